Background: an optimization exercise with open tools, aiming at a short achievable clock period and few clock cycles. Do not read the settings as production practice. In this exercise RTL edits were held to simulation tests only and were not proved equivalent to the original. Runs are listed by start time; runs that overlapped did not see each other's results, and the first one shown may already differ from the original design. Some runs may be left out. An edit can pass the tests and still lose a function that they never use. No activity file was given, so power comes from the tool's default toggle rates.

===== design.v =====
`timescale 1ns / 1ps
module RISC5(
input clk, rst, irq, stallX,
input [31:0] inbus, codebus,
output [23:0] adr,
output rd, wr, ben,
output [31:0] outbus);
localparam [21:0] StartAdr = 22'h3FF800;
reg [31:0] IR;
reg bub;                  
reg [21:0] pcn;           
reg [21:0] tgt;           
reg [31:0] opA, opB, opC;    
reg N, Z, C, OV;
reg [31:0] H;
reg memph, mulph, divph, fixph;
reg [2:0] dcnt;
reg [23:0] madr;
reg mld, mst, mben;
reg [31:0] mdata;
reg [3:0] lwa;            
wire p = IR[31], q = IR[30], u = IR[29], v = IR[28];
wire [3:0] op = IR[19:16], ira = IR[27:24];
wire [2:0] cc = IR[26:24];
wire ph0 = ~(memph | mulph | divph | fixph);
wire go = rst & ~stallX;
wire ex = ~bub & ph0;     
wire MUL = ~p & (op == 10);
wire DIV = ~p & (op == 11);
wire ADD = ~p & (op == 8);
wire SUB = ~p & (op == 9);
wire LDR = p & ~q & ~u;
wire STR = p & ~q & u;
wire MEM = p & ~q;
wire BR = p & q;
wire S = N ^ OV;
wire cond = IR[27] ^
  ((cc == 0) & N | (cc == 1) & Z | (cc == 2) & C | (cc == 3) & OV |
   (cc == 4) & (C|Z) | (cc == 5) & S | (cc == 6) & (S|Z) | (cc == 7));
wire taken = ex & BR & cond;
wire [21:0] fa = ~taken ? pcn : u ? tgt : opC[23:2];
assign adr = memph ? madr : {fa, 2'b00};
assign rd = memph & mld;
assign wr = memph & mst;
assign ben = mben;
assign outbus = mdata;
wire [31:0] lshout, rshout;
LeftShifter LSUnit (.x(opB), .y(lshout), .sc(opC[4:0]));
RightShifter RSUnit (.x(opB), .y(rshout), .sc(opC[4:0]), .md(IR[16]));
wire cin = u & C;
wire [31:0] addend = SUB ? ~opC : opC;
wire [31:0] sum = opB + addend + {31'b0, SUB ? ~cin : cin};
wire [31:0] movres = (~q & u) ? (~v ? H : {N, Z, C, OV, 20'b0, 8'h54}) : opC;
wire [31:0] aluRes =
  ~op[3] ?
    (~op[2] ?
      (~op[1] ? (~op[0] ? movres : lshout) : rshout) :
      (~op[1] ? (~op[0] ? opB & opC : opB & ~opC) :
                (~op[0] ? opB | opC : opB ^ opC))) :
    (~op[2] & ~op[1] ? sum : 32'b0);
wire [31:0] link = {8'b0, pcn, 2'b0};
wire [31:0] eres = BR ? link : aluRes;
wire ewr = ex & ((~p & ~MUL & ~DIV) | (BR & cond & v));
wire [3:0] ewa = BR ? 4'd15 : ira;
wire sa = sum[31], sb = opB[31], sc = opC[31];
wire [63:0] product;
wire [31:0] quotient, remainder;
Multiplier mulUnit (.clk(clk), .en(go & ex & MUL), .u(~u), .x(opB), .y(opC),
  .z(product));
Divider divUnit (.clk(clk), .init(go & ex & DIV), .step(go & divph), .u(~u),
  .x(opB), .y(opC), .quot(quotient), .rem(remainder));
wire [31:0] ldata = ~mben ? inbus :
  {24'b0, (madr[1] ? (madr[0] ? inbus[31:24] : inbus[23:16]) :
                     (madr[0] ? inbus[15:8] : inbus[7:0]))};
wire lwr = (memph & mld) | mulph | fixph;    
wire [31:0] ldat = memph ? ldata : mulph ? product[31:0] : quotient;
wire [31:0] rA, rB, rC;
wire [3:0] fa_ra = codebus[27:24], fa_rb = codebus[23:20], fa_rc = codebus[3:0];
wire rfwr = go & (ewr | lwr);
wire [31:0] rfdin = ph0 ? eres : ldat;
Registers regs (.clk(clk), .wr(rfwr), .wno(ph0 ? ewa : lwa),
  .rno0(fa_ra), .rno1(fa_rb), .rno2(fa_rc), .din(rfdin),
  .dout0(rA), .dout1(rB), .dout2(rC));
wire fp = codebus[31], fq = codebus[30], fu = codebus[29], fv = codebus[28];
wire [15:0] fimm = codebus[15:0];
wire fimmop = ~fp & fq;
wire [31:0] fC1 = (codebus[19:16] == 0 & fu) ? {fimm, 16'b0} : {{16{fv}}, fimm};
wire [31:0] nA = (ewr & ewa == fa_ra) ? eres : rA;
wire [31:0] nB = (ewr & ewa == fa_rb) ? eres : rB;
wire [31:0] nC = fimmop ? fC1 : (ewr & ewa == fa_rc) ? eres : rC;
wire [21:0] fpcn = fa + 1;
wire [21:0] ftgt = fa + codebus[21:0] + 22'd1;
wire lwA = lwr & (IR[27:24] == lwa);
wire lwB = lwr & (IR[23:20] == lwa);
wire lwC = lwr & (p | ~q) & (IR[3:0] == lwa);
always @ (posedge clk) begin
  if (~rst) begin
    bub <= 1'b1;
    pcn <= StartAdr;
    memph <= 1'b0;
    mulph <= 1'b0;
    divph <= 1'b0;
    fixph <= 1'b0;
    mld <= 1'b0;
    mst <= 1'b0;
  end else if (~stallX) begin
    if (ph0) begin
      IR <= codebus;
      bub <= 1'b0;
      pcn <= fpcn;
      tgt <= ftgt;
      opA <= nA;
      opB <= nB;
      opC <= nC;
      if (ex) begin
        if (ewr) begin
          N <= eres[31];
          Z <= eres == 0;
        end
        if (ADD) begin
          C <= (~sb&sc&~sa) | (sb&sc&sa) | (sb&~sa);
          OV <= (sa&~sb&~sc) | (~sa&sb&sc);
        end
        if (SUB) begin
          C <= (~sb&sc&~sa) | (sb&sc&sa) | (~sb&sa);
          OV <= (sa&~sb&sc) | (~sa&sb&~sc);
        end
        lwa <= ira;
        if (MEM) begin
          memph <= 1'b1;
          madr <= opB[23:0] + {{4{IR[19]}}, IR[19:0]};
          mld <= ~u;
          mst <= u;
          mben <= v;
          mdata <= ~v ? opA : {4{opA[7:0]}};
        end
        mulph <= MUL;
        if (DIV) begin
          divph <= 1'b1;
          dcnt <= 0;
        end
      end
    end else begin
      if (lwr) begin
        N <= ldat[31];
        Z <= ldat == 0;
        if (lwA) opA <= ldat;
        if (lwB) opB <= ldat;
        if (lwC) opC <= ldat;
      end
      if (mulph) H <= product[63:32];
      if (fixph) H <= remainder;
      memph <= 1'b0;
      mulph <= 1'b0;
      fixph <= 1'b0;
      if (divph) begin
        dcnt <= dcnt + 1;
        if (dcnt == 7) begin
          divph <= 1'b0;
          fixph <= 1'b1;
        end
      end
    end
  end
end
endmodule
module Registers(
input clk, wr,
input [3:0] wno, rno0, rno1, rno2,
input [31:0] din,
output [31:0] dout0, dout1, dout2);
reg [31:0] R [0:15];
assign dout0 = R[rno0];
assign dout1 = R[rno1];
assign dout2 = R[rno2];
always @ (posedge clk) begin
  if (wr) R[wno] <= din;
end
endmodule
module CSA64(input [63:0] a, b, c, output [63:0] s, co);
  wire [63:0] m = (a & b) | (a & c) | (b & c);
  assign s = a ^ b ^ c;
  assign co = {m[62:0], 1'b0};
endmodule
module Multiplier(
input clk, en, u,
input [31:0] x, y,
output [63:0] z);
wire [63:0] xe = {{32{u & x[31]}}, x};
wire [33:0] ye = {{2{u & y[31]}}, y};
wire [64*17-1:0] pp;
wire [63:0] negs;
genvar i;
generate for (i = 0; i < 17; i = i + 1) begin : booth
  wire b1 = ye[2*i+1];
  wire b0 = ye[2*i];
  wire bm = (i == 0) ? 1'b0 : ye[2*i-1];
  wire one = b0 ^ bm;
  wire two = (b1 & ~b0 & ~bm) | (~b1 & b0 & bm);
  wire neg = b1 & ~(b0 & bm);
  wire [63:0] m = one ? xe : two ? {xe[62:0], 1'b0} : 64'b0;
  wire [63:0] r = m ^ {64{neg}};
  assign pp[64*i +: 64] = r << (2*i);
  assign negs[2*i] = neg;
  if (i < 16) assign negs[2*i+1] = 1'b0;
end endgenerate
assign negs[63:33] = 0;
wire [63:0] s1 [0:5], c1 [0:5];
generate for (i = 0; i < 5; i = i + 1) begin : l1
  CSA64 k (pp[64*(3*i) +: 64], pp[64*(3*i+1) +: 64], pp[64*(3*i+2) +: 64], s1[i], c1[i]);
end endgenerate
CSA64 k15 (pp[64*15 +: 64], pp[64*16 +: 64], negs, s1[5], c1[5]);
wire [63:0] s2 [0:3], c2 [0:3];
CSA64 k20 (s1[0], c1[0], s1[1], s2[0], c2[0]);
CSA64 k21 (c1[1], s1[2], c1[2], s2[1], c2[1]);
CSA64 k22 (s1[3], c1[3], s1[4], s2[2], c2[2]);
CSA64 k23 (c1[4], s1[5], c1[5], s2[3], c2[3]);
wire [63:0] s3 [0:1], c3 [0:1];
CSA64 k30 (s2[0], c2[0], s2[1], s3[0], c3[0]);
CSA64 k31 (c2[1], s2[2], c2[2], s3[1], c3[1]);
wire [63:0] s4 [0:1], c4 [0:1];
CSA64 k40 (s3[0], c3[0], s3[1], s4[0], c4[0]);
CSA64 k41 (c3[1], s2[3], c2[3], s4[1], c4[1]);
wire [63:0] s5, c5;
CSA64 k50 (s4[0], c4[0], s4[1], s5, c5);
wire [63:0] s6, c6;
CSA64 k60 (s5, c5, c4[1], s6, c6);
reg [63:0] S, C;
always @ (posedge clk) if (en) begin
  S <= s6;
  C <= c6;
end
assign z = S + C;
endmodule
module Divider(
input clk, init, step, u,
input [31:0] x, y,
output [31:0] quot, rem);
reg [31:0] R, Q;
reg [31:0] y1, y3, y5, y7, y9, y11, y13, y15;
reg sign;
wire [31:0] P1 = {R[30:0], Q[31]};
wire [31:0] P2 = {R[29:0], Q[31:30]};
wire [31:0] P3 = {R[28:0], Q[31:29]};
wire [31:0] P4 = {R[27:0], Q[31:28]};
wire [31:0] a1 = P1 - y1;
wire [31:0] a20 = P2 - y1, a21 = P2 - y3;
wire [31:0] a30 = P3 - y1, a31 = P3 - y3, a32 = P3 - y5, a33 = P3 - y7;
wire [31:0] a40 = P4 - y1, a41 = P4 - y3, a42 = P4 - y5, a43 = P4 - y7,
            a44 = P4 - y9, a45 = P4 - y11, a46 = P4 - y13, a47 = P4 - y15;
wire q1 = ~a1[31];
wire q2 = ~((q1 & a21[31]) | (~q1 & a20[31]));
wire [3:0] a3s = {a33[31], a32[31], a31[31], a30[31]};
wire q3 = ~a3s[{q1, q2}];
wire [7:0] a4s = {a47[31], a46[31], a45[31], a44[31], a43[31], a42[31], a41[31], a40[31]};
wire q4 = ~a4s[{q1, q2, q3}];
wire [3:0] M = {q1, q2, q3, q4};
wire [32*16-1:0] cand = {
  a47, {a33[30:0], Q[28]}, a46, {a21[29:0], Q[29:28]},
  a45, {a32[30:0], Q[28]}, a44, {a1[28:0], Q[30:28]},
  a43, {a31[30:0], Q[28]}, a42, {a20[29:0], Q[29:28]},
  a41, {a30[30:0], Q[28]}, a40, P4};
reg [31:0] R4;
integer k;
always @* begin
  R4 = 32'b0;
  for (k = 0; k < 16; k = k + 1)
    R4 = R4 | (cand[32*k +: 32] & {32{M == k}});
end
wire s0 = x[31] & u;
always @ (posedge clk) begin
  if (init) begin
    sign <= s0;
    R <= 0;
    Q <= s0 ? -x : x;
    y1 <= y;
    y3 <= y + {y[30:0], 1'b0};
    y5 <= y + {y[29:0], 2'b0};
    y7 <= {y[28:0], 3'b0} - y;
    y9 <= {y[28:0], 3'b0} + y;
    y11 <= {y[28:0], 3'b0} + {y[30:0], 1'b0} + y;
    y13 <= {y[28:0], 3'b0} + {y[29:0], 2'b0} + y;
    y15 <= {y[27:0], 4'b0} - y;
  end else if (step) begin
    R <= R4;
    Q <= {Q[27:0], q1, q2, q3, q4};
  end
end
assign quot = ~sign ? Q : ~Q + {31'b0, R == 0};
assign rem = ~sign ? R : (R == 0) ? 32'b0 : y1 - R;
endmodule
module LeftShifter(
input [31:0] x,
input [4:0] sc,
output [31:0] y);
wire [31:0] t1, t2, t3, t4;
assign t1 = sc[0] ? {x[30:0], 1'b0} : x;
assign t2 = sc[1] ? {t1[29:0], 2'b0} : t1;
assign t3 = sc[2] ? {t2[27:0], 4'b0} : t2;
assign t4 = sc[3] ? {t3[23:0], 8'b0} : t3;
assign y  = sc[4] ? {t4[15:0], 16'b0} : t4;
endmodule
module RightShifter(
input [31:0] x,
input [4:0] sc,
input md,
output [31:0] y);
wire s;
wire [31:0] t1, t2, t3, t4;
assign s = x[31];
assign t1 = sc[0] ? {(md ? x[0] : s), x[31:1]} : x;
assign t2 = sc[1] ? {(md ? t1[1:0] : {2{s}}), t1[31:2]} : t1;
assign t3 = sc[2] ? {(md ? t2[3:0] : {4{s}}), t2[31:4]} : t2;
assign t4 = sc[3] ? {(md ? t3[7:0] : {8{s}}), t3[31:8]} : t3;
assign y  = sc[4] ? {(md ? t4[15:0] : {16{s}}), t4[31:16]} : t4;
endmodule

===== run.sh =====
#!/bin/bash
# synth_recipe.tcl (not shown) runs the flow's synth.tcl, then flattens the netlist and writes it again
# the make line also repeats each setting of config.mk as NAME=value (left out here)
make -C /OpenROAD-flow-scripts/flow DESIGN_CONFIG=/design/flow/config.mk WORK_HOME=/design/flow/orfs CLKGATE_MAP_FILE= SYNTH_SCRIPT=/design/flow/synth_recipe.tcl finish

===== config.mk =====
export PLATFORM = sky130hd
export DESIGN_NAME = RISC5
export DESIGN_NICKNAME = RISC5
export VERILOG_FILES = /design/flow/design.v
export SDC_FILE = /design/flow/constraint.sdc
export NUM_CORES = 4
export LEC_CHECK = 0
export ABC_CLOCK_PERIOD_IN_PS = 4000
export CAP_MARGIN = 20
export CORE_MARGIN = 2
export CORE_UTILIZATION = 30
export SETUP_SLACK_MARGIN = 5
export SLEW_MARGIN = 20
export TNS_END_PERCENT = 100

===== constraint.sdc =====
create_clock -name core_clock -period 13.0 [get_ports {clk}]
set_input_delay 2.6000 -clock core_clock [delete_from_list [all_inputs] [get_ports {clk}]]
set_output_delay 2.6000 -clock core_clock [all_outputs]
set_load 0.01 [all_outputs]

==> results by group, run 1 <==
Routing
  • Via count: 116000
  • 1st-pass router iterations: 8
  • WL per Instance: 27.9 um
  • Post-DRT Antenna Nets: 0
  • Detailed router's first-iteration violation count: 15600
  • Vias per cell: 5.80
  • Final wirelength: 558 mm
  • # DRC: 0

Yosys
  • Synth unique cells: 116
  • Gate count of the mapped netlist: 14100
  • Synthesized flop and latch total: 1218
  • Avg Cell Area, Syn: 9.48 sq um
  • Main flop type after synthesis: edfxtp_1
  • Post-synth EDFFs: 1157
  • Ys async rst share: 0%
  • Syn Std Cell Area: 134000 sq um
  • Synthesized Nets: 15800
  • Yosys warnings: 4
  • Register area share after synthesis: 26.8%

Critical path
  • Startpoint types: flop
  • CP arrival: 8460 ps
  • Worst Path Required: 13670 ps
  • Worst path slowest cell: nor2_2
  • CP max FO: 38
  • Kind of critical path: reg2reg
  • Max incr delay on CP: 560 ps
  • Worst setup EP type: flop
  • CP Cell Sequence: buf_4, inv_1, ha_1, nor2b_1, o2111ai_1, nand3_1, nand3_1, a21oi_1, a21oi_1, mux2i_1, nand2_1, buf_4, nor2_2, a221oi_4, buf_4, and2_1, buf_4, or2_2, buf_4, a221oi_1, o211a_1, a221oi_2
  • CP dominant cell by count: buf_4

Min path
  • Hold WC Path Type: reg2reg

Pwr
  • Clock network power share: 16.1%
  • Internal power: 15.3 mW
  • Total power: 27.5 mW
  • Switching share of total power: 44.1%
  • Pleak: 57.5 nW
  • Net Switching: 12.1 mW
  • Max rail drop VDD: 0.404 mV
  • Sequential power share: 21.7%
  • PD cells: 186 nW/um^2
  • Combinational fraction of design power: 62.2%

STA
  • Worst slew margin: 11.4%
  • Worst hold slack: 448 ps
  • Slew Viols, Final: 0
  • Worst Max-Slew Pin Slew: 1320 ps
  • Final number of setup-violating endpoints: 0
  • Min setup slack post-route: 5210 ps
  • RSZ-0062 raised after global routing: true
  • Period utilisation layout: 59.9%
  • Setup TNS: 0 ps
  • Final min period: 7790 ps
  • Final hold viol count: 0
  • Clk_skew: 120 ps
  • FMAX: 128 MHz

Job
  • Max cap viols: 0

Cells and area
  • Layout cell share with drive strength beyond 1: 9.83%
  • Fin nets: 15600
  • Area growth, synth to finish: 10.3%

Placement
  • HPWL after DPL: 397 mm
  • Place WS: 4750 ps
  • GP Congestion: 1.01
  • Port Buffer Count: 125

Clock tree
  • Skew-Pair Late Insertion Delay: 910 ps
  • Root Buffer: clkbuf_16
  • CTS buffer count: 158
  • Htree depth: 4
  • TritonCTS Sinks: 1218
  • Hold_buf cts: 0
  • Clock Path Buffers: 4
  • Clk pin slew, worst setup/hold paths: 60 ps
  • TritonCTS clock tree: yes

Global route
  • Pin count of the biggest net entering global routing: 107
  • Global route total overflow: 0
  • Antenna violations before repair: 25
  • Vias in the first global route: 110000
  • Overall routing resource usage: 23.8%
  • First-pass GRT wire length: 789 mm

Floorplanning
  • Die width: 672 um
  • Rows: 245
  • Chip height: 672 um
  • IO Pins: 127
  • Initial core utilization: 30.1%
  • Die area: 452000 sq um
  • Core area: 445000 sq um

Run status
  • Status: timing/DRC/antenna clean
flip-flops by register name, summed over array words and instances (netlist names), 30 cells and up:
signal,cells
regs.R,512
mulUnit.S,64
mulUnit.C,59
H,32
IR,32
divUnit.Q,32
divUnit.R,32
divUnit.y15,32
mdata,32
opA,32
opB,32
opC,32
divUnit.y13,31
divUnit.y11,30
divUnit.y9,30
worst max-delay path: cells and delay by family, from the launching register on:
family | cells | cell delay (ps)
adder cells (fa/ha/maj) | 1 | 390
multiplexers | 1 | 390
AND/OR/NAND/NOR | 7 | 2470
buffers and inverters | 6 | 2090
flip-flops | 1 | 330
AO/OA/AOI/OAI | 7 | 1830
power groups by stage:
stage / Clock (mW) / Combinational, mW / Sequential, mW
2_1_floorplan: 0 / 11.5 / 6.05
3_5_place_dp: 0 / 16.9 / 6.04
6_report: 4.42 / 17.1 / 5.96
5_1_grt: 4.60 / 19.5 / 5.96
4_1_cts: 4.45 / 17.1 / 5.95
3_3_place_gp: 0 / 16.7 / 6.04
what timing repair did:
item / 4_1_cts / 5_1_grt
pin swaps: 0 / 0
endpoints found under the setup margin: 16 / 95
gates resized for setup: 1 / 9
buffers inserted: 0 / 2
cells in the final DEF (no fill, tap or decap), types with 133 or more instances in the layout:
cell type and n:
xor2_1 302, inv_1 1246, a21o_1 265, fa_1 642, nand2_1 1591, nand3_1 185, buf_4 334, o21ai_0 1133
nor3_1 192, nand2b_1 133, xnor2_1 1085, clkbuf_16 160, mux2i_1 172, ha_1 971, and3_1 139, edfxtp_1 1157
a21oi_1 867, nor2_1 752, mux4_2 549
logic make-up after synthesis:
| family | count (synthesis) | synth area share [%] |
|---|---|---|
| buf+inv | 2062 | 5.87 |
| xor+xnor | 1390 | 9.10 |
| compound gates | 3569 | 16.8 |
| simple gates | 3492 | 11.6 |
| mux | 769 | 10.9 |
| flops | 1218 | 26.8 |
| fa+ha+maj | 1628 | 18.8 |
cells in the mapped netlist, types with 64 or more instances:
cell type,number,area (sq um)
a211oi_1,116,871
a21o_1,265,1990
a21oi_1,872,4360
a221oi_1,71,622
a31oi_1,110,688
and2_1,72,450
and3_1,140,876
buf_1,123,462
clkbuf_1,634,2380
edfxtp_1,1157,34700
fa_1,642,12900
ha_1,986,12300
inv_1,1251,4700
mux2i_1,172,1720
mux4_2,549,12400
nand2_1,1594,5980
nand2b_1,140,876
nand3_1,187,936
nor2_1,787,2950
nor2b_1,93,582
nor3_1,198,991
o211ai_1,82,616
o21a_1,118,886
o21ai_0,1143,5720
o21bai_1,110,826
o22ai_1,64,400
or3_1,69,432
xnor2_1,1086,9510
xor2_1,303,2650
through the flow:
step | cell area (sq um) | utilization (%) | cells
global route | 148000 | 33.2 | 20000
detailed placement | 143000 | 32.0 | 19700
finish | 148000 | 33.2 | 20000
CTS | 148000 | 33.1 | 20000
floorplan | 134000 | - | 14100
global placement | 143000 | 32.0 | 19700
routing by layer:
metal  wire, um  track usage [%]
met3      69300             6.42
met2     232000             34.9
met1     218000             31.6
met4      38300             13.6
met5        137                0
worst paths after layout:
check	slack [ps]	cells past startpoint	end	from
worst max-delay path	5210	22	divUnit.R[30]$_SDFFE_PP0P_	divUnit.Q[31]$_DFFE_PP_
worst min-delay path	450	0	mdata[5]$_DFFE_PP_	opA[5]$_DFFE_PP_
worst max register to register	5210	22	divUnit.R[30]$_SDFFE_PP0P_	divUnit.Q[31]$_DFFE_PP_
worst min register to register	450	0	mdata[5]$_DFFE_PP_	opA[5]$_DFFE_PP_
cell type report:
type,count,area [sq um]
Antenna cell,17,42.5
Inverter,1261,4740
Clock inverter,81,830
Fill cell,45400,297000
Clock buffer,192,4150
Timing Repair Buffer,466,3870
Tap cell,5928,7420
Multi-Input combinational cell,10800,90700
Sequential cell,1218,36000
Testbench counts, summed over its fixed seeds: cycles 92,656.
==> run 2, diff against run 1 <==
--- a/design.v
+++ b/design.v
@@ -9,9 +9,14 @@
 reg [31:0] IR;
 reg bub;                  
 reg [21:0] pcn;           
-reg [21:0] tgt;           
+reg [10:0] tgtl;          
+reg [10:0] tgth0, tgth1;   
+reg tgtc;                  
 reg [31:0] opA, opB, opC;    
 reg N, Z, C, OV;
+reg dADD, dSUB, dwr, dBL;
+reg [3:0] dewa;
+reg [8:0] dsel;    
 reg [31:0] H;
 reg memph, mulph, divph, fixph;
 reg [2:0] dcnt;
@@ -38,6 +43,7 @@
   ((cc == 0) & N | (cc == 1) & Z | (cc == 2) & C | (cc == 3) & OV |
    (cc == 4) & (C|Z) | (cc == 5) & S | (cc == 6) & (S|Z) | (cc == 7));
 wire taken = ex & BR & cond;
+wire [21:0] tgt = {tgtc ? tgth1 : tgth0, tgtl};
 wire [21:0] fa = ~taken ? pcn : u ? tgt : opC[23:2];
 assign adr = memph ? madr : {fa, 2'b00};
 assign rd = memph & mld;
@@ -48,20 +54,23 @@
 LeftShifter LSUnit (.x(opB), .y(lshout), .sc(opC[4:0]));
 RightShifter RSUnit (.x(opB), .y(rshout), .sc(opC[4:0]), .md(IR[16]));
 wire cin = u & C;
-wire [31:0] addend = SUB ? ~opC : opC;
-wire [31:0] sum = opB + addend + {31'b0, SUB ? ~cin : cin};
+wire [31:0] addend = dSUB ? ~opC : opC;
+wire acin = dSUB ? ~cin : cin;
+wire [31:0] sum = opB + addend + {31'b0, acin};
 wire [31:0] movres = (~q & u) ? (~v ? H : {N, Z, C, OV, 20'b0, 8'h54}) : opC;
-wire [31:0] aluRes =
-  ~op[3] ?
-    (~op[2] ?
-      (~op[1] ? (~op[0] ? movres : lshout) : rshout) :
-      (~op[1] ? (~op[0] ? opB & opC : opB & ~opC) :
-                (~op[0] ? opB | opC : opB ^ opC))) :
-    (~op[2] & ~op[1] ? sum : 32'b0);
 wire [31:0] link = {8'b0, pcn, 2'b0};
-wire [31:0] eres = BR ? link : aluRes;
-wire ewr = ex & ((~p & ~MUL & ~DIV) | (BR & cond & v));
-wire [3:0] ewa = BR ? 4'd15 : ira;
+wire [31:0] other =
+  (movres & {32{dsel[0]}}) | (lshout & {32{dsel[1]}}) |
+  (rshout & {32{dsel[2]}}) | (opB & opC & {32{dsel[3]}}) |
+  (opB & ~opC & {32{dsel[4]}}) | ((opB | opC) & {32{dsel[5]}}) |
+  ((opB ^ opC) & {32{dsel[6]}}) | (link & {32{dsel[8]}});
+wire [31:0] eres = other | (sum & {32{dsel[7]}});
+wire ewr = ex & (dwr | (dBL & cond));
+wire [3:0] ewa = dewa;
+wire [31:0] zx = opB ^ addend;
+wire [31:0] zo = opB | addend;
+wire zadd = (zx == {zo[30:0], acin});
+wire ezero = (~dsel[7] | zadd) & (other == 0);
 wire sa = sum[31], sb = opB[31], sc = opC[31];
 wire [63:0] product;
 wire [31:0] quotient, remainder;
@@ -89,7 +98,9 @@
 wire [31:0] nB = (ewr & ewa == fa_rb) ? eres : rB;
 wire [31:0] nC = fimmop ? fC1 : (ewr & ewa == fa_rc) ? eres : rC;
 wire [21:0] fpcn = fa + 1;
-wire [21:0] ftgt = fa + codebus[21:0] + 22'd1;
+wire [11:0] ftgtl = {1'b0, fa[10:0]} + {1'b0, codebus[10:0]} + 12'd1;
+wire [10:0] ftgth0 = fa[21:11] + codebus[21:11];
+wire [10:0] ftgth1 = fa[21:11] + codebus[21:11] + 11'd1;
 wire lwA = lwr & (IR[27:24] == lwa);
 wire lwB = lwr & (IR[23:20] == lwa);
 wire lwC = lwr & (p | ~q) & (IR[3:0] == lwa);
@@ -108,20 +119,37 @@
       IR <= codebus;
       bub <= 1'b0;
       pcn <= fpcn;
-      tgt <= ftgt;
+      tgtl <= ftgtl[10:0];
+      tgtc <= ftgtl[11];
+      tgth0 <= ftgth0;
+      tgth1 <= ftgth1;
       opA <= nA;
       opB <= nB;
       opC <= nC;
+      dADD <= ~fp & (codebus[19:16] == 8);
+      dSUB <= ~fp & (codebus[19:16] == 9);
+      dwr <= ~fp & (codebus[19:16] != 10) & (codebus[19:16] != 11);
+      dBL <= fp & fq & fv;
+      dewa <= (fp & fq) ? 4'd15 : codebus[27:24];
+      dsel[0] <= ~fp & (codebus[19:16] == 0);
+      dsel[1] <= ~fp & (codebus[19:16] == 1);
+      dsel[2] <= ~fp & (codebus[19:17] == 1);
+      dsel[3] <= ~fp & (codebus[19:16] == 4);
+      dsel[4] <= ~fp & (codebus[19:16] == 5);
+      dsel[5] <= ~fp & (codebus[19:16] == 6);
+      dsel[6] <= ~fp & (codebus[19:16] == 7);
+      dsel[7] <= ~fp & (codebus[19:17] == 4);
+      dsel[8] <= fp & fq;
       if (ex) begin
         if (ewr) begin
           N <= eres[31];
-          Z <= eres == 0;
+          Z <= ezero;
         end
-        if (ADD) begin
+        if (dADD) begin
           C <= (~sb&sc&~sa) | (sb&sc&sa) | (sb&~sa);
           OV <= (sa&~sb&~sc) | (~sa&sb&sc);
         end
-        if (SUB) begin
+        if (dSUB) begin
           C <= (~sb&sc&~sa) | (sb&sc&sa) | (~sb&sa);
           OV <= (sa&~sb&sc) | (~sa&sb&~sc);
         end
@@ -221,16 +249,18 @@
 wire [63:0] s4 [0:1], c4 [0:1];
 CSA64 k40 (s3[0], c3[0], s3[1], s4[0], c4[0]);
 CSA64 k41 (c3[1], s2[3], c2[3], s4[1], c4[1]);
-wire [63:0] s5, c5;
-CSA64 k50 (s4[0], c4[0], s4[1], s5, c5);
-wire [63:0] s6, c6;
-CSA64 k60 (s5, c5, c4[1], s6, c6);
-reg [63:0] S, C;
+reg [63:0] T0, T1, T2, T3;
 always @ (posedge clk) if (en) begin
-  S <= s6;
-  C <= c6;
+  T0 <= s4[0];
+  T1 <= c4[0];
+  T2 <= s4[1];
+  T3 <= c4[1];
 end
-assign z = S + C;
+wire [63:0] s5, c5;
+CSA64 k50 (T0, T1, T2, s5, c5);
+wire [63:0] s6, c6;
+CSA64 k60 (s5, c5, T3, s6, c6);
+assign z = s6 + c6;
 endmodule
 module Divider(
 input clk, init, step, u,
==> flow/run.sh (new file) <==
#!/bin/bash
set -euo pipefail
bash standard.sh synth > synth.log 2>&1
bash standard.sh SETUP_SLACK_MARGIN=7 finish > layout.log 2>&1
test -f out/final.def
==> standard.sh (new file) <==
#!/bin/bash
# synth_recipe.tcl (not shown) runs the flow's synth.tcl, then flattens the netlist and writes it again
# the make line also repeats each setting of config.mk as NAME=value (left out here)
make -C /OpenROAD-flow-scripts/flow DESIGN_CONFIG=/design/flow/config.mk WORK_HOME=/design/flow/orfs CLKGATE_MAP_FILE= SYNTH_SCRIPT=/design/flow/synth_recipe.tcl "${@:-finish}"
--- a/config.mk
+++ b/config.mk
@@ -9,6 +9,5 @@
 export CAP_MARGIN = 20
 export CORE_MARGIN = 2
 export CORE_UTILIZATION = 30
-export SETUP_SLACK_MARGIN = 5
 export SLEW_MARGIN = 20
 export TNS_END_PERCENT = 100
removed: run.sh
==> results by group, run 2 <==
Run status
  • Status: timing/DRC/antenna clean

Yosys
  • Most common cell in the netlist: nand2_1
  • Post-synth EDFFs: 1279 (+11%)
  • Syn Std Cell Area: 138000 sq um (+3.0%)
  • Yosys top cell area share: 27.8% (+1.9 points)
  • Ys async rst share: 0% (unchanged)
  • Top cell type by total area after synthesis: edfxtp_1
  • Gate count of the mapped netlist: 14300 (+1.3%)
  • Register area share after synthesis: 28.7% (+1.9 points)
  • Top cells by count, synth: nand2_1, edfxtp_1, o21ai_0, xnor2_1, ha_1
  • Yosys warnings: 4 (unchanged)
  • Main flop type after synthesis: edfxtp_1
  • Avg Cell Area, Syn: 9.64 sq um (+1.6%)
  • Synth unique cells: 103 (-11%)
  • Synthesized flop and latch total: 1340 (+10%)
  • Synth area leaders: edfxtp_1, ha_1, fa_1
  • Synthesized Nets: 16100 (+1.8%)

Cells and area
  • Commonest cells after routing, fill and taps aside: nand2_1, edfxtp_1, o21ai_0
  • Layout cell share with drive strength beyond 1: 11.5% (+1.7 points)
  • Fin nets: 16100 (+2.7%)
  • Finished Core Util: 33.8% (+0.62 points)
  • Filler cells: 46400 (+2.1%)
  • Largest register FFs: 512 (unchanged)
  • Area growth, synth to finish: 12.5%
  • Most flops, register: regs.R
  • Sequential Area: 39600 sq um (+10%)
  • Most common cell after layout, fill and taps aside: nand2_1
  • Top flop regs: regs.R: 512 flops, mulUnit.T0: 63 flops, mulUnit.T1: 58 flops
  • Final non-filler cell total: 20600 (+2.8%)
  • Finished Cell Area: 155000 sq um (+5.0%)
  • Area of the multi-input gates: 93200 sq um (+2.8%)

Critical path
  • Worst setup EP type: primary output
  • Kind of critical path: reg2out
  • R2R Path Start: divUnit.y1[4]$_DFFE_PP_
  • Worst path slowest cell: mux4_2
  • Max incr delay on CP: 530 ps (-30 ps)
  • CP max FO: 6 (-84%)
  • RR Endpoint: divUnit.R[15]$_SDFFE_PP0P_
  • CP Cell Sequence: mux4_2, mux2i_4, xnor2_2, nand4_1, buf_6, buf_12, buf_16, buf_12, nand2_4, o21ai_4, mux2_4, buf_6
  • Startpoint types: flop
  • CP arrival: 3560 ps (-4900 ps)
  • Worst R2R Path Depth: 21 (-4.5%)
  • Worst Path Required: 10400 ps (-3270 ps)
  • Internal reg-to-reg setup slack: 7030 ps (+1820 ps)

Min path
  • Worst min-delay path endpoint: mdata[7]$_DFFE_PP_
  • Hold WC Path Type: reg2reg
  • Hold Path Depth: 0 (unchanged)
  • Hold path startpoint: opA[7]$_DFFE_PP_

Floorplanning
  • Initial core utilization: 30.1% (-0.043 points)
  • Die width: 682 um (+1.5%)
  • Chip height: 682 um (+1.5%)
  • Die area: 465000 sq um (+2.9%)
  • Core area: 459000 sq um (+3.1%)
  • Rows: 249 (+1.6%)
  • IO Pins: 127 (unchanged)

Global route
  • Global route total overflow: 0 (unchanged)
  • Overall routing resource usage: 24.2% (+0.37 points)
  • Vias in the first global route: 113000 (+3.0%)
  • Pin count of the biggest net entering global routing: 178 (+66%)
  • First-pass GRT wire length: 821 mm (+3.9%)
  • Antenna violations before repair: 24 (-4.0%)

STA
  • Period utilisation layout: 47.4% (-13 points)
  • Worst hold slack: 457 ps (+8.80 ps)
  • FMAX: 162 MHz (+26%)
  • Min setup slack post-route: 6840 ps (+1630 ps)
  • Setup TNS: 0 ps (unchanged)
  • Final number of setup-violating endpoints: 0 (unchanged)
  • Clk_skew: 125 ps (+4.99 ps)
  • RSZ-0062 raised after global routing: true
  • Worst slew margin: 14.0% (+2.6 points)
  • Final hold viol count: 0 (unchanged)
  • Final min period: 6160 ps (-1630 ps)
  • Slew Viols, Final: 0 (unchanged)
  • Worst Max-Slew Pin Slew: 1290 ps (-24.7 ps)

Placement
  • Placed Cells: 20200 (+2.2%)
  • HPWL after DPL: 420 mm (+5.9%)
  • Place WS: 5470 ps (+723 ps)
  • GP Congestion: 1.02 (+1.2%)
  • Area after DPL: 147000 sq um (+3.1%)
  • Port Buffer Count: 125 (unchanged)

Routing
  • Via count: 119000 (+2.5%)
  • Detailed router's first-iteration violation count: 15700 (+0.60%)
  • WL per Instance: 28.3 um (+1.7%)
  • Vias per cell: 5.78 (-0.35%)
  • # DRC: 0 (unchanged)
  • Post-DRT Antenna Nets: 0 (unchanged)
  • 1st-pass router iterations: 9 (+1)
  • Final wirelength: 583 mm (+4.5%)

Clock tree
  • Root Buffer: clkbuf_16
  • Skew-Pair Late Insertion Delay: 930 ps (+20 ps)
  • TritonCTS Sinks: 1340 (+10%)
  • Clock Path Buffers: 4 (unchanged)
  • TritonCTS clock tree: yes
  • Htree depth: 4 (unchanged)
  • Clk pin slew, worst setup/hold paths: 70 ps (about the same)
  • Hold_buf cts: 0 (unchanged)
  • CTS buffer count: 163 (+3.2%)

Pwr
  • PD cells: 140 nW/um^2 (-25%)
  • Max rail drop VDD: 0.193 mV (-52%)
  • Pleak: 60.1 nW (+4.5%)
  • Total power: 21.7 mW (-21%)

Job
  • Max cap viols: 0 (unchanged)
==> run 2: cell types whose count changed after synthesis, sizes merged, moves of 40 or more <==
cell / previous run / this run
edfxtp: 1157 / 1279
ha: 986 / 1079
a22oi: 38 / 78
nand2: 1594 / 1766
mux4: 550 / 495
xor2: 303 / 353
nor2: 790 / 748
inv: 1255 / 1040
==> run 2: how the worst max path moves through the flow <==
stage | startpoint | slack, ps | cells past startpoint | to
finish | C$_DFFE_PP_ | 6840 | 12 | adr[16]
global route | IR[24]$_DFFE_PP_ | 6740 | 14 | adr[20]
CTS | C$_DFFE_PP_ | 6810 | 12 | adr[20]
detailed placement | stallX | 5470 | 7 | divUnit.y5[26]$_DFFE_PP_
global placement | stallX | 5510 | 7 | divUnit.y5[5]$_DFFE_PP_
floorplan | stallX | 4640 | 3 | mulUnit.T0[0]$_DFFE_PP_
==> run 2: logic make-up after synthesis <==
logic type,synth area share [%]
adder cells (fa/ha/maj),19.1
multiplexers,9.96
AND/OR/NAND/NOR,12.1
AO/OA/AOI/OAI,15.9
buffers and inverters,5.00
XOR/XNOR,9.14
flip-flops,28.7
==> run 2: layout make-up <==
class	count	share of cell area [%]
inverters	1047	2.55
well taps	6149	4.96
clock buffers	182	2.70
multi-input cells	11200	60.1
clock inverters	108	0.841
repair inverters	1	0.00565
flip-flops and latches	1340	25.5
repair buffers	580	3.26
diodes	17	0.0274
==> run 2: metal layers <==
layer  share of wire (%)  global-route usage (%)
met5               0.062                   0.167
met4                 6.6                    13.4
met3                  12                    5.70
met2                  43                    36.4
met1                  39                    32.0
==> run 2: repair_timing <==
item                       CTS  global route
setup buffers               58            48
resized for setup          323           150
setup endpoints to repair  615           433
gates cloned                 6             1
pin swaps                   28            33
==> run 2: worst max-delay path, delay by kind of cell (launching register included) <==
family	cells	cell delay, ps
muxes	3	1020
buffers and inverters	5	700
DFF	1	500
and+or+nand+nor	2	210
xor gates and xnor gates	1	160
AOI/OAI and AO/OA	1	90
==> run 2: power breakdown <==
group          internal (mW)  switching, mW
Combinational           4.23           6.89
Clock                   2.83           2.06
Sequential              5.59         0.0677
Total                   12.7           9.02
Testbench counts for the RTL of run 2, summed over its fixed seeds: cycles 92,656.
==> run 3, diff against run 2 <==
==> flow/run.sh (replaced) <==
#!/bin/bash
set -euo pipefail
bash standard.sh synth > synth.log 2>&1
bash standard.sh SETUP_SLACK_MARGIN=8 finish > layout.log 2>&1
test -f out/final.def
==> results by group, run 3 <==
Run status
  • Status: timing/DRC/antenna clean

Yosys
  • Yosys warnings: 4 (unchanged)
  • Synth unique cells: 103 (unchanged)
  • Main flop type after synthesis: edfxtp_1
  • Syn Std Cell Area: 138000 sq um (unchanged)
  • Gate count of the mapped netlist: 14300 (unchanged)
  • Synthesized flop and latch total: 1340 (unchanged)
  • Register area share after synthesis: 28.7% (unchanged)
  • Top cell type by total area after synthesis: edfxtp_1
  • Most common cell in the netlist: nand2_1
  • Ys async rst share: 0% (unchanged)
  • Avg Cell Area, Syn: 9.64 sq um (unchanged)
  • Synth area leaders: edfxtp_1, ha_1, fa_1
  • Post-synth EDFFs: 1279 (unchanged)
  • Synthesized Nets: 16100 (unchanged)
  • Yosys top cell area share: 27.8% (unchanged)
  • Top cells by count, synth: nand2_1, edfxtp_1, o21ai_0, xnor2_1, ha_1

Cells and area
  • Fin nets: 16500 (+2.7%)
  • Top flop regs: regs.R: 512 flops, mulUnit.T0: 63 flops, mulUnit.T1: 58 flops
  • Final non-filler cell total: 21000 (+2.0%)
  • Finished Cell Area: 165000 sq um (+6.1%)
  • Most common cell after layout, fill and taps aside: nand2_1
  • Area growth, synth to finish: 19.4%
  • Largest register FFs: 512 (unchanged)
  • Most flops, register: regs.R
  • Layout cell share with drive strength beyond 1: 17.7% (+6.2 points)
  • Commonest cells after routing, fill and taps aside: nand2_1, edfxtp_1, xnor2_1

Routing
  • Via count: 122000 (+3.0%)
  • Detailed router's first-iteration violation count: 16500 (+5.7%)
  • WL per Instance: 28.4 um (+0.25%)
  • Top Metal Used: met5
  • # DRC: 0 (unchanged)
  • Vias per cell: 5.83 (+0.91%)
  • Met3 wire len: 77.7 mm (+16%)
  • Post-DRT Antenna Nets: 0 (unchanged)
  • WL met2: 249 mm (-0.14%)
  • Final wirelength: 596 mm (+2.3%)
  • 1st-pass router iterations: 7 (-2)
  • Wl on met1: 224 mm (-2.0%)

Floorplanning
  • Initial core utilization: 30.1% (unchanged)
  • IO Pins: 127 (unchanged)
  • Chip height: 682 um (unchanged)
  • Die area: 465000 sq um (unchanged)
  • Rows: 249 (unchanged)
  • Die width: 682 um (unchanged)
  • Core area: 459000 sq um (unchanged)

STA
  • Final hold viol count: 0 (unchanged)
  • Final number of setup-violating endpoints: 0 (unchanged)
  • Clk_skew: 122 ps (-3.11 ps)
  • Final min period: 6020 ps (-139 ps)
  • Slew Viols, Final: 0 (unchanged)
  • Worst Max-Slew Pin Slew: 1270 ps (-18.9 ps)
  • RSZ-0062 raised after global routing: true
  • Worst slew margin: 14.3% (+0.37 points)
  • FMAX: 166 MHz (+2.3%)
  • Setup TNS: 0 ps (unchanged)
  • Period utilisation layout: 46.3% (-1.1 points)

Global route
  • Pin count of the biggest net entering global routing: 169 (-5.1%)
  • Global route total overflow: 0 (unchanged)
  • First-pass GRT wire length: 828 mm (+0.92%)
  • Vias in the first global route: 115000 (+1.9%)
  • Antenna violations before repair: 31 (+29%)
  • Overall routing resource usage: 24.4% (+0.23 points)

Clock tree
  • Hold_buf cts: 0 (unchanged)
  • Skew-Pair Late Insertion Delay: 930 ps (about the same)
  • Root Buffer: clkbuf_16
  • Htree depth: 4 (unchanged)
  • TritonCTS Sinks: 1340 (unchanged)
  • Clk pin slew, worst setup/hold paths: 70 ps (about the same)
  • Clock Path Buffers: 4 (unchanged)
  • TritonCTS clock tree: yes
  • CTS buffer count: 163 (unchanged)

Pwr
  • Max rail drop VDD: 0.160 mV (-17%)
  • Clock network power share: 21.0% (-1.6 points)
  • Internal power: 13.2 mW (+4.0%)
  • Pleak: 63.5 nW (+5.8%)
  • Net Switching: 9.44 mW (+4.6%)
  • Switching share of total power: 41.8% (+0.13 points)
  • Total power: 22.6 mW (+4.3%)
  • PD cells: 137 nW/um^2 (-1.8%)
  • Combinational fraction of design power: 53.9% (+2.6 points)
  • Sequential power share: 25.1% (-1.0 points)

Placement
  • Area after DPL: 147000 sq um (about the same)
  • HPWL after DPL: 412 mm (-2.1%)
  • Placed Cells: 20100 (-0.079%)
  • Port Buffer Count: 125 (unchanged)
  • GP Congestion: 1.05 (+2.2%)

Critical path
  • CP arrival: 3420 ps (-140 ps)
  • Worst Path Required: 10400 ps (about the same)
  • Startpoint types: flop
  • Worst setup EP type: primary output
  • CP max FO: 5 (-1)
  • Kind of critical path: reg2out

Job
  • Max cap viols: 0 (unchanged)

Min path
  • Hold WC Path Type: reg2reg
[run 3: cell counts after synthesis]
No cell type changed its count.
[run 3: critical path, stage by stage, from the launching register on]
cell	delay (ps)
edfxtp_1	450
mux4_2	530
mux2i_1	190
xnor2_1	180
nand4_1	150
buf_6	210
buf_16	160
a211oi_4	260
a21oi_4	50
inv_2	90
mux2_4	170
buf_6	100
[run 3: logic make-up (layout without fill, tap and decap cells)]
group | Yosys count | after routing | synth area share, %
compound gates | 3524 | 3524 | 15.9
other cells | 0 | 10 | 0
fa+ha+maj | 1722 | 1722 | 19.1
flops | 1340 | 1340 | 28.7
buf+inv | 1824 | 2345 | 5.00
simple gates | 3715 | 3717 | 12.1
xor+xnor | 1439 | 1439 | 9.14
mux | 747 | 747 | 9.96
[run 3: path summary, 6_finish.rpt]
check	from	depth (start not counted)	slack, ps	end
max	IR[24]$_DFFE_PP_	11	6980	adr[19]
min	opA[4]$_DFFE_PP_	0	450	mdata[4]$_DFFE_PP_
max reg2reg	divUnit.y3[16]$_DFFE_PP_	24	7640	divUnit.R[2]$_SDFFE_PP0P_
min reg2reg	opA[4]$_DFFE_PP_	0	450	mdata[4]$_DFFE_PP_
[run 3: power by group through the flow]
stage	combinational [mW]	sequential, mW	clock (mW)
floorplan	7.10	5.79	0
global placement	10.5	5.75	0
detailed placement	10.7	5.75	0
CTS	11.6	5.66	4.78
global route	13.3	5.67	4.94
finish	12.2	5.67	4.74
[run 3: layout make-up]
| class | instances | area (sq um) |
|---|---|---|
| Sequential cell | 1340 | 39700 |
| Inverter | 1047 | 4070 |
| Clock buffer | 194 | 4250 |
| Clock inverter | 94 | 1040 |
| Antenna cell | 10 | 25.0 |
| Timing Repair Buffer | 1010 | 10700 |
| Multi-Input combinational cell | 11100 | 97200 |
| Tap cell | 6149 | 7690 |
| Fill cell | 45300 | 294000 |
[run 3: per-stage QoR]
stage          setup WS [ps]  utilization, %  hold WS, ps
3_5_place_dp            5510            32.0          434
4_1_cts                 6970            34.9          437
5_1_grt                 6930            35.9          462
2_1_floorplan           4640               -          424
6_report                6980            35.9          449
3_3_place_gp            5510            32.0          435
[run 3: metal layers]
metal  vias up  global-route usage, %
met5         -                      0
met4        18                   15.4
met1     59700                   31.6
met3      2012                   6.87
met2      8406                   35.8
li1      52300                      -
[run 3: repair_timing]
| item | CTS | global route |
|---|---|---|
| resized for setup | 1106 | 544 |
| gates cloned | 20 | 17 |
| pin swaps | 228 | 275 |
| setup endpoints to repair | 2006 | 1269 |
| setup buffers | 314 | 205 |
==> run 4, diff against run 3 <==
==> design.v (replaced) <==
`timescale 1ns / 1ps
module RISC5(
input clk, rst, irq, stallX,
input [31:0] inbus, codebus,
output [23:0] adr,
output rd, wr, ben,
output [31:0] outbus);
localparam [21:0] StartAdr = 22'h3FF800;
reg [31:0] IR;
reg bub;                  
reg [21:0] pcn;           
reg [10:0] tgtl;          
reg [10:0] tgth0, tgth1;   
reg tgtc;                  
reg [31:0] opA, opB, opC;    
reg N, Z, C, OV;
reg N1, Z1, C1, OV1;      
reg [31:0] H;
reg dADD, dSUB, dwr, dBL;
reg [3:0] dewa;
reg [8:0] dsel;    
reg [7:0] conds;
reg [7:0] dcc;    
reg dinv;         
reg memph;
reg [23:0] madr;
reg mld, mst, mben;
reg [31:0] mdata;
reg [3:0] mla;            
reg lp;                   
reg lmul;                 
reg lrdy;                 
reg divph;                
reg [2:0] dcnt;
reg [3:0] ld;             
reg ldv;                  
reg lnz;                  
wire p = IR[31], q = IR[30], u = IR[29], v = IR[28];
wire [3:0] op = IR[19:16], ira = IR[27:24];
wire [2:0] cc = IR[26:24];
wire MUL = ~p & (op == 10);
wire DIV = ~p & (op == 11);
wire MEM = p & ~q;
wire BR = p & q;
wire rdB = (~p & (op != 0)) | MEM;
wire rdC = (~p & ~q) | (BR & ~u);
wire rdA = MEM & u;
wire rdNZ = (BR & (cc != 7)) | (~p & (op == 0) & ~q & u & v);
wire rdH = ~p & (op == 0) & ~q & u & ~v;
wire haz = lp & ((ldv & ((rdB & (IR[23:20] == ld)) | (rdC & (IR[3:0] == ld)) |
                         (rdA & (ira == ld)))) |
                 (lnz & rdNZ) | rdH | MUL | DIV);
wire run = ~bub & ~memph & ~haz;             
wire adv = ~memph & (bub | ~haz) & ~stallX;  
wire cond = dinv ^ |(conds & dcc);
wire taken = cond;
wire [21:0] tgt = {tgtc ? tgth1 : tgth0, tgtl};
wire [21:0] fa = ~taken ? pcn : u ? tgt : opC[23:2];
assign adr = memph ? madr : {fa, 2'b00};
assign rd = memph & mld;
assign wr = memph & mst;
assign ben = mben;
assign outbus = mdata;
wire [31:0] lshout, rshout;
LeftShifter LSUnit (.x(opB), .y(lshout), .sc(opC[4:0]));
RightShifter RSUnit (.x(opB), .y(rshout), .sc(opC[4:0]), .md(IR[16]));
wire cin = u & C;
wire [31:0] addend = dSUB ? ~opC : opC;
wire acin = dSUB ? ~cin : cin;
wire [31:0] sum;
KSAdd #(32) addUnit (.a(opB), .b(addend), .cin(acin), .s(sum));
wire [31:0] movres = (~q & u) ? (~v ? H : {N, Z, C, OV, 20'b0, 8'h54}) : opC;
wire [31:0] link = {8'b0, pcn, 2'b0};
wire [31:0] other =
  (movres & {32{dsel[0]}}) | (lshout & {32{dsel[1]}}) |
  (rshout & {32{dsel[2]}}) | (opB & opC & {32{dsel[3]}}) |
  (opB & ~opC & {32{dsel[4]}}) | ((opB | opC) & {32{dsel[5]}}) |
  ((opB ^ opC) & {32{dsel[6]}}) | (link & {32{dsel[8]}});
wire [31:0] eres = other | (sum & {32{dsel[7]}});
wire ewr = run & (dwr | (dBL & cond));
wire [3:0] ewa = dewa;
wire [31:0] zx = opB ^ addend;
wire [31:0] zo = opB | addend;
wire zadd = (zx == {zo[30:0], acin});
wire ezero = (~dsel[7] | zadd) & (other == 0);
wire sa = sum[31], sb = opB[31], sc = opC[31];
wire [63:0] product;
wire [31:0] quotient, remainder;
wire lfree = ~bub & ~memph & ~lp;
Multiplier mulUnit (.clk(clk), .en(lfree & MUL), .u(~u), .x(opB), .y(opC),
  .z(product));
Divider divUnit (.clk(clk), .init(lfree & DIV), .step(divph), .u(~u),
  .x(opB), .y(opC), .quot(quotient), .rem(remainder));
wire lwb = lp & lrdy & ~memph & ~stallX;    
wire [31:0] lres = lmul ? product[31:0] : quotient;
wire [31:0] ldata = ~mben ? inbus :
  {24'b0, (madr[1] ? (madr[0] ? inbus[31:24] : inbus[23:16]) :
                     (madr[0] ? inbus[15:8] : inbus[7:0]))};
wire [3:0] bz = {inbus[31:24] == 0, inbus[23:16] == 0, inbus[15:8] == 0, inbus[7:0] == 0};
wire ldz = mben ? bz[madr[1:0]] : &bz;
wire ldn = ~mben & inbus[31];
wire lwr = (memph & mld) | (lwb & ldv);
wire [3:0] lwa = memph ? mla : ld;
wire [31:0] ldat = memph ? ldata : lres;
wire [31:0] rA, rB, rC;
wire [3:0] fa_ra = codebus[27:24], fa_rb = codebus[23:20], fa_rc = codebus[3:0];
Registers regs (.clk(clk), .wr0(ewr), .wr1(lwr), .wno0(ewa), .wno1(lwa),
  .rno0(fa_ra), .rno1(fa_rb), .rno2(fa_rc), .din0(eres), .din1(ldat),
  .dout0(rA), .dout1(rB), .dout2(rC));
wire fp = codebus[31], fq = codebus[30], fu = codebus[29], fv = codebus[28];
wire [15:0] fimm = codebus[15:0];
wire fimmop = ~fp & fq;
wire [31:0] fC1 = (codebus[19:16] == 0 & fu) ? {fimm, 16'b0} : {{16{fv}}, fimm};
wire [31:0] nA = (ewr & ewa == fa_ra) ? eres : (lwr & lwa == fa_ra) ? ldat : rA;
wire [31:0] nB = (ewr & ewa == fa_rb) ? eres : (lwr & lwa == fa_rb) ? ldat : rB;
wire [31:0] nC = fimmop ? fC1 :
  (ewr & ewa == fa_rc) ? eres : (lwr & lwa == fa_rc) ? ldat : rC;
wire [21:0] fpcn = fa + 1;
wire [11:0] ftgtl;
wire [10:0] ftgth0, ftgth1;
KSAdd #(12) tgtL (.a({1'b0, fa[10:0]}), .b({1'b0, codebus[10:0]}), .cin(1'b1), .s(ftgtl));
KSAdd #(11) tgtH0 (.a(fa[21:11]), .b(codebus[21:11]), .cin(1'b0), .s(ftgth0));
KSAdd #(11) tgtH1 (.a(fa[21:11]), .b(codebus[21:11]), .cin(1'b1), .s(ftgth1));
wire lwA = lwr & (IR[27:24] == lwa);
wire lwB = lwr & (IR[23:20] == lwa);
wire lwC = lwr & (p | ~q) & (IR[3:0] == lwa);
always @* begin
  N1 = N; Z1 = Z; C1 = C; OV1 = OV;
  if (~stallX & memph & mld) begin
    N1 = ldn;
    Z1 = ldz;
  end
  if (lwb & lnz) begin
    N1 = lres[31];
    Z1 = lres == 0;
  end
  if (~stallX & run) begin
    if (ewr) begin
      N1 = eres[31];
      Z1 = ezero;
    end
    if (dADD) begin
      C1 = (~sb&sc&~sa) | (sb&sc&sa) | (sb&~sa);
      OV1 = (sa&~sb&~sc) | (~sa&sb&sc);
    end
    if (dSUB) begin
      C1 = (~sb&sc&~sa) | (sb&sc&sa) | (~sb&sa);
      OV1 = (sa&~sb&sc) | (~sa&sb&~sc);
    end
  end
end
always @ (posedge clk) begin
  N <= N1;
  Z <= Z1;
  C <= C1;
  OV <= OV1;
  conds <= {1'b1, (N1 ^ OV1) | Z1, N1 ^ OV1, C1 | Z1, OV1, C1, Z1, N1};
end
always @ (posedge clk) begin
  if (~rst) begin
    bub <= 1'b1;
    pcn <= StartAdr;
    memph <= 1'b0;
    mld <= 1'b0;
    mst <= 1'b0;
    lp <= 1'b0;
    lrdy <= 1'b0;
    divph <= 1'b0;
  end else begin
    if (divph) begin
      dcnt <= dcnt + 1;
      if (dcnt == 7) begin
        divph <= 1'b0;
        lrdy <= 1'b1;
      end
    end
    if (lwb) begin
      lp <= 1'b0;
      lrdy <= 1'b0;
    end
    if (~stallX) begin
      if (memph) begin
        memph <= 1'b0;
        if (mld & (mla == ld)) ldv <= 1'b0;
        if (mld) lnz <= 1'b0;
      end
      if (adv) begin
        bub <= 1'b0;
        pcn <= fpcn;
      end
      if (run) begin
        if (MEM) begin
          memph <= 1'b1;
          mld <= ~u;
          mst <= u;
        end
        if (MUL | DIV) begin
          lp <= 1'b1;
          lmul <= MUL;
          ld <= ira;
          ldv <= 1'b1;
          lnz <= 1'b1;
          lrdy <= MUL;
          if (DIV) begin
            divph <= 1'b1;
            dcnt <= 0;
          end
        end
        if (ewr & (ewa == ld)) ldv <= 1'b0;
        if (ewr) lnz <= 1'b0;
      end
    end
  end
end
always @ (posedge clk) begin
  if (~rst) begin
    dcc <= 8'b0;
    dinv <= 1'b0;
  end else if (adv) begin
    dcc <= (fp & fq) ? 8'b1 << codebus[26:24] : 8'b0;
    dinv <= fp & fq & codebus[27];
  end
end
always @ (posedge clk) begin
  if (adv) begin
    IR <= codebus;
    tgtl <= ftgtl[10:0];
    tgtc <= ftgtl[11];
    tgth0 <= ftgth0;
    tgth1 <= ftgth1;
    opA <= nA;
    opB <= nB;
    opC <= nC;
    dADD <= ~fp & (codebus[19:16] == 8);
    dSUB <= ~fp & (codebus[19:16] == 9);
    dwr <= ~fp & (codebus[19:16] != 10) & (codebus[19:16] != 11);
    dBL <= fp & fq & fv;
    dewa <= (fp & fq) ? 4'd15 : codebus[27:24];
    dsel[0] <= ~fp & (codebus[19:16] == 0);
    dsel[1] <= ~fp & (codebus[19:16] == 1);
    dsel[2] <= ~fp & (codebus[19:17] == 1);
    dsel[3] <= ~fp & (codebus[19:16] == 4);
    dsel[4] <= ~fp & (codebus[19:16] == 5);
    dsel[5] <= ~fp & (codebus[19:16] == 6);
    dsel[6] <= ~fp & (codebus[19:16] == 7);
    dsel[7] <= ~fp & (codebus[19:17] == 4);
    dsel[8] <= fp & fq;
  end else if (lwr) begin
    if (lwA) opA <= ldat;
    if (lwB) opB <= ldat;
    if (lwC) opC <= ldat;
  end
  if (~bub & ~memph) begin
    mla <= ira;
    madr <= opB[23:0] + {{4{IR[19]}}, IR[19:0]};
    mben <= v;
    mdata <= ~v ? opA : {4{opA[7:0]}};
  end
  if (lwb) H <= lmul ? product[63:32] : remainder;
end
endmodule
module Registers(
input clk, wr0, wr1,
input [3:0] wno0, wno1, rno0, rno1, rno2,
input [31:0] din0, din1,
output [31:0] dout0, dout1, dout2);
reg [31:0] R [0:15];
assign dout0 = R[rno0];
assign dout1 = R[rno1];
assign dout2 = R[rno2];
integer i;
always @ (posedge clk) begin
  for (i = 0; i < 16; i = i + 1)
    if (wr0 && wno0 == i) R[i] <= din0;
    else if (wr1 && wno1 == i) R[i] <= din1;
end
endmodule
module CSA64(input [63:0] a, b, c, output [63:0] s, co);
  wire [63:0] m = (a & b) | (a & c) | (b & c);
  assign s = a ^ b ^ c;
  assign co = {m[62:0], 1'b0};
endmodule
module Multiplier(
input clk, en, u,
input [31:0] x, y,
output [63:0] z);
wire [63:0] xe = {{32{u & x[31]}}, x};
wire [33:0] ye = {{2{u & y[31]}}, y};
wire [64*17-1:0] pp;
wire [63:0] negs;
genvar i;
generate for (i = 0; i < 17; i = i + 1) begin : booth
  wire b1 = ye[2*i+1];
  wire b0 = ye[2*i];
  wire bm = (i == 0) ? 1'b0 : ye[2*i-1];
  wire one = b0 ^ bm;
  wire two = (b1 & ~b0 & ~bm) | (~b1 & b0 & bm);
  wire neg = b1 & ~(b0 & bm);
  wire [63:0] m = one ? xe : two ? {xe[62:0], 1'b0} : 64'b0;
  wire [63:0] r = m ^ {64{neg}};
  assign pp[64*i +: 64] = r << (2*i);
  assign negs[2*i] = neg;
  if (i < 16) assign negs[2*i+1] = 1'b0;
end endgenerate
assign negs[63:33] = 0;
wire [63:0] s1 [0:5], c1 [0:5];
generate for (i = 0; i < 5; i = i + 1) begin : l1
  CSA64 k (pp[64*(3*i) +: 64], pp[64*(3*i+1) +: 64], pp[64*(3*i+2) +: 64], s1[i], c1[i]);
end endgenerate
CSA64 k15 (pp[64*15 +: 64], pp[64*16 +: 64], negs, s1[5], c1[5]);
wire [63:0] s2 [0:3], c2 [0:3];
CSA64 k20 (s1[0], c1[0], s1[1], s2[0], c2[0]);
CSA64 k21 (c1[1], s1[2], c1[2], s2[1], c2[1]);
CSA64 k22 (s1[3], c1[3], s1[4], s2[2], c2[2]);
CSA64 k23 (c1[4], s1[5], c1[5], s2[3], c2[3]);
wire [63:0] s3 [0:1], c3 [0:1];
CSA64 k30 (s2[0], c2[0], s2[1], s3[0], c3[0]);
CSA64 k31 (c2[1], s2[2], c2[2], s3[1], c3[1]);
wire [63:0] s4 [0:1], c4 [0:1];
CSA64 k40 (s3[0], c3[0], s3[1], s4[0], c4[0]);
CSA64 k41 (c3[1], s2[3], c2[3], s4[1], c4[1]);
reg [63:0] T0, T1, T2, T3;
always @ (posedge clk) if (en) begin
  T0 <= s4[0];
  T1 <= c4[0];
  T2 <= s4[1];
  T3 <= c4[1];
end
wire [63:0] s5, c5;
CSA64 k50 (T0, T1, T2, s5, c5);
wire [63:0] s6, c6;
CSA64 k60 (s5, c5, T3, s6, c6);
KSAdd #(64) cpa (.a(s6), .b(c6), .cin(1'b0), .s(z));
endmodule
module Divider(
input clk, init, step, u,
input [31:0] x, y,
output [31:0] quot, rem);
reg [31:0] R, Q;
reg [31:0] y1, y3, y5, y7, y9, y11, y13, y15;
reg sign;
wire [31:0] P1 = {R[30:0], Q[31]};
wire [31:0] P2 = {R[29:0], Q[31:30]};
wire [31:0] P3 = {R[28:0], Q[31:29]};
wire [31:0] P4 = {R[27:0], Q[31:28]};
wire [31:0] a1, a20, a21, a30, a31, a32, a33, a40, a41, a42, a43, a44, a45, a46, a47;
KSAdd #(32) s1 (.a(P1), .b(~y1), .cin(1'b1), .s(a1));
KSAdd #(32) s20 (.a(P2), .b(~y1), .cin(1'b1), .s(a20));
KSAdd #(32) s21 (.a(P2), .b(~y3), .cin(1'b1), .s(a21));
KSAdd #(32) s30 (.a(P3), .b(~y1), .cin(1'b1), .s(a30));
KSAdd #(32) s31 (.a(P3), .b(~y3), .cin(1'b1), .s(a31));
KSAdd #(32) s32 (.a(P3), .b(~y5), .cin(1'b1), .s(a32));
KSAdd #(32) s33 (.a(P3), .b(~y7), .cin(1'b1), .s(a33));
KSAdd #(32) s40 (.a(P4), .b(~y1), .cin(1'b1), .s(a40));
KSAdd #(32) s41 (.a(P4), .b(~y3), .cin(1'b1), .s(a41));
KSAdd #(32) s42 (.a(P4), .b(~y5), .cin(1'b1), .s(a42));
KSAdd #(32) s43 (.a(P4), .b(~y7), .cin(1'b1), .s(a43));
KSAdd #(32) s44 (.a(P4), .b(~y9), .cin(1'b1), .s(a44));
KSAdd #(32) s45 (.a(P4), .b(~y11), .cin(1'b1), .s(a45));
KSAdd #(32) s46 (.a(P4), .b(~y13), .cin(1'b1), .s(a46));
KSAdd #(32) s47 (.a(P4), .b(~y15), .cin(1'b1), .s(a47));
wire q1 = ~a1[31];
wire q2 = ~((q1 & a21[31]) | (~q1 & a20[31]));
wire [3:0] a3s = {a33[31], a32[31], a31[31], a30[31]};
wire q3 = ~a3s[{q1, q2}];
wire [7:0] a4s = {a47[31], a46[31], a45[31], a44[31], a43[31], a42[31], a41[31], a40[31]};
wire q4 = ~a4s[{q1, q2, q3}];
wire [3:0] M = {q1, q2, q3, q4};
wire [32*16-1:0] cand = {
  a47, {a33[30:0], Q[28]}, a46, {a21[29:0], Q[29:28]},
  a45, {a32[30:0], Q[28]}, a44, {a1[28:0], Q[30:28]},
  a43, {a31[30:0], Q[28]}, a42, {a20[29:0], Q[29:28]},
  a41, {a30[30:0], Q[28]}, a40, P4};
reg [31:0] R4;
integer k;
always @* begin
  R4 = 32'b0;
  for (k = 0; k < 16; k = k + 1)
    R4 = R4 | (cand[32*k +: 32] & {32{M == k}});
end
wire s0 = x[31] & u;
always @ (posedge clk) begin
  if (init) begin
    sign <= s0;
    R <= 0;
    Q <= s0 ? -x : x;
    y1 <= y;
    y3 <= y + {y[30:0], 1'b0};
    y5 <= y + {y[29:0], 2'b0};
    y7 <= {y[28:0], 3'b0} - y;
    y9 <= {y[28:0], 3'b0} + y;
    y11 <= {y[28:0], 3'b0} + {y[30:0], 1'b0} + y;
    y13 <= {y[28:0], 3'b0} + {y[29:0], 2'b0} + y;
    y15 <= {y[27:0], 4'b0} - y;
  end else if (step) begin
    R <= R4;
    Q <= {Q[27:0], q1, q2, q3, q4};
  end
end
assign quot = ~sign ? Q : ~Q + {31'b0, R == 0};
assign rem = ~sign ? R : (R == 0) ? 32'b0 : y1 - R;
endmodule
module LeftShifter(
input [31:0] x,
input [4:0] sc,
output [31:0] y);
wire [31:0] t1, t2, t3, t4;
assign t1 = sc[0] ? {x[30:0], 1'b0} : x;
assign t2 = sc[1] ? {t1[29:0], 2'b0} : t1;
assign t3 = sc[2] ? {t2[27:0], 4'b0} : t2;
assign t4 = sc[3] ? {t3[23:0], 8'b0} : t3;
assign y  = sc[4] ? {t4[15:0], 16'b0} : t4;
endmodule
module KSAdd #(parameter W = 32) (
input [W-1:0] a, b,
input cin,
output [W-1:0] s);
localparam L = (W < 8) ? 3 : (W < 16) ? 4 : (W < 32) ? 5 : (W < 64) ? 6 : 7;
wire [W:0] g [0:L];
wire [W:0] p [0:L];
assign g[0] = {a & b, cin};
assign p[0] = {a ^ b, 1'b0};
genvar k, i;
generate for (k = 0; k < L; k = k + 1) begin : lv
  for (i = 0; i <= W; i = i + 1) begin : bt
    if (i >= (1 << k)) begin : m
      assign g[k+1][i] = g[k][i] | (p[k][i] & g[k][i - (1 << k)]);
      assign p[k+1][i] = p[k][i] & p[k][i - (1 << k)];
    end else begin : c
      assign g[k+1][i] = g[k][i];
      assign p[k+1][i] = p[k][i];
    end
  end
end endgenerate
assign s = p[0][W:1] ^ g[L][W-1:0];
endmodule
module RightShifter(
input [31:0] x,
input [4:0] sc,
input md,
output [31:0] y);
wire s;
wire [31:0] t1, t2, t3, t4;
assign s = x[31];
assign t1 = sc[0] ? {(md ? x[0] : s), x[31:1]} : x;
assign t2 = sc[1] ? {(md ? t1[1:0] : {2{s}}), t1[31:2]} : t1;
assign t3 = sc[2] ? {(md ? t2[3:0] : {4{s}}), t2[31:4]} : t2;
assign t4 = sc[3] ? {(md ? t3[7:0] : {8{s}}), t3[31:8]} : t3;
assign y  = sc[4] ? {(md ? t4[15:0] : {16{s}}), t4[31:16]} : t4;
endmodule
==> results by group, run 4 <==
Global route
  • First-pass GRT wire length: 989 mm (+19%)
  • Overall routing resource usage: 28.3% (+3.8 points)
  • Global route total overflow: 0 (unchanged)
  • Vias in the first global route: 132000 (+15%)
  • Pin count of the biggest net entering global routing: 155 (-8.3%)
  • Antenna violations before repair: 39 (+26%)

STA
  • Final hold viol count: 0 (unchanged)
  • Final min period: 5580 ps (-441 ps)
  • Worst Max-Slew Pin Slew: 1340 ps (+63.8 ps)
  • Worst slew margin: 11.0% (-3.4 points)
  • Final number of setup-violating endpoints: 0 (unchanged)
  • Period utilisation layout: 42.9% (-3.4 points)
  • Clk_skew: 141 ps (+19.3 ps)
  • RSZ-0062 raised after global routing: true
  • Slew Viols, Final: 0 (unchanged)
  • FMAX: 179 MHz (+7.9%)
  • Setup TNS: 0 ps (unchanged)

Cells and area
  • Largest register FFs: 512 (unchanged)
  • Layout cell share with drive strength beyond 1: 14.5% (-3.2 points)
  • Commonest cells after routing, fill and taps aside: nand2_1, edfxtp_1, o21ai_0
  • Most common cell after layout, fill and taps aside: nand2_1
  • Most flops, register: regs.R
  • Top flop regs: regs.R: 512 flops, mulUnit.T0: 63 flops, mulUnit.T1: 58 flops
  • Fin nets: 18300 (+11%)
  • Final non-filler cell total: 23100 (+9.8%)
  • Area growth, synth to finish: 19.8%

Min path
  • Hold Path Depth: 0 (unchanged)
  • Hold path startpoint: opA[6]$_DFFE_PP_
  • Worst min-delay path endpoint: mdata[6]$_DFFE_PP_
  • Hold WC Path Type: reg2reg

Floorplanning
  • Core area: 478000 sq um (+4.2%)
  • Die width: 696 um (+2.1%)
  • Die area: 485000 sq um (+4.2%)
  • Initial core utilization: 30.1% (about the same)
  • IO Pins: 127 (unchanged)
  • Chip height: 696 um (+2.1%)
  • Rows: 254 (+2.0%)

Placement
  • GP Congestion: 1.06 (+1.0%)
  • Port Buffer Count: 125 (unchanged)
  • Placed Cells: 22200 (+10%)
  • HPWL after DPL: 478 mm (+16%)

Critical path
  • Worst R2R Path Depth: 21 (-13%)
  • CP max FO: 6 (+1)
  • Kind of critical path: reg2out
  • R2R Path Start: divUnit.y3[6]$_DFFE_PP_
  • Startpoint types: flop
  • Worst Path Required: 10400 ps (about the same)
  • Worst setup EP type: primary output
  • Internal reg-to-reg setup slack: 7680 ps (+40 ps)
  • CP arrival: 2980 ps (-440 ps)
  • RR Endpoint: divUnit.R[28]$_SDFFE_PP0P_

Routing
  • Vias per cell: 6.16 (+5.7%)
  • WL per Instance: 31.5 um (+11%)
  • Via count: 142000 (+16%)
  • # DRC: 0 (unchanged)
  • Detailed router's first-iteration violation count: 23900 (+44%)
  • Final wirelength: 726 mm (+22%)
  • Post-DRT Antenna Nets: 0 (unchanged)
  • 1st-pass router iterations: 14 (+7)

Yosys
  • Synth area leaders: edfxtp_1, ha_1, fa_1
  • Top cell type by total area after synthesis: edfxtp_1
  • Yosys top cell area share: 26.8% (-1.1 points)
  • Top cells by count, synth: nand2_1, edfxtp_1, a21oi_1, o21ai_0, xnor2_1
  • Register area share after synthesis: 27.9% (-0.87 points)
  • Avg Cell Area, Syn: 8.86 sq um (-8.0%)
  • Gate count of the mapped netlist: 16200 (+13%)
  • Synthesized Nets: 18000 (+12%)
  • Post-synth EDFFs: 1282 (+0.23%)
  • Synthesized flop and latch total: 1359 (+1.4%)
  • Syn Std Cell Area: 144000 sq um (+4.2%)
  • Most common cell in the netlist: nand2_1
  • Synth unique cells: 118 (+15%)
  • Ys async rst share: 0% (unchanged)
  • Main flop type after synthesis: edfxtp_1
  • Yosys warnings: 9 (+5)

Pwr
  • Pleak: 68.6 nW (+7.9%)
  • Net Switching: 19.6 mW (+110%)
  • Clock network power share: 13.0% (-8.0 points)
  • Internal power: 20.8 mW (+58%)
  • Combinational fraction of design power: 69.5% (+16 points)
  • Max rail drop VDD: 0.275 mV (+71%)
  • Switching share of total power: 48.4% (+6.7 points)
  • Sequential power share: 17.5% (-7.6 points)
  • PD cells: 235 nW/um^2 (+71%)

Clock tree
  • TritonCTS Sinks: 1359 (+1.4%)
  • Clock Path Buffers: 4 (unchanged)
  • CTS buffer count: 170 (+4.3%)
  • Clk pin slew, worst setup/hold paths: 60 ps (about the same)
  • Hold_buf cts: 0 (unchanged)
  • Htree depth: 4 (unchanged)
  • Skew-Pair Late Insertion Delay: 1000 ps (+70 ps)
  • TritonCTS clock tree: yes
  • Root Buffer: clkbuf_16

Run status
  • Status: timing/DRC/antenna clean

Job
  • Max cap viols: 0 (unchanged)
-- run 4: cell count changes in the layout (fill, tap and decap cells not counted), moves of 61 or more --
cell,change
mux4_2,-450
nand2_1,-61
buf_4,+88
nand4_1,+89
nor2_1,+279
a221oi_1,+141
a21oi_1,+343
a22o_1,+117
mux2i_1,+286
a22oi_1,+320
-- run 4: kinds of logic (layout without fill, tap and decap cells) --
family	count (synthesis)	in the layout	synth area share, %
compound gates	4828	4828	21.7
buf+inv	2082	2486	5.48
other cells	0	32	0
mux	592	593	4.59
xor+xnor	1489	1489	9.07
simple gates	4144	4149	13.0
flops	1359	1359	27.9
fa+ha+maj	1719	1719	18.3
-- run 4: power groups by stage --
stage	clock (mW)	sequential (mW)	combinational [mW]
after floorplan	0	7.20	16.1
after global placement	0	7.15	23.9
after detailed placement	0	7.15	24.2
after CTS	5.22	7.07	26.3
after global routing	5.38	7.09	30.6
final	5.24	7.09	28.1
-- run 4: repair_timing --
action | 4_1_cts | 5_1_grt
hold endpoints to repair | 0 | 0
gates cloned | 25 | 22
pin swaps | 209 | 264
gates resized for setup | 1051 | 587
setup endpoints to repair | 1027 | 627
setup buffers | 280 | 194
-- run 4: layout make-up --
cell class,instances,area [sq um]
Sequential cell,1359,40100
Tap cell,6400,8010
Timing Repair inverter,1,16.3
Timing Repair Buffer,1111,11500
Antenna cell,32,80.1
Multi-Input combinational cell,12800,102000
Fill cell,48000,306000
Clock inverter,99,1280
Clock buffer,206,4610
Inverter,1069,4210
-- run 4: how the worst max path moves through the flow --
stage | depth (start not counted) | endpoint | startpoint
after floorplan | 9 | regs.R[7][0]$_DFFE_PP_ | stallX
after global placement | 12 | opA[14]$_DFFE_PP_ | codebus[24]
after detailed placement | 12 | opA[14]$_DFFE_PP_ | codebus[24]
after CTS | 10 | adr[23] | dcc[3]$_SDFFE_PN0P_
after global routing | 10 | adr[13] | conds[1]$_DFF_P_
final | 10 | adr[13] | dcc[3]$_SDFFE_PN0P_
-- run 4: through the flow --
step / instance area (sq um) / utilization (%) / hold slack [ps] / setup slack (ps) / power (mW)
6_report: 172000 / 36.0 / 468 / 7420 / 40.4
5_1_grt: 172000 / 36.0 / 472 / 7380 / 43.1
4_1_cts: 167000 / 35.0 / 453 / 7390 / 38.5
3_5_place_dp: 154000 / 32.2 / 436 / 5790 / 31.3
3_3_place_gp: 154000 / 32.2 / 431 / 5900 / 31.0
2_1_floorplan: 144000 / - / 427 / 7780 / 23.3
-- run 4: critical path: stages (launching register included) --
cell	delay, ps
dfxtp_2	320
a22oi_2	180
nand4_1	240
xnor2_2	210
buf_6	200
buf_12	160
a211oi_4	40
a21oi_2	150
inv_2	80
mux2_4	290
buf_6	130
-- run 4: routing by layer --
metal	part of all wire (%)	GRT usage, %	vias to the layer above	wire, um
met3	15	10.4	3238	107000
met1	36	34.8	68300	261000
met5	0.12	0.376	-	858
met4	9.7	20.3	43	70300
li1	-	-	59200	-
met2	40	40.4	11300	287000
Testbench counts for the RTL of run 4, summed over its fixed seeds: cycles 85,833.
==> run 5, diff against run 4 <==
--- a/design.v
+++ b/design.v
@@ -19,9 +19,11 @@
 reg dADD, dSUB, dwr, dBL;
 reg [3:0] dewa;
 reg [8:0] dsel;    
-reg [7:0] conds;
-reg [7:0] dcc;    
-reg dinv;         
+reg condr;
+reg selT, selN;   
+reg dbu;          
+reg [7:0] dccT;   
+reg [7:0] dccF;   
 reg memph;
 reg [23:0] madr;
 reg mld, mst, mben;
@@ -52,11 +54,12 @@
                  (lnz & rdNZ) | rdH | MUL | DIV);
 wire run = ~bub & ~memph & ~haz;             
 wire adv = ~memph & (bub | ~haz) & ~stallX;  
-wire cond = dinv ^ |(conds & dcc);
+wire cond = condr;
 wire taken = cond;
 wire [21:0] tgt = {tgtc ? tgth1 : tgth0, tgtl};
 wire [21:0] fa = ~taken ? pcn : u ? tgt : opC[23:2];
-assign adr = memph ? madr : {fa, 2'b00};
+assign adr = ({24{memph}} & madr) | ({24{selT}} & {dbu ? tgt : opC[23:2], 2'b00}) |
+  ({24{selN}} & {pcn, 2'b00});
 assign rd = memph & mld;
 assign wr = memph & mst;
 assign ben = mben;
@@ -124,6 +127,13 @@
 wire lwA = lwr & (IR[27:24] == lwa);
 wire lwB = lwr & (IR[23:20] == lwa);
 wire lwC = lwr & (p | ~q) & (IR[3:0] == lwa);
+wire [7:0] conds1 = {1'b1, (N1 ^ OV1) | Z1, N1 ^ OV1, C1 | Z1, OV1, C1, Z1, N1};
+wire [7:0] fccT = (fp & fq & ~codebus[27]) ? 8'b1 << codebus[26:24] : 8'b0;
+wire [7:0] fccF = (fp & fq & codebus[27]) ? 8'b1 << codebus[26:24] : 8'b0;
+wire [7:0] ccT1 = ~rst ? 8'b0 : adv ? fccT : dccT;
+wire [7:0] ccF1 = ~rst ? 8'b0 : adv ? fccF : dccF;
+wire cond1 = |(conds1 & ccT1) | |(~conds1 & ccF1);
+wire memph1 = rst & (stallX ? memph : run & MEM);
 always @* begin
   N1 = N; Z1 = Z; C1 = C; OV1 = OV;
   if (~stallX & memph & mld) begin
@@ -154,7 +164,9 @@
   Z <= Z1;
   C <= C1;
   OV <= OV1;
-  conds <= {1'b1, (N1 ^ OV1) | Z1, N1 ^ OV1, C1 | Z1, OV1, C1, Z1, N1};
+  condr <= cond1;
+  selT <= ~memph1 & cond1;
+  selN <= ~memph1 & ~cond1;
 end
 always @ (posedge clk) begin
   if (~rst) begin
@@ -214,11 +226,11 @@
 end
 always @ (posedge clk) begin
   if (~rst) begin
-    dcc <= 8'b0;
-    dinv <= 1'b0;
+    dccT <= 8'b0;
+    dccF <= 8'b0;
   end else if (adv) begin
-    dcc <= (fp & fq) ? 8'b1 << codebus[26:24] : 8'b0;
-    dinv <= fp & fq & codebus[27];
+    dccT <= fccT;
+    dccF <= fccF;
   end
 end
 always @ (posedge clk) begin
@@ -235,6 +247,7 @@
     dSUB <= ~fp & (codebus[19:16] == 9);
     dwr <= ~fp & (codebus[19:16] != 10) & (codebus[19:16] != 11);
     dBL <= fp & fq & fv;
+    dbu <= fp & fq & fu;
     dewa <= (fp & fq) ? 4'd15 : codebus[27:24];
     dsel[0] <= ~fp & (codebus[19:16] == 0);
     dsel[1] <= ~fp & (codebus[19:16] == 1);
==> results by group, run 5 <==
Yosys
  • Yosys top cell area share: 26.7% (-0.060 points)
  • Synth unique cells: 113 (-4.2%)
  • Synth Area in XOR/XNOR: 9.06% (-0.017 points)
  • Simple-gate portion of the synthesized area: 13.2% (+0.21 points)
  • Post-synth EDFFs: 1283 (+0.078%)
  • Complex-gate fraction of the synthesized area: 22.2% (+0.49 points)
  • Synthesized Nets: 18000 (+0.27%)
  • Largest family of logic cells by synthesized area: compound AO/OA/AOI/OAI gates
  • Post-synthesis adder-cell area fraction: 18.2% (-0.055 points)
  • Mux contribution to synthesized area: 3.79% (-0.80 points)
  • Register area share after synthesis: 27.9% (about the same)
  • Main flop type after synthesis: edfxtp_1
  • Ys async rst share: 0% (unchanged)
  • Synth area leaders: edfxtp_1, ha_1, fa_1
  • Yosys warnings: 9 (unchanged)
  • Most common cell in the netlist: nand2_1
  • Synthesized flop and latch total: 1366 (+0.52%)
  • Avg Cell Area, Syn: 8.86 sq um (about the same)
  • Gate count of the mapped netlist: 16300 (+0.30%)
  • Syn Std Cell Area: 144000 sq um (+0.30%)
  • Top cell type by total area after synthesis: edfxtp_1
  • Top cells by count, synth: nand2_1, edfxtp_1, a21oi_1, xnor2_1, o21ai_0

Routing
  • Vias per cell: 6.19 (+0.40%)
  • Detailed router's first-iteration violation count: 23500 (-1.8%)
  • # DRC: 0 (unchanged)
  • WL per Instance: 32.4 um (+2.8%)
  • Via count: 143000 (+0.42%)
  • 1st-pass router iterations: 13 (-1)
  • Final wirelength: 746 mm (+2.8%)
  • Post-DRT Antenna Nets: 0 (unchanged)

Cells and area
  • Commonest cells after routing, fill and taps aside: nand2_1, edfxtp_1, xnor2_1
  • Finished Cell Area: 172000 sq um (about the same)
  • Most common cell after layout, fill and taps aside: nand2_1
  • Layout cell share with drive strength beyond 1: 14.5% (-0.022 points)
  • Most flops, register: regs.R
  • Filler cells: 48200 (+0.55%)
  • Top flop regs: regs.R: 512 flops, mulUnit.T0: 63 flops, mulUnit.T1: 58 flops
  • Fin nets: 18300 (-0.077%)
  • Largest register FFs: 512 (unchanged)
  • Area growth, synth to finish: 19.5%

Placement
  • GP Congestion: 1.04 (-1.6%)
  • Port Buffer Count: 125 (unchanged)
  • HPWL after DPL: 494 mm (+3.2%)
  • Area after DPL: 154000 sq um (+0.18%)

Global route
  • Global route total overflow: 0 (unchanged)
  • Pin count of the biggest net entering global routing: 169 (+9.0%)
  • Vias in the first global route: 133000 (+0.65%)
  • Overall routing resource usage: 28.9% (+0.70 points)
  • First-pass GRT wire length: 1020 mm (+2.7%)
  • Antenna violations before repair: 64 (+64%)

Clock tree
  • Clock Path Buffers: 4 (unchanged)
  • TritonCTS clock tree: yes
  • Hold_buf cts: 0 (unchanged)
  • Root Buffer: clkbuf_16
  • Clk pin slew, worst setup/hold paths: 60 ps (about the same)
  • CTS buffer count: 175 (+2.9%)
  • Htree depth: 4 (unchanged)
  • TritonCTS Sinks: 1366 (+0.52%)
  • Skew-Pair Late Insertion Delay: 1010 ps (about the same)

Pwr
  • Max rail drop VDD: 0.230 mV (-17%)
  • Pleak: 68.3 nW (-0.37%)
  • Internal power: 20.1 mW (-3.8%)
  • Clock network power share: 13.4% (+0.4 points)
  • Combinational fraction of design power: 69.3% (-0.2 points)
  • Net Switching: 19.2 mW (-2.0%)
  • Sequential power share: 17.3% (-0.2 points)
  • PD cells: 228 nW/um^2 (-3.0%)
  • Switching share of total power: 48.9% (+0.45 points)

STA
  • Final hold viol count: 0 (unchanged)
  • Final number of setup-violating endpoints: 0 (unchanged)
  • Clk_skew: 153 ps (+12.5 ps)
  • Slew Viols, Final: 0 (unchanged)
  • Worst slew margin: 15.6% (+4.6 points)
  • Setup TNS: 0 ps (unchanged)
  • Worst Max-Slew Pin Slew: 1270 ps (-68.8 ps)
  • Final min period: 5580 ps (-3.38 ps)
  • Period utilisation layout: 42.9% (about the same)
  • RSZ-0062 raised after global routing: true
  • FMAX: 179 MHz (about the same)

Floorplanning
  • Die area: 486000 sq um (+0.30%)
  • Rows: 254 (unchanged)
  • Initial core utilization: 30.1% (+0.051 points)
  • IO Pins: 127 (unchanged)
  • Die width: 697 um (+0.15%)
  • Core area: 479000 sq um (+0.13%)
  • Chip height: 697 um (+0.15%)

Critical path
  • CP arrival: 6330 ps (+3350 ps)
  • Internal reg-to-reg setup slack: 7420 ps (-260 ps)
  • Kind of critical path: reg2reg
  • Worst setup EP type: flop
  • Worst Path Required: 13750 ps (+3350 ps)
  • Startpoint types: flop
  • CP max FO: 42 (+36)

Job
  • Max cap viols: 0 (unchanged)

Run status
  • Status: timing/DRC/antenna clean

Min path
  • Hold WC Path Type: reg2reg
-- run 5: cell count changes after synthesis, sizes merged, moves of 24 or more --
cell	previous run	this run
a22o	125	167
a221oi	228	255
nand3	259	284
a22oi	410	481
o21ai	1251	1136
mux2i	488	372
clkbuf	882	906
-- run 5: power by group through the flow --
stage	Combinational (mW)	Clock [mW]	Sequential (mW)
after floorplan	15.8	0	6.96
after global placement	23.6	0	6.85
after detailed placement	23.9	0	6.86
after CTS	25.5	5.27	6.76
after global routing	29.6	5.41	6.78
final	27.2	5.26	6.77
-- run 5: stage by stage --
stage	hold WS [ps]	std cells	power (mW)	setup slack, ps	utilization (%)
after floorplan	424	16300	22.8	7530	-
after detailed placement	439	22200	30.8	5490	32.2
after global placement	444	22200	30.5	5500	32.2
after CTS	452	22800	37.5	7400	35.0
after global routing	461	23000	41.8	7460	36.0
final	454	23100	39.2	7420	36.0
-- run 5: area by class of cell --
class,instances,area (sq um),area share (%)
clock buffers,211,4600,2.67
well taps,6400,8010,4.65
diodes,38,95.1,0.0552
multi-input cells,12700,102000,59.2
clock inverters,111,1320,0.764
inverters,1092,4310,2.50
flip-flops and latches,1366,40200,23.3
repair buffers,1095,11800,6.86
-- run 5: kinds of logic after synthesis --
logic type | Yosys count
buffers and inverters | 2150
multiplexers | 467
XOR/XNOR | 1487
AO/OA/AOI/OAI | 4889
AND/OR/NAND/NOR | 4184
adder cells (fa/ha/maj) | 1719
flip-flops | 1366
-- run 5: path summary, 6_finish.rpt --
path | startpoint | endpoint | cells past startpoint
setup / recovery | opB[23]$_DFFE_PP_ | selT$_DFF_P_ | 18
hold / removal | opA[3]$_DFFE_PP_ | mdata[3]$_DFFE_PP_ | 0
setup reg to reg | opB[23]$_DFFE_PP_ | selT$_DFF_P_ | 18
hold reg to reg | opA[3]$_DFFE_PP_ | mdata[3]$_DFFE_PP_ | 0
-- run 5: timing repair --
item	in CTS	in global routing
buffers inserted	293	171
gates resized for setup	979	711
setup endpoints to repair	1001	519
gates cloned	32	13
pin swaps	212	388
-- run 5: metal layers --
| layer | global-route usage (%) | vias to the layer above | part of all wire (%) |
|---|---|---|---|
| met5 | 1.25 | - | 0.12 |
| li1 | - | 59500 | - |
| met2 | 41.8 | 11100 | 41 |
| met1 | 35.9 | 69000 | 37 |
| met3 | 10.2 | 3127 | 14 |
| met4 | 19.9 | 54 | 8.7 |
-- run 5: critical path, stage by stage (launching register included) --
cell	delay, ps
edfxtp_1	420
buf_12	170
buf_4	190
buf_4	330
mux4_2	600
mux2_2	350
mux2i_2	360
a21oi_1	120
a211o_1	250
a211o_1	330
nor4_1	380
nand4_1	210
o41ai_4	590
nor2_4	120
mux2i_1	180
nand4_1	130
buf_6	160
nor3_4	280
nor2_2	70
Testbench counts for the RTL of run 5, summed over its fixed seeds: cycles 85,833.
==> run 6, diff against run 5 <==
--- a/design.v
+++ b/design.v
@@ -9,9 +9,8 @@
 reg [31:0] IR;
 reg bub;                  
 reg [21:0] pcn;           
-reg [10:0] tgtl;          
-reg [10:0] tgth0, tgth1;   
-reg tgtc;                  
+reg [21:0] TA, TB;        
+reg tsel;                  
 reg [31:0] opA, opB, opC;    
 reg N, Z, C, OV;
 reg N1, Z1, C1, OV1;      
@@ -20,8 +19,7 @@
 reg [3:0] dewa;
 reg [8:0] dsel;    
 reg condr;
-reg selT, selN;   
-reg dbu;          
+reg selTA, selTB, selN;   
 reg [7:0] dccT;   
 reg [7:0] dccF;   
 reg memph;
@@ -56,10 +54,9 @@
 wire adv = ~memph & (bub | ~haz) & ~stallX;  
 wire cond = condr;
 wire taken = cond;
-wire [21:0] tgt = {tgtc ? tgth1 : tgth0, tgtl};
-wire [21:0] fa = ~taken ? pcn : u ? tgt : opC[23:2];
-assign adr = ({24{memph}} & madr) | ({24{selT}} & {dbu ? tgt : opC[23:2], 2'b00}) |
-  ({24{selN}} & {pcn, 2'b00});
+wire [21:0] fa = ~taken ? pcn : tsel ? TA : TB;
+assign adr = ({24{memph}} & madr) | ({24{selTA}} & {TA, 2'b00}) |
+  ({24{selTB}} & {TB, 2'b00}) | ({24{selN}} & {pcn, 2'b00});
 assign rd = memph & mld;
 assign wr = memph & mst;
 assign ben = mben;
@@ -133,6 +130,8 @@
 wire [7:0] ccT1 = ~rst ? 8'b0 : adv ? fccT : dccT;
 wire [7:0] ccF1 = ~rst ? 8'b0 : adv ? fccF : dccF;
 wire cond1 = |(conds1 & ccT1) | |(~conds1 & ccF1);
+wire ftsel = fu & ftgtl[11];
+wire tsel1 = adv ? ftsel : tsel;
 wire memph1 = rst & (stallX ? memph : run & MEM);
 always @* begin
   N1 = N; Z1 = Z; C1 = C; OV1 = OV;
@@ -165,7 +164,8 @@
   C <= C1;
   OV <= OV1;
   condr <= cond1;
-  selT <= ~memph1 & cond1;
+  selTA <= ~memph1 & cond1 & tsel1;
+  selTB <= ~memph1 & cond1 & ~tsel1;
   selN <= ~memph1 & ~cond1;
 end
 always @ (posedge clk) begin
@@ -236,10 +236,9 @@
 always @ (posedge clk) begin
   if (adv) begin
     IR <= codebus;
-    tgtl <= ftgtl[10:0];
-    tgtc <= ftgtl[11];
-    tgth0 <= ftgth0;
-    tgth1 <= ftgth1;
+    TA <= fu ? {ftgth1, ftgtl[10:0]} : nC[23:2];
+    TB <= fu ? {ftgth0, ftgtl[10:0]} : nC[23:2];
+    tsel <= ftsel;
     opA <= nA;
     opB <= nB;
     opC <= nC;
@@ -247,7 +246,6 @@
     dSUB <= ~fp & (codebus[19:16] == 9);
     dwr <= ~fp & (codebus[19:16] != 10) & (codebus[19:16] != 11);
     dBL <= fp & fq & fv;
-    dbu <= fp & fq & fu;
     dewa <= (fp & fq) ? 4'd15 : codebus[27:24];
     dsel[0] <= ~fp & (codebus[19:16] == 0);
     dsel[1] <= ~fp & (codebus[19:16] == 1);
@@ -262,6 +260,10 @@
     if (lwA) opA <= ldat;
     if (lwB) opB <= ldat;
     if (lwC) opC <= ldat;
+    if (lwC & BR & ~u) begin
+      TA <= ldat[23:2];
+      TB <= ldat[23:2];
+    end
   end
   if (~bub & ~memph) begin
     mla <= ira;
@@ -392,19 +394,30 @@
     R4 = R4 | (cand[32*k +: 32] & {32{M == k}});
 end
 wire s0 = x[31] & u;
+wire [31:0] y2 = {y[30:0], 1'b0}, y4 = {y[29:0], 2'b0}, y8 = {y[28:0], 3'b0};
+wire [31:0] m3, m5, m7, m9, m11, m13, m15;
+KSAdd #(32) ma3 (.a(y), .b(y2), .cin(1'b0), .s(m3));
+KSAdd #(32) ma5 (.a(y), .b(y4), .cin(1'b0), .s(m5));
+KSAdd #(32) ma7 (.a(y8), .b(~y), .cin(1'b1), .s(m7));
+KSAdd #(32) ma9 (.a(y8), .b(y), .cin(1'b0), .s(m9));
+wire [31:0] x11s = y8 ^ y2 ^ y, x11c = {((y8 & y2) | (y8 & y) | (y2 & y)), 1'b0};
+wire [31:0] x13s = y8 ^ y4 ^ y, x13c = {((y8 & y4) | (y8 & y) | (y4 & y)), 1'b0};
+KSAdd #(32) ma11 (.a(x11s), .b(x11c), .cin(1'b0), .s(m11));
+KSAdd #(32) ma13 (.a(x13s), .b(x13c), .cin(1'b0), .s(m13));
+KSAdd #(32) ma15 (.a({y[27:0], 4'b0}), .b(~y), .cin(1'b1), .s(m15));
 always @ (posedge clk) begin
   if (init) begin
     sign <= s0;
     R <= 0;
     Q <= s0 ? -x : x;
     y1 <= y;
-    y3 <= y + {y[30:0], 1'b0};
-    y5 <= y + {y[29:0], 2'b0};
-    y7 <= {y[28:0], 3'b0} - y;
-    y9 <= {y[28:0], 3'b0} + y;
-    y11 <= {y[28:0], 3'b0} + {y[30:0], 1'b0} + y;
-    y13 <= {y[28:0], 3'b0} + {y[29:0], 2'b0} + y;
-    y15 <= {y[27:0], 4'b0} - y;
+    y3 <= m3;
+    y5 <= m5;
+    y7 <= m7;
+    y9 <= m9;
+    y11 <= m11;
+    y13 <= m13;
+    y15 <= m15;
   end else if (step) begin
     R <= R4;
     Q <= {Q[27:0], q1, q2, q3, q4};
==> results by group, run 6 <==
Routing
  • Via count: 142000 (-0.79%)
  • Detailed router's first-iteration violation count: 22200 (-5.2%)
  • Vias per cell: 6.10 (-1.5%)
  • Final wirelength: 754 mm (+1.1%)
  • WL per Instance: 32.5 um (+0.44%)
  • Post-DRT Antenna Nets: 0 (unchanged)
  • # DRC: 0 (unchanged)
  • 1st-pass router iterations: 14 (+1)

Pwr
  • Pleak: 68.8 nW (+0.67%)
  • Max rail drop VDD: 0.279 mV (+22%)
  • Total power: 36.4 mW (-7.1%)
  • PD cells: 212 nW/um^2 (-7.0%)

Global route
  • Antenna violations before repair: 84 (+31%)
  • Overall routing resource usage: 29.6% (+0.60 points)
  • Pin count of the biggest net entering global routing: 93 (-45%)
  • Vias in the first global route: 133000 (+0.49%)
  • First-pass GRT wire length: 1020 mm (+0.82%)
  • Global route total overflow: 0 (unchanged)

Placement
  • Port Buffer Count: 125 (unchanged)
  • Place WS: 5370 ps (-125 ps)
  • HPWL after DPL: 512 mm (+3.8%)
  • GP Congestion: 1.05 (+0.58%)

Yosys
  • Synthesized Nets: 18100 (+0.29%)
  • Gate count of the mapped netlist: 16300 (+0.32%)
  • Synth unique cells: 121 (+7.1%)
  • Main flop type after synthesis: edfxtp_1
  • Ys async rst share: 0% (unchanged)
  • Avg Cell Area, Syn: 8.83 sq um (-0.42%)
  • Post-synth EDFFs: 1281 (-0.16%)
  • Register area share after synthesis: 27.9% (about the same)
  • Synthesized flop and latch total: 1366 (unchanged)
  • Top cells by count, synth: nand2_1, edfxtp_1, a21oi_1, o21ai_0, inv_1
  • Yosys top cell area share: 26.7% (about the same)
  • Syn Std Cell Area: 144000 sq um (-0.10%)
  • Top cell type by total area after synthesis: edfxtp_1
  • Yosys warnings: 9 (unchanged)
  • Synth area leaders: edfxtp_1, ha_1, fa_1
  • Most common cell in the netlist: nand2_1

Floorplanning
  • Die area: 486000 sq um (-0.10%)
  • Rows: 254 (unchanged)
  • Die width: 697 um (about the same)
  • Initial core utilization: 30.1% (about the same)
  • Core area: 478000 sq um (about the same)
  • Chip height: 697 um (about the same)
  • IO Pins: 127 (unchanged)

Critical path
  • Startpoint types: flop
  • Worst Path Required: 13720 ps (-30 ps)
  • Worst setup EP type: flop
  • CP max FO: 47 (+12%)
  • Kind of critical path: reg2reg
  • CP arrival: 6250 ps (-80 ps)

Clock tree
  • Clk pin slew, worst setup/hold paths: 70 ps (about the same)
  • CTS buffer count: 168 (-4.0%)
  • Skew-Pair Late Insertion Delay: 930 ps (-80 ps)
  • Htree depth: 4 (unchanged)
  • Clock Path Buffers: 4 (unchanged)
  • Root Buffer: clkbuf_16
  • TritonCTS Sinks: 1366 (unchanged)
  • TritonCTS clock tree: yes

Cells and area
  • Finished Core Util: 36.0% (about the same)
  • Area growth, synth to finish: 19.5% (about the same)
  • Most flops, register: regs.R
  • Most common cell after layout, fill and taps aside: nand2_1
  • Layout cell share with drive strength beyond 1: 14.3% (-0.12 points)
  • Largest register FFs: 512 (unchanged)
  • Fin nets: 18400 (+0.66%)
  • Top flop regs: regs.R: 512 flops, mulUnit.T0: 63 flops, mulUnit.T1: 58 flops
  • Commonest cells after routing, fill and taps aside: nand2_1, edfxtp_1, a21oi_1

STA
  • RSZ-0062 raised after global routing: true
  • Min setup slack post-route: 7470 ps (+50.7 ps)
  • Final hold viol count: 0 (unchanged)
  • Setup TNS: 0 ps (unchanged)
  • Period utilisation layout: 42.5% (-0.39 points)
  • FMAX: 181 MHz (+0.92%)
  • Slew Viols, Final: 0 (unchanged)
  • Final number of setup-violating endpoints: 0 (unchanged)
  • Clk_skew: 93.6 ps (-59.7 ps)
  • Worst Max-Slew Pin Slew: 1370 ps (+99.0 ps)
  • Final min period: 5530 ps (-50.7 ps)
  • Worst slew margin: 8.96% (-6.6 points)

Job
  • Max cap viols: 0 (unchanged)

Run status
  • Status: timing/DRC/antenna clean

Min path
  • Hold WC Path Type: reg2reg
run 6: routing by layer:
metal	track usage, %	share of wire, %	routed length (um)
met5	0.406	0.062	471
met3	9.09	13	100000
met2	43.4	41	310000
met4	22.1	9.4	70600
met1	36.3	36	273000
run 6: worst paths after layout:
| path | start | endpoint | slack (ps) | cells after the start |
|---|---|---|---|---|
| worst min register to register | dccT[2]$_DFF_P_ | dccT[2]$_DFF_P_ | 460 | 2 |
| worst min-delay path | dccT[2]$_DFF_P_ | dccT[2]$_DFF_P_ | 460 | 2 |
| worst max register to register | opC[0]$_DFFE_PP_ | selTB$_DFF_P_ | 7470 | 19 |
| worst max-delay path | opC[0]$_DFFE_PP_ | selTB$_DFF_P_ | 7470 | 19 |
run 6: cell families (layout without fill, tap and decap cells):
logic type | after synthesis | after routing | share of synthesized area [%]
AOI/OAI and AO/OA | 4858 | 4858 | 21.6
and+or+nand+nor | 4203 | 4209 | 13.2
buffers and inverters | 2159 | 2561 | 5.73
adders and majority gates | 1719 | 1719 | 18.2
xor gates and xnor gates | 1459 | 1459 | 8.89
DFF | 1366 | 1366 | 27.9
muxes | 550 | 551 | 4.40
other | 0 | 91 | 0
run 6: worst max-delay path, stage by stage (launching register included):
cell and delay, ps:
edfxtp_1 430, buf_12 140, buf_16 180, buf_12 310, mux4_2 580, a21oi_1 200, and2_1 150, a311oi_1 50
a21oi_1 540, nor2_1 80, nor3_1 420, nor4bb_4 500, nand4_1 240, o31ai_4 330, buf_12 160, nor2_4 40
a211o_1 270, o221ai_2 180, and4b_4 380, nor3_1 70
run 6: what timing repair did:
item	4_1_cts	5_1_grt
pin swaps	252	207
setup buffers	343	145
setup endpoints to repair	1617	436
hold buffers	0	0
gates cloned	30	14
gates resized for setup	1014	517
run 6: final cells by class:
class	instances	area (sq um)
inverters	1101	4410
clock inverters	104	1170
fillers	48300	306000
repair buffers	1163	12300
clock buffers	193	4390
diodes	91	228
multi-input cells	12800	101000
well taps	6400	8010
flip-flops and latches	1366	40200
run 6: metrics by stage:
stage          cells  hold WS, ps  instance area [sq um]
2_1_floorplan  16300          427                 144000
3_3_place_gp   22300          446                 154000
3_5_place_dp   22300          451                 154000
4_1_cts        23000          458                 168000
5_1_grt        23200          476                 172000
6_report       23200          464                 172000
run 6: power breakdown:
part	internal, mW	switching [mW]	total [mW]
clock network	2.90	2.16	5.06
logic	9.58	15.1	24.6
registers	6.55	0.184	6.73
Testbench counts for the RTL of run 6, summed over its fixed seeds: cycles 85,833.

==> re-timing with driven ports <==
How much do the figures lean on ideal ports? The routed layouts below were timed once more, with nothing changed but the port constraints. Step 1 sets driving cells, clkbuf_16 on the clock port and buf_2 on the other inputs (assumed; they add their load-dependent delay and slew). Step 2 times the ports against the registers' clock, not the clock port: input delays grow and output delays shrink by t, the midpoint of the rising clock arrivals with the driver on. Three values: no drivers, after step 1, after step 2; two values: the first two.
run | t (ns) | slack for setup (ns) | worst hold slack (ns) | worst data-port slew with drivers (ns) | pins driven straight from the clock port
run 1 | 0.964 | 5.209 / 5.209 / 4.773 | 0.448 / 0.448 / 0.448 | 0.24 | 1
run 2 | 0.978 | 6.840 / 6.727 / 6.211 | 0.457 / 0.457 / 0.457 | 0.19 | 1
run 3 | 0.988 | 6.979 / 6.859 / 6.913 | 0.449 / 0.449 / 0.449 | 0.22 | 1
run 4 | 1.050 | 7.420 / 7.295 / 6.837 | 0.468 / 0.468 / 0.468 | 0.30 | 1
run 5 | 1.060 | 7.423 / 7.382 / 6.609 | 0.454 / 0.454 / 0.454 | 0.27 | 1
run 6 | 0.991 | 7.474 / 7.474 / 6.608 | 0.464 / 0.464 / 0.464 | 0.39 | 1
After both steps every run listed still meets setup and hold. The setup slack of run 6, which loses most, moves by 0.000 ns with the drivers and by -0.866 ns with both steps.
